Context: an optimization exercise on an open-source flow, tuned for a short achievable clock period and few clock cycles. The choices shown serve that exercise and are no tape-out recipe. The RTL was checked by simulation tests, not by an equivalence proof against the original design. Order is by start time. A run may have started before the one above it ended, and the first run may already hold edits. Some runs may be left out. An edit can pass the tests and still lose a function that they never use. No activity file was given, so power comes from the tool's default toggle rates.

**constraint.sdc**
```tcl
create_clock -name core_clock -period 18.0 [get_ports {i_clk}]
set_input_delay 3.6000 -clock core_clock [delete_from_list [all_inputs] [get_ports {i_clk}]]
set_output_delay 3.6000 -clock core_clock [all_outputs]
set_load 0.01 [all_outputs]
```
**config.mk**
```make
export PLATFORM = sky130hd
export DESIGN_NAME = forwarding
export DESIGN_NICKNAME = forwarding
export VERILOG_FILES = /design/flow/design.v
export SDC_FILE = /design/flow/constraint.sdc
export NUM_CORES = 4
export LEC_CHECK = 0
export CAP_MARGIN = 20
export CORE_MARGIN = 2
export CORE_UTILIZATION = 40
export SLEW_MARGIN = 20
```
**run.sh**
```bash
#!/bin/bash
# synth_recipe.tcl (not shown) runs the flow's synth.tcl, then flattens the netlist and writes it again
# the make line also repeats each setting of config.mk as NAME=value (left out here)
make -C /OpenROAD-flow-scripts/flow DESIGN_CONFIG=/design/flow/config.mk WORK_HOME=/design/flow/orfs CLKGATE_MAP_FILE= SYNTH_SCRIPT=/design/flow/synth_recipe.tcl finish
```
**design.v**
```verilog
module mux_2to1   #(parameter WIDTH = 32)
(
    input wire [WIDTH-1:0]  d0,     
    input wire [WIDTH-1:0]  d1,     
    input wire sel,    
    output reg [WIDTH-1:0] y       
);
always @(*) begin
    case (sel)
        1'b0: y = d0;  
        1'b1: y = d1;  
        default: y = d0;  
    endcase
end
endmodule
module register_nor #(parameter WIDTH = 32)
(
    input logic rst, 
    input logic en,  
    input logic clk,    
    input logic [WIDTH-1:0] D,
    output logic [WIDTH-1:0] Q
);
    logic [WIDTH-1:0] D_in;
    always_comb begin
        if (en)
            D_in = D;
        else
            D_in = Q;
    end
    always_ff @(posedge clk or posedge rst) begin
        if (rst)
            Q <= 0;
        else
            Q <= D_in;
    end
endmodule
module pc_reg (
	input wire i_clk,
	input wire i_rst,en,
	input wire [31:0] pc_next,
	output reg [31:0] pc
);
always @(posedge i_clk or posedge i_rst) begin
	if (i_rst) begin 
		pc <= 32'b0;
	end else if (en) begin
		pc <= pc_next;
	end else begin
		pc <= pc;
	end
end
endmodule
module pc_plus4 (
	input wire [31:0] pc,
	output reg [31:0] pc_four	
);
always @(*) begin
	pc_four = pc + 4;
end
endmodule
module IF_stage (
	input wire i_clk,
	input wire i_rst, 
	input wire IF_stall, EX_br_sel,  
	input wire [31:0] EX_alu_data,
	input wire [31:0] i_imem_data,
	output reg [31:0] IF_inst, IF_pc
);
	wire [31:0] IF_pc_four, IF_next_pc;
	mux_2to1 mux_pc_sel(
		    .d0(IF_pc_four),
		    .d1(EX_alu_data),
		    .sel(EX_br_sel),
		    .y(IF_next_pc)    
		);
	pc_reg pc_reg_block(
		    .i_clk(i_clk),
		    .i_rst(i_rst),
			.en(~IF_stall),
		    .pc_next(IF_next_pc),
		    .pc(IF_pc)    
		);
	pc_plus4 pc_plus4_block(
		    .pc(IF_pc),
		    .pc_four(IF_pc_four)    
		);
	assign IF_inst = i_imem_data;
endmodule
module IF_buf #(parameter WIDTH = 32)
(
    input wire i_rst, i_clk,
    input wire ID_stall, ID_flush,
    input wire [WIDTH-1:0] IF_inst, IF_pc,
    output reg [WIDTH-1:0] ID_inst,
    output reg [WIDTH-1:0] ID_pc
);
	wire flush;
	assign flush = i_rst | ID_flush;
	always @(posedge i_clk or posedge i_rst) begin
        if (i_rst) begin
            ID_pc <= 32'b0;
			ID_inst <= 32'b0;         
        end else if (ID_flush) begin
            ID_pc <= 32'b0;
			ID_inst <= 32'b0;         
        end else if (~ID_stall) begin
            ID_pc 	<= IF_pc;
			ID_inst <= IF_inst;   
        end
    end
endmodule
module MUX (
    input logic [1023:0] d,      
    input logic [4:0] sel,
    output logic [31:0] y
);
    assign y = d[32*sel +: 32];
endmodule
module MUX2 (
    input logic [4:0] A,
    input logic sel,
    output logic [4:0] out
);	
    assign out = sel ? A : 5'b0;
endmodule
module register (
    input logic rst, en, clk,
    input logic [31:0] D,
    output logic [31:0] Q
);
    always_ff @(posedge clk or posedge rst) begin    
        if (rst)
            Q <= 32'b0;
        else if (en)
            Q <= D;
    end
endmodule
module decoder_5to32 (
  input  wire [4:0]  x,   
  output reg [31:0] en    
);
  always @(*) begin
    en = 32'b0;             
    en[x] = 1'b1;       
  end
endmodule
module regfile (
	 input logic i_rst_n, i_rd_wren, i_clk,
    input logic [4:0] i_rs1_addr,
	 input logic [4:0] i_rs2_addr,
	 input logic [4:0] i_rd_addr,
	 input logic [31:0] i_rd_data,
    output logic [31:0] o_rs1_data,
	 output logic [31:0] o_rs2_data);
	 logic [4:0] rd_addr_en;
	 logic [31:0] reg_en;
	 MUX2 rdaddr_en(
					.A(i_rd_addr),
					.sel(i_rd_wren),
					.out(rd_addr_en));
	 decoder_5to32 decoder5_32(
					.x(rd_addr_en),
					.en(reg_en));
    logic [1023:0] Q;	 
	 genvar i;
	 generate
    for (i = 0; i < 32; i = i + 1) begin : register_loop
        register register_inst (
            .rst(~i_rst_n),
            .en(reg_en[i]),
            .clk(i_clk),
            .D(i == 0 ? 32'b0 : i_rd_data),
            .Q(Q[32*i +: 32])
        );
    end
	endgenerate
	MUX muxA(
					.sel(i_rs1_addr),
					.d(Q),
					.y(o_rs1_data));
	MUX muxB(
					.sel(i_rs2_addr),
					.d(Q),
					.y(o_rs2_data));
		endmodule
module cla_4bit 
( 
    input wire [3:0] A, B,
    input wire Cin,
    output reg [3:0] S,
    output reg Co
);
    wire [3:0] P, G;
    wire [4:0] C;
    assign C[0] = Cin;
    generate
	genvar i;
	for (i = 0; i < 4; i = i + 1) begin : adder_loop
		assign G[i] = A[i] & B[i];     
        	assign P[i] = A[i] ^ B[i];     
        	assign C[i+1] = G[i] | (P[i] & C[i]);  
		assign S[i] = P[i] ^ C[i];     
        end
    endgenerate
	assign Co=C[4];
endmodule
module cla_32bit (
    input [31:0] a,
    input [31:0] b,
    input Cin,
    output [31:0] S,
    output Cout
);
    wire [8:0] c;
    assign c[0]=Cin ;
    wire [31:0] b_sel;
    genvar i;
    generate
        for (i = 0; i < 8; i = i + 1) begin : cla_loop
            wire [3:0] a_part = a[4*i +: 4];
            wire [3:0] b_part = b[4*i +: 4];
            wire [3:0] sum_part;
            wire cout_part;
            cla_4bit cla (
                .A(a_part),
                .B(b_part),
                .Cin(c[i]),
                .S(S[4*i +: 4]),
                .Co(cout_part)
            );
            assign c[i+1] =  cout_part;
        end
    endgenerate
    assign Cout= c[8];
endmodule
module BRC (
    input wire [31:0] rs1_data, rs2_data,
    input wire br_un,
    output reg br_less, br_equal
);
    logic [31:0]S;
    logic Cin, a , b, f, c, Cout;
    assign a= rs1_data[31];
    assign b= rs2_data[31];
    assign c= ~Cout;    
    logic [31:0] xor_result;
    assign xor_result = rs1_data ^ rs2_data;
    assign br_equal = ~|xor_result;
cla_32bit sub_block (
	        .a(rs1_data),
	        .b(~rs2_data),
		.S(S),
	        .Cin(1'b1),
		.Cout(Cout)
    );
    assign f =( (~a & ~b &c) | a&(b ~^ c) ) &~br_equal ;
mux_2to1 #(.WIDTH(1)) mux_block (
        .d0(f),
        .d1(c),
        .sel(br_un),
        .y(br_less)
    );
endmodule 
/*verilator lint_off UNUSED*/
module immGen(
    input [31:0] instr,    
    output reg [31:0] immediate  
);
    always @(*) begin
        case (instr[6:0])
            7'b0010011, 7'b0000011, 7'b1100111: begin  
                immediate = {{20{instr[31]}}, instr[31:20]};
            end
            7'b0100011: begin  
                immediate = {{20{instr[31]}}, instr[31:25], instr[11:7]};
            end
            7'b1100011: begin  
                immediate = {{19{instr[31]}}, instr[31], instr[7], instr[30:25], instr[11:8], 1'b0};
            end
            7'b1101111: begin  
                immediate = {{11{instr[31]}}, instr[31], instr[19:12], instr[20], instr[30:21], 1'b0};
            end
            7'b0110111, 7'b0010111: begin  
                immediate = {instr[31:12], 12'b0};
            end
            default: begin
                immediate = 32'b0;  
            end
        endcase
    end
endmodule
/*verilator lint_on UNUSED*/
/*verilator lint_off UNUSED*/
module controlunit(
    input logic [31:0] instr,      
    input logic br_less,           
    input logic br_equal,          
	output logic br_un,  
    output logic pc_sel,        
    output logic rd_wren,          
    output logic mem_wren,         
    output logic mem_rden,         
    output logic op_a_sel,         
    output logic op_b_sel, id_is_rs2, id_is_rs1,       
    output logic [1:0] wb_sel,     
    output logic [2:0] funct3,     
    output logic [3:0] alu_op,
    output logic w_b_LSU,
    output logic l_unsigned, 
    output logic o_insn_vld  
);
    logic [6:0] opcode;
    logic [6:0] funct7;
    assign opcode = instr[6:0];
    assign funct3 = instr[14:12];
    assign funct7 = instr[31:25];
	localparam OPCODE_RTYPE     = 7'b0110011;
	localparam OPCODE_ITYPE     = 7'b0010011;
	localparam OPCODE_LOAD      = 7'b0000011;
	localparam OPCODE_STORE     = 7'b0100011;
	localparam OPCODE_BRANCH    = 7'b1100011;
	localparam OPCODE_JAL		= 7'b1101111;
	localparam OPCODE_JALR		= 7'b1100111;
	localparam OPCODE_LUI		= 7'b0110111;
	localparam OPCODE_AUIPC		= 7'b0010111;
    always_comb begin
        pc_sel      = 1'b0;
        br_un 		= 1'b0;
        rd_wren     = 1'b0;
        mem_wren    = 1'b0;
		id_is_rs2   = 1'b0;
		id_is_rs1   = 1'b0;
        mem_rden    = 1'b0;
        op_a_sel    = 1'b0;
        op_b_sel    = 1'b0;
        wb_sel      = 2'b00;
        alu_op		= 4'b0;
		w_b_LSU 	= 1'b0;
		l_unsigned 	= 1'b0;
		o_insn_vld  = 1'b0;
        case (opcode)
            OPCODE_BRANCH: begin  
            rd_wren     = 1'b0;
            mem_wren    = 1'b0;
			id_is_rs2   = 1'b1;
			id_is_rs1   = 1'b1;
            mem_rden    = 1'b0;
            op_a_sel    = 1'b1;
            op_b_sel    = 1'b1;
            wb_sel      = 2'b00;
            alu_op		= 4'b0;
           	w_b_LSU 	= 1'b0;
			l_unsigned 	= 1'b0;
                case (funct3)  
                    3'b000: begin  
                    pc_sel = br_equal;  
                    br_un = 1'b0;
		    o_insn_vld  = 1'b1;
                    end  
                    3'b001: begin  
                    pc_sel = ~br_equal;      
                    br_un = 1'b0;
		    o_insn_vld  = 1'b1;
                    end  
                    3'b100: begin  
                    pc_sel = br_less;        
                    br_un = 1'b0;
		    o_insn_vld  = 1'b1;
                    end  
                    3'b101: begin  
                    pc_sel = ~br_less;       
                    br_un = 1'b0;
		    o_insn_vld  = 1'b1;
                    end  
                    3'b110: begin  
                    pc_sel = br_less;        
                    br_un = 1'b1;
		    o_insn_vld  = 1'b1;
                    end  
                    3'b111: begin  
                    pc_sel = ~br_less;
                    br_un = 1'b1;
		    o_insn_vld  = 1'b1;
                    end  
                default:     
		    o_insn_vld  = 1'b0;
                endcase
            end
            OPCODE_LOAD: begin  
            	pc_sel      = 1'b0;
            	br_un 		= 1'b0;
            	mem_wren    = 1'b0;
            	mem_rden    = 1'b1;
            	op_a_sel    = 1'b0;
				id_is_rs1   = 1'b1;
            	alu_op		= 4'b0;
                rd_wren 	= 1'b1;      
                op_b_sel 	= 1'b1;     
                wb_sel 		= 2'b01; 
                case (funct3)
                    3'd0: begin  
						w_b_LSU = 1'b1;
						l_unsigned = 1'b0;
                				o_insn_vld  = 1'b1;     
					end
					3'd1: begin  
						w_b_LSU = 1'b0;
						l_unsigned = 1'b0;
                				o_insn_vld  = 1'b1;     
					end
					3'd2: begin  
						w_b_LSU = 1'b0;
						l_unsigned = 1'b0;
                				o_insn_vld  = 1'b1;     
					end
					3'd4: begin  
						w_b_LSU = 1'b1;
						l_unsigned = 1'b1;
                				o_insn_vld  = 1'b1;     
					end
					3'd5: begin  
						w_b_LSU = 1'b0;
						l_unsigned = 1'b1;
                				o_insn_vld  = 1'b1;     
					end
					default:				
                				o_insn_vld  = 1'b0;     
                endcase
            end
            OPCODE_STORE: begin  
            	pc_sel      = 1'b0;
				br_un 		= 1'b0;
				rd_wren     = 1'b0;
				mem_wren 	= 1'b1;
				mem_rden 	= 1'b0;
				op_a_sel	= 1'b0;
				op_b_sel    = 1'b1;
				id_is_rs2   = 1'b1;
				id_is_rs1   = 1'b1;
				wb_sel      = 2'b00;
				alu_op		= 4'b0;
                case (funct3)
                    3'd0: begin  
						w_b_LSU = 1'b1;
						l_unsigned = 1'b0;
						o_insn_vld  = 1'b1;
                    end
                    3'd1: begin  
                    	w_b_LSU = 1'b0;
						l_unsigned = 1'b0;
						o_insn_vld  = 1'b1;
					end
		   3'd2: begin  
                    	w_b_LSU = 1'b0;
						l_unsigned = 1'b0;
						o_insn_vld  = 1'b1;
					end
				default:
						o_insn_vld  = 1'b0;
                endcase
            end
            OPCODE_ITYPE: begin  
                rd_wren 	= 1'b1;         
                op_a_sel 	= 1'b0;        
                op_b_sel 	= 1'b1;        
                wb_sel 		= 2'b00;
				id_is_rs1   = 1'b1;         
                pc_sel      = 1'b0;
				br_un 		= 1'b0;
				mem_wren = 1'b0;
				mem_rden = 1'b0;
				w_b_LSU = 1'b0;
				l_unsigned = 1'b0;
				o_insn_vld  = 1'b1;
				case (funct3)
                	3'b000: alu_op = 4'b0000;
                   	3'b001: alu_op = 4'b0111;	
           			3'b010: alu_op = 4'b0010;
           			3'b011: alu_op = 4'b0011;
                    3'b100: alu_op = 4'b0100;
                    3'b101: alu_op = (funct7[5] ? 4'b1001 : 4'b1000);	
                    3'b110: alu_op = 4'b0101;
                    3'b111: alu_op = 4'b0110;
                endcase
            end
            OPCODE_RTYPE: begin  
				pc_sel 	= 1'b0;
                rd_wren = 1'b1;         
                op_a_sel = 1'b0;        
                op_b_sel = 1'b0;        
                wb_sel = 2'b00;         
                mem_wren = 1'b0;
				id_is_rs2 = 1'b1;
				id_is_rs1   = 1'b1;
                mem_rden = 1'b0;
				br_un 	= 1'b0;
				w_b_LSU = 1'b0;
				l_unsigned = 1'b0;
				o_insn_vld  = 1'b1;
                case (funct3)
	            	3'b000: alu_op = (funct7[5] ? 4'b0001: 4'b0000);  
	                3'b001: alu_op = 4'b0111;
                    3'b010: alu_op = 4'b0010;
                    3'b011: alu_op = 4'b0011;
                    3'b100: alu_op = 4'b0100;
                    3'b101: alu_op = (funct7[5] ? 4'b1001 : 4'b1000);
                    3'b110: alu_op = 4'b0101;
                    3'b111: alu_op = 4'b0110;
                endcase
            end
			OPCODE_JAL: begin  
                pc_sel      = 1'b1;
                br_un 		= 1'b0;
                rd_wren     = 1'b1;
                mem_wren    = 1'b0;
                mem_rden    = 1'b0;
                op_a_sel    = 1'b1;
                op_b_sel    = 1'b1;
                wb_sel      = 2'b11;
                alu_op		= 4'b0;
                w_b_LSU		= 1'b0;
				l_unsigned 	= 1'b0;
				o_insn_vld  = 1'b1;
            end
            OPCODE_JALR: begin  
                pc_sel      = 1'b1;
                br_un 		= 1'b0;
                id_is_rs1   = 1'b1;
                rd_wren     = 1'b1;
                mem_wren    = 1'b0;
                mem_rden    = 1'b0;
               	op_a_sel    = 1'b0;
                op_b_sel    = 1'b1;
                wb_sel      = 2'b11;
                alu_op		= 4'b0;
                w_b_LSU		= 1'b0;
                l_unsigned 	= 1'b0;
                o_insn_vld  = 1'b1;
            end
			 OPCODE_LUI: begin 
                pc_sel      = 1'b0;
                br_un 		= 1'b0;
                rd_wren     = 1'b1;
                mem_wren    = 1'b0;
                mem_rden    = 1'b0;
               	op_a_sel    = 1'b0;
                op_b_sel    = 1'b1;
                wb_sel      = 2'b00;
                alu_op		= 4'b0;
                w_b_LSU		= 1'b0;
                l_unsigned 	= 1'b0;
                o_insn_vld  = 1'b1;
            end
			OPCODE_AUIPC: begin 
                pc_sel      = 1'b0;
                br_un 		= 1'b0;
                rd_wren     = 1'b1;
                mem_wren    = 1'b0;
                mem_rden    = 1'b0;
               	op_a_sel    = 1'b1;
                op_b_sel    = 1'b1;
                wb_sel      = 2'b00;
                alu_op		= 4'b0;
                w_b_LSU		= 1'b0;
                l_unsigned 	= 1'b0;
                o_insn_vld  = 1'b1;
            end
            default: o_insn_vld  = 1'b0;
        endcase
    end
endmodule: controlunit
/*verilator lint_off UNUSED*/
module ID_stage (
	input wire i_clk,
	input wire i_rst, 
	input wire WB_rd_wren, 
	input wire [31:0] ID_inst, WB_wb_data,
	input wire [4:0] WB_rd_addr,
	input wire ID_forward_rs1, ID_forward_rs2,
	output reg [1:0]  ID_wb_sel,
	output reg [3:0]  ID_alu_op,
	output reg  ID_rd_wren, ID_mem_wren, ID_mem_rden, ID_op_b_sel, ID_op_a_sel, ID_insn_vld,id_is_rs1, id_is_rs2,ID_br_un,  
	output reg [31:0] ID_rs1_data, ID_rs2_data, ID_immediate,
	output reg [4:0] ID_rd_addr, ID_rs1_addr, ID_rs2_addr,
	output reg [2:0] ID_funct3
);
	wire [31:0] reg_res1_data, reg_res2_data;
    assign ID_rs1_addr = (ID_inst[6:0] == 7'b0110111) ? 5'd0 : ID_inst [19:15];
    assign ID_rs2_addr = ID_inst [24:20];
    assign ID_rd_addr  = ID_inst [11:7];
	mux_2to1 forward_rs1_sel(
		    .d0(reg_res1_data),
		    .d1(WB_wb_data),
		    .sel(ID_forward_rs1),
		    .y(ID_rs1_data)    
		);
	mux_2to1 forward_rss_sel(
		    .d0(reg_res2_data),
		    .d1(WB_wb_data),
		    .sel(ID_forward_rs2),
		    .y(ID_rs2_data)    
		);
    regfile regfile_block(
        .i_rst_n(~i_rst),
        .i_clk(i_clk),
        .i_rs1_addr(ID_rs1_addr),
        .i_rs2_addr(ID_rs2_addr),
        .i_rd_addr(WB_rd_addr), 
        .i_rd_wren(WB_rd_wren), 
        .i_rd_data(WB_wb_data),
        .o_rs1_data(reg_res1_data),
        .o_rs2_data(reg_res2_data)    
    );
    immGen immGen_block(
        .instr(ID_inst),
        .immediate(ID_immediate)
    );
	controlunit controlunit(
        .instr(ID_inst),
        .br_un(ID_br_un),
	.id_is_rs1(id_is_rs1),
	.id_is_rs2(id_is_rs2),
        .rd_wren(ID_rd_wren), 
        .mem_wren(ID_mem_wren),
        .mem_rden(ID_mem_rden),
        .funct3(ID_funct3),
	.wb_sel(ID_wb_sel),
        .op_a_sel(ID_op_a_sel),
        .op_b_sel(ID_op_b_sel),
        .alu_op(ID_alu_op),
        .o_insn_vld(ID_insn_vld)
    );
endmodule
module ID_buf (
	input wire i_clk, i_rst, EX_flush,
	input wire ID_rd_wren, ID_br_un, ID_mem_wren, ID_mem_rden, ID_op_b_sel, ID_op_a_sel, ID_insn_vld,id_is_rs1, id_is_rs2,  
	input wire [2:0] ID_funct3,
	input wire [1:0] ID_wb_sel,
	input wire [3:0] ID_alu_op,
	input wire [31:0] ID_rs1_data, ID_rs2_data, ID_immediate, ID_pc,ID_inst,
	input wire [4:0] ID_rd_addr, ID_rs1_addr, ID_rs2_addr,
	output reg [1:0] EX_wb_sel,
	output reg [3:0] EX_alu_op,
	output reg EX_rd_wren, EX_br_un, EX_mem_wren, EX_mem_rden,  EX_op_b_sel, EX_op_a_sel, EX_insn_vld,ex_is_rs1, ex_is_rs2,  
	output reg [2:0] EX_funct3,
	output reg [31:0] EX_rs1_data, EX_rs2_data, EX_immediate, EX_pc,EX_inst,
	output reg [4:0] EX_rd_addr, EX_rs1_addr, EX_rs2_addr	
);
	always @(posedge i_clk or posedge i_rst) begin
    if (i_rst) begin
      EX_rs1_data       <= 32'd0;
      EX_rs2_data      	<= 32'd0;
      EX_immediate    	<= 32'd0;
      EX_pc    			<= 32'd0;
      EX_inst    		<= 32'd0;
	  EX_rd_addr   		<= 5'd0;
	  EX_rs1_addr   		<= 5'd0;
	  EX_rs2_addr   		<= 5'd0;
      EX_funct3    		<= 3'd0;
      ex_is_rs1     	<= 1'd0;
      ex_is_rs2     	<= 1'd0;		
      EX_rd_wren     	<= 1'd0;
      EX_br_un     	<= 1'd0;
      EX_wb_sel      	<= 1'd0;
      EX_mem_wren     	<= 1'd0;
      EX_mem_rden      	<= 1'd0;
      EX_alu_op     	<= 1'd0;
      EX_op_b_sel     	<= 1'd0;
      EX_op_a_sel      	<= 1'd0;
      EX_insn_vld     	<= 1'd0;
    end else if (EX_flush) begin
      EX_rs1_data       <= 32'd0;
      EX_rs2_data      	<= 32'd0;
      EX_immediate    	<= 32'd0;
      EX_pc    			<= 32'd0;
      EX_inst    		<= 32'd0;
	  EX_rd_addr   		<= 5'd0;
	  EX_rs1_addr   		<= 5'd0;
	  EX_rs2_addr   		<= 5'd0;
      EX_funct3    		<= 3'd0;
      ex_is_rs1     	<= 1'd0;
      ex_is_rs2     	<= 1'd0;		
      EX_rd_wren     	<= 1'd0;
      EX_br_un     	<= 1'd0;
      EX_wb_sel      	<= 1'd0;
      EX_mem_wren     	<= 1'd0;
      EX_mem_rden      	<= 1'd0;
      EX_alu_op     	<= 1'd0;
      EX_op_b_sel     	<= 1'd0;
      EX_op_a_sel      	<= 1'd0;
      EX_insn_vld     	<= 1'd0;
    end else begin
      ex_is_rs1     	<= id_is_rs1;
      ex_is_rs2     	<= id_is_rs2;
      EX_rs1_data       <= ID_rs1_data;
      EX_rs2_data      	<= ID_rs2_data;
      EX_immediate    	<= ID_immediate;
      EX_pc    			<= ID_pc;
	  EX_inst    			<= ID_inst;
	  EX_rd_addr   		<= ID_rd_addr;
	  EX_rs1_addr   		<= ID_rs1_addr;
	  EX_rs2_addr   		<= ID_rs2_addr;
      EX_funct3    		<= ID_funct3;
      EX_rd_wren     	<= ID_rd_wren;
      EX_br_un     	<= ID_br_un;
      EX_wb_sel      	<= ID_wb_sel;
      EX_mem_wren     	<= ID_mem_wren;
      EX_mem_rden      	<= ID_mem_rden;
      EX_alu_op     	<= ID_alu_op;
      EX_op_b_sel     	<= ID_op_b_sel;
      EX_op_a_sel      	<= ID_op_a_sel;
      EX_insn_vld     	<= ID_insn_vld;
    end
  end
endmodule
module full_adder(
    input a, 
    input b, 
    input cin, 
    output sum, 
    output cout
);
    assign sum = a ^ b ^ cin;        		     
    assign cout = (a & b) | (b & cin) | (a & cin);   
endmodule
/*verilator lint_off UNOPTFLAT*/
module adder (
    input [31:0] a,     
    input [31:0] b,     
    input cin,          
    output [31:0] sum,  
    output cout         
);
    wire [31:0] carry;  
    generate
        genvar i;
        full_adder fa0 (
            .a(a[0]),
            .b(b[0]),
            .cin(cin),
            .sum(sum[0]),
            .cout(carry[0])
        );
        for (i = 1; i < 32; i = i + 1) begin : gen_block  
            full_adder fa (
                .a(a[i]),
                .b(b[i]),
                .cin(carry[i-1]),
                .sum(sum[i]),
                .cout(carry[i])
            );
        end
    endgenerate
    assign cout = carry[31];
endmodule
/*verilator lint_on UNOPTFLAT*/
module subtractor(
    input  [31:0] a, 
    input  [31:0] b,  
    input  cin,	
    output  [31:0] sub,
    output  cout      
);
    wire [31:0] b_neg;   
    assign b_neg = ~b;
    adder adder_inst (
        .a(a),
        .b(b_neg),        
        .cin(cin),        
        .sum(sub),        
        .cout(cout)       
    );
endmodule
module and_32bit (
    input [31:0] a,     
    input [31:0] b,     
    output [31:0] result   
);
    assign result = a & b;  
endmodule
module or_32bit (
    input [31:0] a,     
    input [31:0] b,     
    output [31:0] result   
);
    assign result = a | b;  
endmodule
module xor_32bit (
    input [31:0] a,     
    input [31:0] b,     
    output [31:0] result   
);
    assign result = a ^ b;  
endmodule
module sll (
    input [31:0] a,           
    input [4:0] b,            
    output reg [31:0] result  
);
    reg [31:0] stage1, stage2, stage3, stage4;
    always @(*) begin
        if (b[4] == 1'b1)
            stage1 = {a[15:0], 16'b0};
        else
            stage1 = a;
        if (b[3] == 1'b1)
            stage2 = {stage1[23:0], 8'b0};
        else
            stage2 = stage1;
        if (b[2] == 1'b1)
            stage3 = {stage2[27:0], 4'b0};
        else
            stage3 = stage2;
        if (b[1] == 1'b1)
            stage4 = {stage3[29:0], 2'b0};
        else
            stage4 = stage3;
        if (b[0] == 1'b1)
            result = {stage4[30:0], 1'b0};
        else
            result = stage4;
    end
endmodule
module slr (
    input [31:0] a,           
    input [4:0] b,            
    output reg [31:0] result  
);
    reg [31:0] stage1, stage2, stage3, stage4;
    always @(*) begin
        if (b[4] == 1'b1)
            stage1 = {16'b0, a[31:16]};
        else
            stage1 = a;
        if (b[3] == 1'b1)
            stage2 = {8'b0, stage1[31:8]};
        else
            stage2 = stage1;
        if (b[2] == 1'b1)
            stage3 = {4'b0, stage2[31:4]};
        else
            stage3 = stage2;
        if (b[1] == 1'b1)
            stage4 = {2'b0, stage3[31:2]};
        else
            stage4 = stage3;
        if (b[0] == 1'b1)
            result = {1'b0, stage4[31:1]};
        else
            result = stage4;
    end
endmodule
module sra (
    input [31:0] a,             
    input [4:0] b,              
    output reg [31:0] result    
);
    reg [31:0] stage1, stage2, stage3, stage4;
    wire sign_bit;
    assign sign_bit = a[31];   
    always @(*) begin
        if (b[4] == 1'b1)
            stage1 = {{16{sign_bit}}, a[31:16]};
        else
            stage1 = a;
        if (b[3] == 1'b1)
            stage2 = {{8{sign_bit}}, stage1[31:8]};
        else
            stage2 = stage1;
        if (b[2] == 1'b1)
            stage3 = {{4{sign_bit}}, stage2[31:4]};
        else
            stage3 = stage2;
        if (b[1] == 1'b1)
            stage4 = {{2{sign_bit}}, stage3[31:2]};
        else
            stage4 = stage3;
        if (b[0] == 1'b1)
            result = {sign_bit, stage4[31:1]};
        else
            result = stage4;
    end
endmodule
/*verilator lint_off UNUSED*/
module slt (
    input [31:0] a,   
    input [31:0] b,   
    output reg [31:0] result   
);
    wire [31:0] b_negated;
    wire [31:0] diff;
    wire cout;
    wire is_a_neg, is_b_neg, diff_sign;
    assign b_negated = ~b ;
    adder subtractor_unit (
        .a(a),
        .b(b_negated),
        .cin(1'b1),
        .sum(diff),
        .cout(cout)
    );
    assign is_a_neg = a[31];
    assign is_b_neg = b[31];
    assign diff_sign = diff[31];
    always @(*) begin
        if (is_a_neg != is_b_neg) begin
            result = {31'b0,is_a_neg};
        end else begin
            result = {31'b0,diff_sign};
        end
    end
endmodule
/*verilator lint_off UNUSED*/
/*verilator lint_off UNUSED*/
module sltu (
    input [31:0] a,     
    input [31:0] b,     
    output reg [31:0] result   
);
    wire [31:0] b_negated;
    wire [31:0] diff;
    wire cout;
    assign b_negated = ~b;
    adder subtractor (
        .a(a),
        .b(b_negated),
        .cin(1'b1),
        .sum(diff),
        .cout(cout)
    );
    always @(*) begin
        result = {31'b0,~cout};
    end
endmodule
/*verilator lint_off UNUSED*/
module alu(
    input [31:0] i_operand_a, 		  
    input [31:0] i_operand_b, 		      
    input [3:0] i_alu_op, 
    output reg [31:0] o_alu_data  
);
/*verilator lint_off UNUSED*/
    wire [31:0] add_res, sub_res, and_res, or_res, xor_res, sll_res, slr_res, sra_res, slt_res, sltu_res;  
    wire cout_res, cout_sub;
    adder add_unit 	(.a(i_operand_a), .b(i_operand_b), .cin(1'b0), .sum(add_res), .cout(cout_res));
    subtractor sub_unit (.a(i_operand_a), .b(i_operand_b), .cin(1'b1), .sub(sub_res), .cout(cout_sub));
    slt slt_unit  	(.a(i_operand_a), .b(i_operand_b), .result(slt_res));  
    sltu sltu_unit 	(.a(i_operand_a), .b(i_operand_b), .result(sltu_res));  
    xor_32bit xor_unit  	(.a(i_operand_a), .b(i_operand_b), .result(xor_res));
    or_32bit or_unit  	(.a(i_operand_a), .b(i_operand_b), .result(or_res));
    and_32bit and_unit  	(.a(i_operand_a), .b(i_operand_b), .result(and_res));
    sll sll_unit  	(.a(i_operand_a), .b(i_operand_b[4:0]), .result(sll_res));
    slr slr_unit  	(.a(i_operand_a), .b(i_operand_b[4:0]), .result(slr_res));
    sra sra_unit  	(.a(i_operand_a), .b(i_operand_b[4:0]), .result(sra_res));
    always @* begin
        case (i_alu_op)
            4'b0000: o_alu_data = add_res;
            4'b0001: o_alu_data = sub_res;
            4'b0010: o_alu_data = slt_res; 
            4'b0011: o_alu_data = sltu_res;
            4'b0100: o_alu_data = xor_res;
            4'b0101: o_alu_data = or_res;
            4'b0110: o_alu_data = and_res;
            4'b0111: o_alu_data = sll_res;
            4'b1000: o_alu_data = slr_res;    
            4'b1001: o_alu_data = sra_res;           
            default: o_alu_data = 32'b0;  
        endcase
    end
endmodule  
/*verilator lint_off UNUSED*/
module brc_taken_n_forwarding(
	input  logic [31:0]   i_inst,
	input  logic 		  i_br_less,
	input  logic  		  i_br_equal,
	output logic		  brc_taken
);
	localparam [4:0]	B_TYPE = 5'b11000,
							JAL    = 5'b11011,
							JALR   = 5'b11001;
	localparam [2:0]	BEQ  = 3'b000,
							BNE  = 3'b001,
							BLT  = 3'b100,
							BGE  = 3'b101,
							BLTU = 3'b110,
							BGEU = 3'b111;
	localparam 			pc_four     = 1'b0,
							pc_plus_imm = 1'b1;
	always_comb begin: proc_decoder_o_pc
		if(i_inst[6:2] == B_TYPE) begin  
			case(i_inst[14:12])  
				BEQ  : brc_taken   = i_br_equal;
				BNE  : brc_taken   = ~i_br_equal;
				BLT  : brc_taken   = i_br_less;
				BGE  : brc_taken   = ~i_br_less;
				BLTU : brc_taken   = i_br_less;
				BGEU : brc_taken   = ~i_br_less;
				default: brc_taken   = pc_four;
			endcase
		end else if((i_inst[6:2] == JAL) || (i_inst[6:2] == JALR)) brc_taken = pc_plus_imm;
		else brc_taken = pc_four;
	end		  
endmodule 
module EX_stage (
	input wire i_clk,
	input wire i_rst, 
	input wire EX_rd_wren, EX_br_un, EX_mem_wren, EX_mem_rden, EX_op_b_sel, EX_op_a_sel, EX_insn_vld, MEM_flush,  
	input wire [2:0] EX_funct3, 
	input wire [1:0] EX_wb_sel, ID_forward_A, ID_forward_B, 
	input wire [31:0] EX_rs1_data, EX_rs2_data, EX_immediate, EX_pc, EX_inst,
	input wire [31:0] WB_wb_data,
	input wire [4:0] EX_rd_addr,
	input wire [3:0]  EX_alu_op,
	output reg [1:0] MEM_wb_sel,
	output reg MEM_rd_wren, MEM_mem_wren, MEM_mem_rden, MEM_insn_vld, EX_br_sel, MEM_br_sel,
	output reg [2:0] MEM_funct3,
	output reg [31:0] MEM_alu_data, MEM_rs2_data, MEM_pc, EX_alu_data, MEM_inst,
	output reg [4:0] MEM_rd_addr
);
	wire [31:0] operand_a, operand_b;
	wire [31:0] EX_forward_dataA, EX_forward_dataB;
	wire br_less, br_equal;
	wire [31:0] MEM_fwd_data;
	assign MEM_fwd_data = (MEM_wb_sel == 2'b11) ? (MEM_pc + 32'd4) : MEM_alu_data;
	BRC BRC_block (
        .rs1_data(EX_forward_dataA), 
        .rs2_data(EX_forward_dataB),
        .br_un(EX_br_un),
        .br_less(br_less), 
        .br_equal(br_equal)    
    );
	brc_taken_n_forwarding brc_taken_block (
        .i_inst    (EX_inst),         
        .i_br_less (br_less),      
        .i_br_equal(br_equal),    
        .brc_taken (EX_br_sel)      
    );
	mux_4to1 forward_a_sel(
        .d0(EX_rs1_data),
        .d1(WB_wb_data),
        .d2(MEM_fwd_data),
        .d3(EX_rs1_data),
        .sel(ID_forward_A),
        .y(EX_forward_dataA)
    );
	mux_4to1 forward_b_sel(
        .d0(EX_rs2_data),
        .d1(WB_wb_data),
        .d2(MEM_fwd_data),
        .d3(EX_rs2_data),
        .sel(ID_forward_B),
        .y(EX_forward_dataB)
    );
	mux_2to1 mux_op_a_sel(
		    .d0(EX_forward_dataA),
		    .d1(EX_pc),
		    .sel(EX_op_a_sel),
		    .y(operand_a)    
		);
	mux_2to1 mux_op_b_sel(
		    .d0(EX_forward_dataB),
		    .d1(EX_immediate),
		    .sel(EX_op_b_sel),
		    .y(operand_b)    
		);
	alu alu_block(
        .i_operand_a(operand_a),
        .i_operand_b(operand_b),
        .i_alu_op(EX_alu_op),
        .o_alu_data(EX_alu_data)
    );
		always @(posedge i_clk or posedge i_rst) begin
    if (i_rst) begin
      MEM_rs2_data      <= 32'd0;
      MEM_alu_data    	<= 32'd0;
      MEM_pc    	<= 32'd0;
	  MEM_inst    	<= 32'd0;
      MEM_rd_addr   	<= 5'd0;
      MEM_funct3    	<= 3'd0;
      MEM_rd_wren     	<= 1'd0;
     MEM_br_sel     	<= 1'd0;
      MEM_wb_sel      	<= 1'd0;
      MEM_mem_wren     	<= 1'd0;
      MEM_mem_rden      <= 1'd0;
      MEM_insn_vld     	<= 1'd0;
    end else if (MEM_flush) begin
      MEM_rs2_data      <= 32'd0;
      MEM_alu_data    	<= 32'd0;
      MEM_pc    	<= 32'd0;
	  MEM_inst    	<= 32'd0;
      MEM_rd_addr   	<= 5'd0;
      MEM_funct3    	<= 3'd0;
      MEM_rd_wren     	<= 1'd0;
     MEM_br_sel     	<= 1'd0;
      MEM_wb_sel      	<= 1'd0;
      MEM_mem_wren     	<= 1'd0;
      MEM_mem_rden      <= 1'd0;
      MEM_insn_vld     	<= 1'd0;
    end else begin
      MEM_rs2_data      <= EX_forward_dataB;
      MEM_alu_data    	<= EX_alu_data;
      MEM_pc    		<= EX_pc;
	  MEM_inst    		<= EX_inst;
      MEM_rd_addr       <= EX_rd_addr;
      MEM_funct3    	<= EX_funct3;
      MEM_rd_wren     	<= EX_rd_wren;
     MEM_br_sel     	<= EX_br_sel;
      MEM_wb_sel      	<= EX_wb_sel;
      MEM_mem_wren     	<= EX_mem_wren;
      MEM_mem_rden      <= EX_mem_rden;
      MEM_insn_vld     	<= EX_insn_vld;
    end
  end
endmodule
module decode_buf (
	input wire [31:0] i_lsu_addr,   
	output reg output_buf_en,    
	output reg sram_buf_en    
);
    wire [31:0] addr;
    assign addr =  i_lsu_addr[31:0];
    assign output_buf_en = ~addr[15] & ( addr[14] & addr[13] & addr[12] ) & ~( addr[11] | addr[10] | addr[9] | addr[8] ) ;
    assign sram_buf_en = ~addr[15] & ~addr[14] & addr[13] ;
endmodule
/*verilator lint_off UNUSED*/
module dmem (
    input wire i_rst,                
    input wire [31:0] i_lsu_addr,    
    input wire i_lsu_wren,           
    input wire i_lsu_rden, sram_buf_en,  
    input wire [31:0] wdata,         
    input wire [2:0] funct3,         
    output reg [31:0] rdata,         
    output wire [10:0] o_mem_addr,   
    output reg  [31:0] o_mem_wdata,  
    output reg  [3:0]  o_mem_wmask,  
    input  wire [31:0] i_mem_rdata   
);
    wire [1:0] byte_offset;
	wire write_en, read_en;
    reg  [7:0]  rd_byte;
    reg  [15:0] rd_half;
    assign o_mem_addr = i_lsu_addr[12:2];
    assign byte_offset = i_lsu_addr[1:0];
	assign write_en = ~i_rst & i_lsu_wren & sram_buf_en;
	assign read_en = ~i_rst & i_lsu_rden & sram_buf_en;
    always_comb begin
        case (byte_offset)
            2'b00: rd_byte = i_mem_rdata[7:0];
            2'b01: rd_byte = i_mem_rdata[15:8];
            2'b10: rd_byte = i_mem_rdata[23:16];
            default: rd_byte = i_mem_rdata[31:24];
        endcase
        rd_half = byte_offset[1] ? i_mem_rdata[31:16] : i_mem_rdata[15:0];
    end
    always_comb begin
        if (read_en) begin
            case (funct3)
                3'd0: rdata = {{24{rd_byte[7]}}, rd_byte};    
                3'd1: rdata = {{16{rd_half[15]}}, rd_half};   
                3'd2: rdata = i_mem_rdata;                    
                3'd4: rdata = {24'b0, rd_byte};               
                3'd5: rdata = {16'b0, rd_half};               
                default: rdata = 32'b0;
            endcase
        end else begin
            rdata = 32'b0;
        end
    end
    always_comb begin
        o_mem_wdata = wdata;
        o_mem_wmask = 4'b0000;
        case (funct3)
            3'd0: begin  
                o_mem_wdata = {4{wdata[7:0]}};
                o_mem_wmask = {4{write_en}} & (4'b0001 << byte_offset);
            end
            3'd1: begin  
                o_mem_wdata = {2{wdata[15:0]}};
                o_mem_wmask = {4{write_en}} & (byte_offset[1] ? 4'b1100 : 4'b0011);
            end
            3'd2: begin  
                o_mem_wmask = {4{write_en}};
            end
            default: o_mem_wmask = 4'b0000;
        endcase
    end
endmodule
module input_bank (
    input wire [31:0] i_io_sw, i_lsu_addr, 
    input wire [3:0] i_io_btn,    
    input wire i_clk, i_rst,  i_lsu_wren, o_ACK,i_lsu_rden,  
    input wire [2:0] funct3,       
    output reg [31:0] input_buffer_out    
);
    wire [31:0] i_io_btn_in;
    reg [31:0] buttons_buf_out;
    reg [31:0] swiches_buf_out;
    reg [31:0] flag_buf_out;
    wire [31:0] ready;
    reg sw_en, btn_en, flag_en;
    reg [1:0] sel;  
    reg [31:0] read_data;
    wire [1:0] byte_offset;        
    wire read_en;
    wire [31:0] addr;
    assign i_io_btn_in = {28'b0, i_io_btn};
    assign byte_offset = i_lsu_addr[1:0];  
    assign addr = i_lsu_addr[31:0];  
    assign read_en = ~i_rst & i_lsu_rden;
    register_nor buttons_buf(
        .clk    (i_clk),
        .rst    (i_rst),
        .en     (1'b1),
        .D      (i_io_btn_in),
        .Q      (buttons_buf_out)
    );
    register_nor swiches_buf(
        .clk    (i_clk),
        .rst    (i_rst),
        .en     (1'b1),
        .D      (i_io_sw),
        .Q      (swiches_buf_out)
    );
    register_nor flag_buf(
        .clk    (i_clk),
        .rst    (i_rst | i_lsu_wren | read_en),
        .en     (o_ACK),
        .D      ({31'b0, o_ACK}),
        .Q      (flag_buf_out)
    );
    assign ready = flag_buf_out | {31'b0, o_ACK};
	always @(*) begin
    	sw_en = ~addr[15] & 
                   (addr[14] & addr[13] & addr[12] ) & 
                   (addr[11] &~addr[10] & ~addr[9] & ~addr[8] ) & (~addr[7] & ~addr[6] & ~addr[5] & ~addr[4])  & (~addr[3] & ~addr[2]);
    	btn_en = ~addr[15] & 
                    (addr[14] & addr[13] & addr[12] ) & 
                    ( addr[11] & ~addr[10] & ~addr[9] & ~addr[8]) & (~addr[7] & ~addr[6] & ~addr[5] & addr[4] ) & (~addr[3] & ~addr[2]);
    	flag_en = ~addr[15] & 
                     (addr[14] & addr[13] & addr[12] & addr[11]) & 
                     (~addr[10] & ~addr[9] & ~addr[8] & ~addr[7] & ~addr[6] & addr[5] & ~addr[4] & ~addr[3] & ~addr[2]);
    	sel[0] = ~flag_en & btn_en & ~sw_en;
    	sel[1] = flag_en & ~btn_en & ~sw_en;
	end
    mux_4to1 mux(
        .d0(swiches_buf_out),
        .d1(buttons_buf_out),
        .d2(ready),
        .d3(swiches_buf_out),
        .sel(sel),            
        .y(read_data)
    );
    always @(*) begin
        if (read_en) begin
            case (funct3)
                3'd0: begin  
                    case (byte_offset)
                        2'b00: input_buffer_out = {{24{read_data[7]}}, read_data[7:0]};     
                        2'b01: input_buffer_out = {{24{read_data[15]}}, read_data[15:8]};   
                        2'b10: input_buffer_out = {{24{read_data[23]}}, read_data[23:16]};  
                        2'b11: input_buffer_out = {{24{read_data[31]}}, read_data[31:24]};  
                        default: input_buffer_out = 32'b0;
                    endcase
                end
                3'd1: begin  
                    input_buffer_out = {{16{read_data[15]}}, read_data[15:0]};
                end
                3'd2: begin  
                    input_buffer_out = read_data;
                end
                3'd4: begin  
                    case (byte_offset)
                        2'b00: input_buffer_out = {24'b0, read_data[7:0]};    
                        2'b01: input_buffer_out = {24'b0, read_data[15:8]};   
                        2'b10: input_buffer_out = {24'b0, read_data[23:16]};  
                        2'b11: input_buffer_out = {24'b0, read_data[31:24]};  
                        default: input_buffer_out = 32'b0;
                    endcase
                end
                3'd5: begin  
                    input_buffer_out = {16'b0, read_data[15:0]};
                end
                default: begin
                    input_buffer_out = 32'b0;  
                end
            endcase
        end else begin
            input_buffer_out = 32'b0;  
        end
    end
endmodule
module output_bank (
    input wire i_clk,                
    input wire i_rst,                
    input wire i_lsu_wren,           
    input wire i_lsu_rden,            
    input wire [31:0] i_lsu_addr,        
    input wire [31:0] i_st_data,       
    input wire [2:0] funct3,       
    input wire 	  output_buf_en,
	output reg [31:0] o_ld_data,  
	output reg [31:0] o_io_ledr,    
	output reg [31:0] o_io_ledg,
	output reg [6:0]  o_io_hex0,
	output reg [6:0]  o_io_hex1,
	output reg [6:0]  o_io_hex2,
	output reg [6:0]  o_io_hex3,
	output reg [6:0]  o_io_hex4,
	output reg [6:0]  o_io_hex5,
	output reg [6:0]  o_io_hex6,
	output reg [6:0]  o_io_hex7,
	output reg [31:0] o_io_lcd  
);
    	reg [31:0] red_reg ;  
	reg [31:0] green_reg ;  
	reg [31:0] seven_seg_reg[1:0];  
	reg [31:0] lcd_reg;  
	reg [31:0] read_data;  
    	wire [12:0] addr_word;         
    	wire [1:0] byte_offset;        
	reg write_en;
	reg read_en;
	reg red_en;
	reg green_en;
	reg seven_seg_en;
	reg lcd_en;
    	assign addr_word = i_lsu_addr[14:2];  
    	assign byte_offset = i_lsu_addr[1:0];  
	assign write_en= ~i_rst & i_lsu_wren & output_buf_en;
	assign read_en = ~i_rst & i_lsu_rden & output_buf_en;
    always @(*) begin
        red_en = 1'b0;
        green_en = 1'b0;
        seven_seg_en = 1'b0;
        lcd_en = 1'b0;
        case (i_lsu_addr[5:3])
            3'b000: red_en = ~i_rst & output_buf_en & ~i_lsu_addr[2];
            3'b010: green_en = ~i_rst & output_buf_en & ~i_lsu_addr[2];
            3'b100: seven_seg_en = ~i_rst & output_buf_en;
            3'b110: lcd_en = ~i_rst & output_buf_en & ~i_lsu_addr[2];
        endcase
    end
    always @(*) begin
        read_data = 32'b0;  
        case (i_lsu_addr[5:4])
            2'd0: read_data = red_reg;
            2'd1: read_data = green_reg;
            2'd2: read_data = seven_seg_en ? 
                    (i_lsu_addr[2] ? seven_seg_reg[1] : seven_seg_reg[0]) : 32'b0;
            2'd3: read_data = lcd_reg;
            default: read_data = 32'b0;
        endcase
    end
    always @(*) begin
        if (read_en) begin
            case (funct3)
                3'd0: begin  
                    case (byte_offset)
                        2'b00: o_ld_data = {{24{read_data[7]}}, read_data[7:0]};     
                        2'b01: o_ld_data = {{24{read_data[15]}}, read_data[15:8]};   
                        2'b10: o_ld_data = {{24{read_data[23]}}, read_data[23:16]};  
                        2'b11: o_ld_data = {{24{read_data[31]}}, read_data[31:24]};  
                        default: o_ld_data = 32'b0;
                    endcase
                end
                3'd1: begin  
                    o_ld_data = {{16{read_data[15]}}, read_data[15:0]};
                end
                3'd2: begin  
                    o_ld_data = read_data;
                end
                3'd4: begin  
                    case (byte_offset)
                        2'b00: o_ld_data = {24'b0, read_data[7:0]};    
                        2'b01: o_ld_data = {24'b0, read_data[15:8]};   
                        2'b10: o_ld_data = {24'b0, read_data[23:16]};  
                        2'b11: o_ld_data = {24'b0, read_data[31:24]};  
                        default: o_ld_data = 32'b0;
                    endcase
                end
                3'd5: begin  
                    o_ld_data = {16'b0, read_data[15:0]};
                end
                default: begin
                    o_ld_data = 32'b0;  
                end
            endcase
        end else begin
            o_ld_data = 32'b0;  
        end
    end
    always @(posedge i_clk or posedge i_rst) begin 
        if (i_rst) begin
            red_reg <=0; 
        end else if (red_en & write_en) begin
            case (funct3)
                3'd0: begin  
                    case (byte_offset)
                        2'b00: red_reg[7:0]   <= i_st_data[7:0];    
                        2'b01: red_reg[15:8]  <= i_st_data[7:0];    
                        2'b10: red_reg[23:16] <= i_st_data[7:0];    
                        2'b11: red_reg[31:24] <= i_st_data[7:0];    
                    endcase
                end
                3'd1: begin  
                        red_reg[15:0] <= i_st_data[15:0];
                end
                3'd2: begin  
                    red_reg <= i_st_data;  
                end
            endcase
        end
    end
	always @(posedge i_clk or posedge i_rst) begin  
        if (i_rst) begin
            green_reg <=0; 
        end else if (green_en & write_en) begin
            case (funct3)
                3'd0: begin  
                    case (byte_offset)
                        2'b00: green_reg[7:0]   <= i_st_data[7:0];    
                        2'b01: green_reg[15:8]  <= i_st_data[7:0];    
                        2'b10: green_reg[23:16] <= i_st_data[7:0];    
                        2'b11: green_reg[31:24] <= i_st_data[7:0];    
                    endcase
                end
                3'd1: begin  
                        green_reg[15:0] <= i_st_data[15:0];
                end
                3'd2: begin  
                    green_reg <= i_st_data;  
                end
                default: begin
                end
            endcase
        end
    end
	always @(posedge i_clk or posedge i_rst) begin  
        if (i_rst) begin
            seven_seg_reg[0] <=0; 
			seven_seg_reg[1] <=0; 
        end else if (seven_seg_en & ~i_lsu_addr[2] & write_en) begin 	 
            case (funct3)
                3'd0: begin  
                    case (byte_offset)
		                2'b00: seven_seg_reg[0][7:0]   <= i_st_data[7:0];    
		                2'b01: seven_seg_reg[0][15:8]  <= i_st_data[7:0];    
		                2'b10: seven_seg_reg[0][23:16] <= i_st_data[7:0];    
		                2'b11: seven_seg_reg[0][31:24] <= i_st_data[7:0];    
                endcase
                end
                3'd1: begin  
                        seven_seg_reg[0][15:0] <= i_st_data[15:0];
                end
                3'd2: begin  
                    seven_seg_reg[0] <= i_st_data;  
                end
                default: begin
                end
            endcase
        end else if (seven_seg_en & i_lsu_addr[2] & write_en) begin                  
            case (funct3)
                3'd0: begin  
                    case (byte_offset)
		                2'b00: seven_seg_reg[1][7:0]   <= i_st_data[7:0];    
		                2'b01: seven_seg_reg[1][15:8]  <= i_st_data[7:0];    
		                2'b10: seven_seg_reg[1][23:16] <= i_st_data[7:0];    
		                2'b11: seven_seg_reg[1][31:24] <= i_st_data[7:0];    
                endcase
                end
                3'd1: begin  
                        seven_seg_reg[1][15:0] <= i_st_data[15:0];
                end
                3'd2: begin  
                    seven_seg_reg[1] <= i_st_data;  
                end
                default: begin
                end
            endcase
        end
    end
	always @(posedge i_clk or posedge i_rst) begin  
        if (i_rst) begin
            lcd_reg <=0; 
        end else if (lcd_en & write_en) begin
            case (funct3)
                3'd0: begin  
                    case (byte_offset)
                        2'b00: lcd_reg[7:0]   <= i_st_data[7:0];    
                        2'b01: lcd_reg[15:8]  <= i_st_data[7:0];    
                        2'b10: lcd_reg[23:16] <= i_st_data[7:0];    
                        2'b11: lcd_reg[31:24] <= i_st_data[7:0];    
                    endcase
                end
                3'd1: begin  
                        lcd_reg[15:0] <= i_st_data[15:0];
                end
                3'd2: begin  
                    lcd_reg <= i_st_data;  
                end
                default: begin
                end
            endcase
        end
    end
	always @(*) begin
		o_io_lcd = lcd_reg;
	end
    assign o_io_ledr = red_reg;
    assign o_io_ledg = green_reg;
				assign o_io_hex0 = seven_seg_reg[0][0 +: 7]; 
			    assign o_io_hex1 = seven_seg_reg[0][8 +: 7]; 
			    assign o_io_hex2 = seven_seg_reg[0][16 +: 7]; 
			    assign o_io_hex3 = seven_seg_reg[0][24 +: 7]; 
				assign o_io_hex4 = seven_seg_reg[1][0 +: 7]; 
			    assign o_io_hex5 = seven_seg_reg[1][8 +: 7]; 
			    assign o_io_hex6 = seven_seg_reg[1][16 +: 7]; 
			    assign o_io_hex7 = seven_seg_reg[1][24 +: 7];
endmodule
module out_mux (
	input wire [31:0] ip,   
	input wire [31:0] op,
	input wire [31:0] sram,
 	input wire [31:0] addr,       
	output reg [31:0] o_ld_data    
);
	wire [1:0] sel;
	wire 	   ip_en,op_en,sram_en;
	assign ip_en = ~addr[15] & 
								(addr[14] & addr[13] & addr[12] & addr[11]) & 
								(~addr[10] & ~addr[9] & ~addr[8] & ~addr[7] & ~addr[6]);
	assign op_en = ~addr[15] & 
								(addr[14] & addr[13] & addr[12]) & 
								(~addr[11] & ~addr[10] & ~addr[9] & ~addr[8] & ~addr[7] & ~addr[6] );
	assign sram_en = ~addr[15] & ~addr[14] & addr[13];
	assign sel[1] = ~ip_en & ~op_en & sram_en;
	assign sel[0] = ~ip_en &  op_en & ~sram_en;	
mux_4to1 mux_(
    .d0    	(ip),
    .d1    	(op),
    .d2  	(sram),
    .d3    	(ip),
    .sel 	(sel),
    .y 		(o_ld_data)
    );
endmodule
module LSU (
	input wire [31:0] i_io_sw,   
	input wire [3:0] i_io_btn,    
	input wire i_clk, i_rst, i_lsu_wren, i_lsu_rden,
	input wire [2:0] funct3,
	input wire [31:0] i_lsu_addr,
	input wire [31:0] i_st_data,
	output reg [31:0] o_ld_data,
	output reg [31:0] o_io_ledr,
	output reg [31:0] o_io_ledg,
	output reg [6:0] o_io_hex0,
	output reg [6:0] o_io_hex1,
	output reg [6:0] o_io_hex2,
	output reg [6:0] o_io_hex3,
	output reg [6:0] o_io_hex4,
	output reg [6:0] o_io_hex5,
	output reg [6:0] o_io_hex6,
	output reg [6:0] o_io_hex7,
	output reg [31:0] o_io_lcd,
	output wire [10:0] o_mem_addr,
	output wire [31:0] o_mem_wdata,
	output wire [3:0]  o_mem_wmask,
	input  wire [31:0] i_mem_rdata
);
	wire [31:0] addr ;
    assign addr = i_lsu_addr;
	wire [31:0] input_buffer_out;
input_bank input_buff(
    .i_io_sw   			(i_io_sw),
    .i_io_btn   		(i_io_btn),
	.i_lsu_addr  		(i_lsu_addr),
    .i_clk 				(i_clk),
    .i_rst  			(i_rst),
    .i_lsu_wren 		(i_lsu_wren),
    .i_lsu_rden  		(i_lsu_rden),
    .o_ACK  			(1'b0),
	.funct3		  		(funct3),
    .input_buffer_out   (input_buffer_out)
	);
	wire output_buf_en ;
	wire sram_buf_en  ;
decode_buf sel_buf(
    .i_lsu_addr    (i_lsu_addr),
    .output_buf_en (output_buf_en),
    .sram_buf_en   (sram_buf_en)
	);
	wire [31:0] o_ld_data_op ;
output_bank output_buf(
    .i_clk (i_clk),
    .i_rst (i_rst),
    .i_lsu_wren   (i_lsu_wren),
    .i_lsu_rden   (i_lsu_rden),
    .i_lsu_addr   (i_lsu_addr),  
    .i_st_data    (i_st_data),
	.funct3		  (funct3),
    .output_buf_en (output_buf_en),
    .o_ld_data (o_ld_data_op),
    .o_io_ledr (o_io_ledr),
    .o_io_ledg (o_io_ledg),
    .o_io_hex0 (o_io_hex0),
    .o_io_hex1 (o_io_hex1),
    .o_io_hex2 (o_io_hex2),
    .o_io_hex3 (o_io_hex3),
    .o_io_hex4 (o_io_hex4),
    .o_io_hex5 (o_io_hex5),
    .o_io_hex6 (o_io_hex6),
    .o_io_hex7 (o_io_hex7),
    .o_io_lcd  (o_io_lcd)
	);
	wire [31:0] o_RDATA;
dmem dmem_bank(
	.i_rst(i_rst),
    .i_lsu_addr(i_lsu_addr),
	.sram_buf_en(sram_buf_en),
    .i_lsu_wren(i_lsu_wren),
    .i_lsu_rden(i_lsu_rden),
    .wdata(i_st_data),
    .funct3(funct3),
    .rdata(o_RDATA),
    .o_mem_addr(o_mem_addr),
    .o_mem_wdata(o_mem_wdata),
    .o_mem_wmask(o_mem_wmask),
    .i_mem_rdata(i_mem_rdata)
    );
out_mux mux_out_data(
    .addr(addr),
	.ip(input_buffer_out),
    .op(o_ld_data_op),
    .sram(o_RDATA),
    .o_ld_data(o_ld_data)
    );
endmodule
module MA_stage (
	input wire [31:0] i_io_sw,   
	input wire [3:0] i_io_btn,    
	input wire i_clk, i_rst,
	output reg [31:0] o_io_ledr, 
	output reg [31:0] o_io_ledg,
	output reg [6:0] o_io_hex0,
	output reg [6:0] o_io_hex1,
	output reg [6:0] o_io_hex2,
	output reg [6:0] o_io_hex3,
	output reg [6:0] o_io_hex4,
	output reg [6:0] o_io_hex5,
	output reg [6:0] o_io_hex6,
	output reg [6:0] o_io_hex7,
	output reg [31:0] o_io_lcd, 
	output wire [10:0] o_mem_addr,
	output wire [31:0] o_mem_wdata,
	output wire [3:0]  o_mem_wmask,
	input  wire [31:0] i_mem_rdata,
	input wire MEM_rd_wren, MEM_mem_wren, MEM_mem_rden, MEM_insn_vld,
	input wire [2:0] MEM_funct3,
	input wire [1:0] MEM_wb_sel,
	input wire [31:0] MEM_alu_data, MEM_rs2_data, MEM_pc,MEM_inst, 
	input wire [4:0] MEM_rd_addr,
	output reg  [1:0]WB_wb_sel,
	output reg  WB_rd_wren,
	output reg  WB_insn_vld,
	output reg [31:0] WB_alu_data,WB_inst,
	output reg [31:0] WB_ld_data,
	output reg [31:0] WB_pc,
	output reg [4:0]  WB_rd_addr
);
	wire [31:0] MEM_ld_data;
    LSU lsu_block(
        .i_io_sw(i_io_sw),
        .i_io_btn(i_io_btn),
        .i_lsu_wren(MEM_mem_wren),
        .i_lsu_rden(MEM_mem_rden),
        .i_clk(i_clk),
        .i_rst(i_rst),
        .i_lsu_addr(MEM_alu_data),
        .i_st_data(MEM_rs2_data),
        .o_ld_data(MEM_ld_data),
        .o_io_ledr(o_io_ledr),
        .o_io_ledg(o_io_ledg),
        .o_io_hex0(o_io_hex0),
        .o_io_hex1(o_io_hex1),
        .o_io_hex2(o_io_hex2),
        .o_io_hex3(o_io_hex3),
        .o_io_hex4(o_io_hex4),
        .o_io_hex5(o_io_hex5),
        .o_io_hex6(o_io_hex6),
        .o_io_hex7(o_io_hex7),
        .o_io_lcd(o_io_lcd),
		.funct3(MEM_funct3),
        .o_mem_addr(o_mem_addr),
        .o_mem_wdata(o_mem_wdata),
        .o_mem_wmask(o_mem_wmask),
        .i_mem_rdata(i_mem_rdata)
		);
always @(posedge i_clk or posedge i_rst) begin
    if(i_rst) begin
      WB_alu_data      	<= 32'd0;
      WB_ld_data    	<= 32'd0;
      WB_pc    	<= 32'd0;
	  WB_inst    	<= 32'd0;
	  WB_rd_addr   		<= 5'd0;
      WB_wb_sel     	<= 1'd0;
      WB_rd_wren     	<= 1'd0;
      WB_insn_vld      	<= 1'd0;
    end else begin
      WB_alu_data      	<= MEM_alu_data;
      WB_ld_data    	<= MEM_ld_data;
      WB_pc    			<= MEM_pc;
      WB_inst    			<= MEM_inst;
	  WB_rd_addr   		<= MEM_rd_addr;
      WB_wb_sel     	<= MEM_wb_sel;
      WB_rd_wren     	<= MEM_rd_wren;
      WB_insn_vld      	<= MEM_insn_vld;
    end
  end
endmodule
module mux_4to1 #(parameter WIDTH = 32)
(
    input wire [WIDTH-1:0] d0,     
    input wire [WIDTH-1:0] d1,     
    input wire [WIDTH-1:0] d2,     
    input wire [WIDTH-1:0] d3,     
    input wire [1:0] sel,          
    output reg [WIDTH-1:0] y       
);
always @(*) begin
    case (sel)
        2'b00: y = d0;  
        2'b01: y = d1;  
        2'b10: y = d2;  
        2'b11: y = d3;  
        default: y = d0;  
    endcase
end
endmodule
module WB_stage (
	input wire [1:0] WB_wb_sel,
	input wire [31:0] WB_alu_data,  
	input wire [31:0] WB_ld_data,  
	input wire [31:0] WB_pc,     
	output reg [31:0] WB_wb_data, o_pc_debug
);
	reg  [31:0] WB_pc_four;
	always @(*) begin
	WB_pc_four = WB_pc + 32'd4;
	o_pc_debug = WB_pc;
	end
    mux_4to1 mux_wb_data(
        .d0(WB_alu_data),
        .d1(WB_ld_data),
        .d2(WB_alu_data),
        .d3(WB_pc_four),
        .sel(WB_wb_sel),
        .y(WB_wb_data)
    );
endmodule
module hazard_detect(
   input wire EX_rd_wren,         
   input wire MEM_rd_wren,        
   input wire WB_rd_wren,         
   input wire id_is_rs1, id_is_rs2,  
   input wire ex_is_rs1, ex_is_rs2,        
   input wire MEM_br_sel,
   input wire EX_br_sel, EX_mem_rden, MEM_mem_rden,
   input wire [4:0] EX_rd_addr,   
   input wire [4:0] MEM_rd_addr,  
   input wire [4:0] WB_rd_addr,   
   input wire [4:0] ID_rs1_addr,  
   input wire [4:0] ID_rs2_addr,  
   input wire [4:0] EX_rs1_addr,  
   input wire [4:0] EX_rs2_addr,  
   input wire [31:0] ID_inst,
   output reg [1:0] ID_forward_A,         
   output reg [1:0] ID_forward_B,         
   output reg 		ID_forward_rs1, ID_forward_rs2,       
   output reg pc_enable_o,         
   output reg id_enable_o,         
   output reg ex_enable_o,         
   output reg mem_enable_o,        
   output reg wb_enable_o,         
   output reg id_reset_no,         
   output reg ex_reset_no,         
   output reg mem_reset_no,        
   output reg wb_reset_no          
);
	always_comb begin
		ID_forward_A = 2'b00;
		if (ex_is_rs1) begin
			if (MEM_rd_wren && (MEM_rd_addr != 5'b00000) && (MEM_rd_addr == EX_rs1_addr)) begin
				ID_forward_A = 2'b10;
			end else if (WB_rd_wren && (WB_rd_addr != 5'b00000) && (WB_rd_addr == EX_rs1_addr)) begin
				ID_forward_A = 2'b01;
			end
		end
		ID_forward_B = 2'b00;
		if (MEM_rd_wren && (MEM_rd_addr != 5'b00000) 
				&& (MEM_rd_addr == EX_rs2_addr)&& ex_is_rs2)
		    ID_forward_B = 2'b10;
		else if (WB_rd_wren && (WB_rd_addr != 5'b00000) 
				    && (WB_rd_addr == EX_rs2_addr)&& ex_is_rs2)
		    ID_forward_B = 2'b01;
		ID_forward_rs1 = 1'b0;
		ID_forward_rs2 = 1'b0;
		if (WB_rd_wren && (WB_rd_addr != 5'b0) &&
                     (WB_rd_addr == ID_rs1_addr) && id_is_rs1)
		    ID_forward_rs1 = 1'b1;
		if (WB_rd_wren && (WB_rd_addr != 5'b0) &&
                      (WB_rd_addr == ID_rs2_addr) && id_is_rs2)
		    ID_forward_rs2 = 1'b1;
	end
   always_comb
	begin
    pc_enable_o = 1'b1;
    id_enable_o = 1'b1;
    ex_enable_o = 1'b1;
    mem_enable_o = 1'b1;
    wb_enable_o = 1'b1;
    id_reset_no = 1'b1;
    ex_reset_no = 1'b1;
    mem_reset_no = 1'b1;
    wb_reset_no = 1'b1;
  if (EX_br_sel ) 
        begin
			  pc_enable_o = 1'b1;
              id_enable_o = 1'b1;
              ex_enable_o = 1'b1;
              id_reset_no = 1'b0;   
			  ex_reset_no = 1'b0;   
        end
	     if (EX_mem_rden | MEM_mem_rden)
        begin
			  pc_enable_o = MEM_mem_rden;
              id_enable_o = MEM_mem_rden;
              ex_enable_o = 1'b1;
              id_reset_no = 1'b1;   
              ex_reset_no = MEM_mem_rden;   
        end
end
endmodule: hazard_detect
module forwarding (
    input wire i_clk,
    input wire i_rst_n,
    input wire [31:0] i_io_sw,
    input wire [3:0] i_io_btn,
    output reg [31:0] o_pc_debug,
    output reg        o_insn_vld,
    output reg [31:0] o_io_ledr,
    output reg [31:0] o_io_ledg,
    output reg [6:0] o_io_hex0,
    output reg [6:0] o_io_hex1,
    output reg [6:0] o_io_hex2,
    output reg [6:0] o_io_hex3,
    output reg [6:0] o_io_hex4,
    output reg [6:0] o_io_hex5,
    output reg [6:0] o_io_hex6,
    output reg [6:0] o_io_hex7,
    output reg [31:0] o_io_lcd,
    output wire [31:0] o_imem_addr,
    input  wire [31:0] i_imem_data,
    output wire [10:0] o_dmem_addr,
    output wire [31:0] o_dmem_wdata,
    output wire [3:0]  o_dmem_wmask,
    input  wire [31:0] i_dmem_rdata
);	
	wire IF_stall;
	wire [31:0] IF_inst, IF_pc, EX_alu_data;
	wire ID_stall, ID_flush;
	wire [31:0] ID_pc, ID_inst;
	wire [4:0] WB_rd_addr;
	wire [3:0] ID_alu_op ;
	wire [1:0] ID_wb_sel;
	wire ID_rd_wren, ID_br_sel, ID_br_un, ID_mem_wren, ID_mem_rden, ID_op_b_sel, ID_op_a_sel, ID_insn_vld, id_is_rs2, ID_forward_rs1, ID_forward_rs2; 
	wire [31:0] ID_rs1_data, ID_rs2_data, ID_immediate;
	wire [4:0] ID_rd_addr, ID_rs1_addr, ID_rs2_addr;
	wire [2:0] ID_funct3;
	wire EX_flush;
	wire [3:0] EX_alu_op ;
	wire [1:0] EX_wb_sel;
	wire EX_rd_wren, EX_br_sel,EX_br_un, EX_mem_wren, EX_mem_rden,  EX_op_b_sel, EX_op_a_sel, EX_insn_vld;
	wire [2:0] EX_funct3;
	wire [31:0] EX_rs1_data, EX_rs2_data, EX_immediate, EX_pc, EX_inst;
	wire [4:0] EX_rd_addr, EX_rs1_addr, EX_rs2_addr;
	wire [1:0]  MEM_wb_sel;
	wire MEM_rd_wren, MEM_mem_wren, MEM_mem_rden, MEM_insn_vld, MEM_flush, MEM_br_sel;
	wire [2:0] MEM_funct3;
	wire [31:0] MEM_alu_data, MEM_rs2_data, MEM_pc, MEM_inst;
	wire [4:0] MEM_rd_addr;
	wire [1:0] WB_wb_sel;
	wire WB_insn_vld;
	wire [31:0] WB_alu_data;
	wire [31:0] WB_ld_data;
	wire [31:0] WB_pc;
	wire [31:0] WB_wb_data, WB_inst;
	wire pc_enable_o;      
	wire id_enable_o;      
	wire ex_enable_o;      
	wire mem_enable_o;     
	wire wb_enable_o;
	wire [1:0] ID_forward_A;
	wire [1:0] ID_forward_B;      
	wire id_reset_no;      
	wire ex_reset_no;      
	wire mem_reset_no;     
	wire wb_reset_no;      
    IF_stage IF_block(
        .i_clk(i_clk),
        .i_rst(~i_rst_n),
        .IF_stall(~IF_stall),
        .EX_br_sel(EX_br_sel),
        .EX_alu_data(EX_alu_data),
        .i_imem_data(i_imem_data),
        .IF_inst(IF_inst),
        .IF_pc(IF_pc)
    );
    IF_buf IF_buf_block(
        .i_clk(i_clk),
        .i_rst(~i_rst_n),
        .ID_stall(~ID_stall),
        .ID_flush(~ID_flush),
        .IF_inst(IF_inst),
        .IF_pc(IF_pc),
        .ID_inst(ID_inst),
        .ID_pc(ID_pc)    
    );
    ID_stage ID_stage_block (
        .i_clk		(i_clk),
        .i_rst		(~i_rst_n),
		.WB_rd_wren   (WB_rd_wren),   
		.ID_inst      (ID_inst),      
		.WB_wb_data   (WB_wb_data),   
		.WB_rd_addr   (WB_rd_addr),   
		.ID_rd_wren   (ID_rd_wren),
		.ID_br_un    (ID_br_un),
		.ID_wb_sel    (ID_wb_sel),
		.ID_mem_wren  (ID_mem_wren),
		.ID_mem_rden  (ID_mem_rden),
		.ID_alu_op    (ID_alu_op),
		.ID_op_b_sel  (ID_op_b_sel),
		.ID_op_a_sel  (ID_op_a_sel),
		.ID_insn_vld  (ID_insn_vld),
		.id_is_rs1    (id_is_rs1),
		.id_is_rs2    (id_is_rs2),
		.ID_forward_rs1    (ID_forward_rs1),
		.ID_forward_rs2    (ID_forward_rs2),
		.ID_rs1_data  (ID_rs1_data),
		.ID_rs2_data  (ID_rs2_data),
		.ID_immediate (ID_immediate),
		.ID_rd_addr   (ID_rd_addr),
		.ID_rs1_addr   (ID_rs1_addr),
		.ID_rs2_addr   (ID_rs2_addr),
		.ID_funct3    (ID_funct3)
);
    ID_buf ID_buf_block (
        .i_clk		(i_clk),
        .i_rst		(~i_rst_n),
    	.EX_flush      (~EX_flush),        
	    .id_is_rs1    (id_is_rs1),
	    .id_is_rs2    (id_is_rs2),
    .ID_rd_wren    (ID_rd_wren),
    .ID_br_un     (ID_br_un),
    .ID_wb_sel     (ID_wb_sel),
    .ID_mem_wren   (ID_mem_wren),
    .ID_mem_rden   (ID_mem_rden),
    .ID_alu_op     (ID_alu_op),
    .ID_op_b_sel   (ID_op_b_sel),
    .ID_op_a_sel   (ID_op_a_sel),
    .ID_insn_vld   (ID_insn_vld),
    .ID_funct3     (ID_funct3),
    .ID_rs1_data   (ID_rs1_data),
    .ID_rs2_data   (ID_rs2_data),
    .ID_immediate  (ID_immediate),
    .ID_pc         (ID_pc),
    .ID_rd_addr    (ID_rd_addr),
	.ID_rs1_addr    (ID_rs1_addr),
	.ID_rs2_addr    (ID_rs2_addr),
	.ID_inst    (ID_inst),
	    .ex_is_rs1    (ex_is_rs1),
	    .ex_is_rs2    (ex_is_rs2),
	.EX_inst    (EX_inst),
    .EX_rd_wren    (EX_rd_wren),
    .EX_br_un     (EX_br_un),
    .EX_wb_sel     (EX_wb_sel),
    .EX_mem_wren   (EX_mem_wren),
    .EX_mem_rden   (EX_mem_rden),
    .EX_alu_op     (EX_alu_op),
    .EX_op_b_sel   (EX_op_b_sel),
    .EX_op_a_sel   (EX_op_a_sel),
    .EX_insn_vld   (EX_insn_vld),
    .EX_funct3     (EX_funct3),
    .EX_rs1_data   (EX_rs1_data),
    .EX_rs2_data   (EX_rs2_data),
	.EX_rs1_addr   (EX_rs1_addr),
	.EX_rs2_addr   (EX_rs2_addr),
    .EX_immediate  (EX_immediate),
    .EX_pc         (EX_pc),
    .EX_rd_addr    (EX_rd_addr)
);
    EX_stage EX_stage_block (
        .i_clk		(i_clk),
        .i_rst		(~i_rst_n),      
		.ID_forward_A(ID_forward_A),     
		.ID_forward_B(ID_forward_B),
    	.EX_br_un     (EX_br_un),
		.EX_rd_wren    (EX_rd_wren), 
		.WB_wb_data    (WB_wb_data),
		.EX_wb_sel     (EX_wb_sel),
		.EX_mem_wren   (EX_mem_wren),
		.EX_mem_rden   (EX_mem_rden),
		.EX_alu_op     (EX_alu_op),
		.EX_op_b_sel   (EX_op_b_sel),
		.EX_op_a_sel   (EX_op_a_sel),
		.EX_insn_vld   (EX_insn_vld),
		.EX_funct3     (EX_funct3),
		.EX_rs1_data   (EX_rs1_data),
		.EX_rs2_data   (EX_rs2_data),
		.EX_immediate  (EX_immediate),
		.EX_pc         (EX_pc),
		.EX_rd_addr    (EX_rd_addr),
		.EX_inst    (EX_inst),
		.MEM_inst    (MEM_inst),
    	.MEM_flush      (~MEM_flush),
		.EX_br_sel   (EX_br_sel),
		.MEM_br_sel   (MEM_br_sel), 
		.EX_alu_data   (EX_alu_data),
		.MEM_rd_wren   (MEM_rd_wren),
		.MEM_wb_sel    (MEM_wb_sel),
		.MEM_mem_wren  (MEM_mem_wren),
		.MEM_mem_rden  (MEM_mem_rden),
		.MEM_insn_vld  (MEM_insn_vld),
		.MEM_funct3    (MEM_funct3),
		.MEM_alu_data  (MEM_alu_data),
		.MEM_rs2_data  (MEM_rs2_data),
		.MEM_pc        (MEM_pc),
		.MEM_rd_addr   (MEM_rd_addr)
);
    MA_stage MA_stage_block (
		.i_io_sw        (i_io_sw),       
		.i_io_btn       (i_io_btn),      
		.i_clk          (i_clk),         
		.i_rst          (~i_rst_n),         
		.o_io_ledr      (o_io_ledr),     
		.o_io_ledg      (o_io_ledg),     
		.o_io_hex0      (o_io_hex0),     
		.o_io_hex1      (o_io_hex1),     
		.o_io_hex2      (o_io_hex2),   
		.o_io_hex3      (o_io_hex3),     
		.o_io_hex4      (o_io_hex4),     
		.o_io_hex5      (o_io_hex5),     
		.o_io_hex6      (o_io_hex6),     
		.o_io_hex7      (o_io_hex7),     
		.o_io_lcd       (o_io_lcd),      
		.o_mem_addr     (o_dmem_addr),
		.o_mem_wdata    (o_dmem_wdata),
		.o_mem_wmask    (o_dmem_wmask),
		.i_mem_rdata    (i_dmem_rdata),
		.MEM_rd_wren    (MEM_rd_wren),   
		.MEM_wb_sel     (MEM_wb_sel),    
		.MEM_mem_wren   (MEM_mem_wren),  
		.MEM_mem_rden   (MEM_mem_rden),  
		.MEM_insn_vld   (MEM_insn_vld),  
		.MEM_funct3     (MEM_funct3),    
		.MEM_alu_data   (MEM_alu_data),  
		.MEM_rs2_data   (MEM_rs2_data),  
		.MEM_pc         (MEM_pc),        
		.MEM_rd_addr    (MEM_rd_addr),
		.MEM_inst    (MEM_inst),   
		.WB_inst    (WB_inst),
		.WB_wb_sel      (WB_wb_sel),    
		.WB_rd_wren     (WB_rd_wren),    
		.WB_insn_vld    (o_insn_vld),   
		.WB_alu_data    (WB_alu_data),   
		.WB_ld_data     (WB_ld_data),    
		.WB_pc    		(WB_pc),    
		.WB_rd_addr     (WB_rd_addr)     
);
	WB_stage WB_stage_block (
		.WB_wb_sel     (WB_wb_sel),     
		.WB_alu_data   (WB_alu_data),   
		.WB_ld_data    (WB_ld_data),    
		.WB_pc    (WB_pc),    
		.o_pc_debug    (o_pc_debug), 
		.WB_wb_data    (WB_wb_data)    
);
	hazard_detect hazard_detect_inst (
		.EX_rd_wren(EX_rd_wren),         
		.MEM_rd_wren(MEM_rd_wren),       
		.WB_rd_wren(WB_rd_wren),        
		.MEM_br_sel(MEM_br_sel),
		.ID_inst   (ID_inst),         
		.EX_br_sel(EX_br_sel),           
		.id_is_rs1(id_is_rs1),               
		.id_is_rs2(id_is_rs2),  
		.ex_is_rs1(ex_is_rs1),               
		.ex_is_rs2(ex_is_rs2),
    	.MEM_mem_rden   (MEM_mem_rden),
    	.EX_mem_rden   (EX_mem_rden),             
		.ID_forward_rs1    (ID_forward_rs1),
		.ID_forward_rs2    (ID_forward_rs2),
		.EX_rd_addr(EX_rd_addr),         
		.MEM_rd_addr(MEM_rd_addr),      
		.WB_rd_addr(WB_rd_addr),        
		.ID_rs1_addr(ID_rs1_addr),       
		.ID_rs2_addr(ID_rs2_addr),          
		.EX_rs1_addr(EX_rs1_addr),       
		.EX_rs2_addr(EX_rs2_addr),   
		.ID_forward_A(ID_forward_A),     
		.ID_forward_B(ID_forward_B),
		.pc_enable_o(IF_stall),       
		.id_enable_o(ID_stall),       
		.id_reset_no(ID_flush),       
		.ex_reset_no(EX_flush),
    	.mem_reset_no    (MEM_flush)       
	);
    assign o_imem_addr = IF_pc;
endmodule
```
==> results of run 1 <==
## path summary, 6_finish.rpt
kind | start | endpoint | depth (start not counted)
max | EX_stage_block.MEM_rd_addr[1] | IF_block.pc_reg_block.pc[0] | 60
min | ID_buf_block.EX_insn_vld | EX_stage_block.MEM_insn_vld | 0
max reg2reg | EX_stage_block.MEM_rd_addr[1] | IF_block.pc_reg_block.pc[0] | 60
min reg2reg | ID_buf_block.EX_insn_vld | EX_stage_block.MEM_insn_vld | 0
max in group asynchronous | i_rst_n | IF_buf_block.ID_inst[24] | 5
min in group asynchronous | i_rst_n | asynchronous set/reset pin | 1
## per-stage QoR
| step | instance area, um2 | std cells | power, mW | setup slack, ns | hold slack [ns] |
|---|---|---|---|---|---|
| floorplan | 95200 | 10300 | 6.48 | 3.84 | 0.331 |
| global placement | 101000 | 13100 | 8.63 | 2.57 | 0.344 |
| detailed placement | 102000 | 13100 | 8.62 | 2.50 | 0.337 |
| CTS | 108000 | 13500 | 12.7 | 2.47 | 0.350 |
| global route | 108000 | 13500 | 13.1 | 1.55 | 0.355 |
| finish | 108000 | 13500 | 12.8 | 2.31 | 0.349 |
## layout make-up
type	count	share of cell area [%]
sequential	1665	38.6
tap	3167	3.67
multi-input combinational	7466	45.6
clock inverter	81	1.02
timing repair buffer	643	5.49
clock buffer	261	4.97
inverter	173	0.603
antenna	25	0.0579
## cells by family after synthesis
group | share of synthesized area (%)
flip-flops | 43.8
buffers and inverters | 5.09
AND/OR/NAND/NOR | 15.8
AO/OA/AOI/OAI | 19.6
adder cells (fa/ha/maj) | 2.99
multiplexers | 12.3
XOR/XNOR | 0.570
## per-layer routing
layer,up-vias,part of all wire [%]
met2,5632,43
met5,-,0.042
li1,36800,-
met4,26,7.1
met3,1254,10
met1,43800,40
## power by group
group	switching, mW	leakage [nW]	total (mW)	internal [mW]
clock	1.72	3.18	4.07	2.35
combinational	2.76	18.9	3.93	1.17
sequential	0.721	22.6	4.82	4.10
total	5.20	44.6	12.8	7.62
## cells in the mapped netlist (all sizes together) (103+ instances only)
cell type,instances
o21ai,1368
a21oi,626
nor3,103
nand3,348
mux2,154
mux4,325
nor2,512
nand2,1933
inv,170
and3,125
mux2i,261
dfrtp,1665
ha,128
clkbuf,754
buf,255
==> metrics.md, run 1 <==
| Metric | Value |
|---|---|
| Gpl congestion | 1.07 |
| Required time of the worst setup path | 18.77 ns |
| Crit-path max cell delay | 0.57 ns |
| Largest register FFs | 992 |
| Vias per inst | 6.49 |
| Startpoint Class | flop |
| Reg2Reg Setup Slack | 2.31 ns |
| Post-CTS Resized | 0 |
| Mapped Area | 95,200 um2 |
| Crit-path slowest cell | or4_4 |
| Layout area overhead | 13.5% |
| Initial Util | 40.1% |
| Clk sink count | 1,665 |
| Status | timing/DRC/antenna clean |
| Synth cell types | 102 |
| Num ports | 366 |
| # Max-Cap Violations | 0 |
| Slew Limit Headroom | 11.2% |
| Avg Synthesized Cell Area | 9.23 um2 |
| DR iter-0 viols | 11.4k |
| # setup viols final | 0 |
| Setup TNS | 0 ns |
| Met3 global-route usage | 8.20% |
| Synth area leaders | dfrtp_1, mux4_2, nand2_1 |
| Post-CTS setup buffer count | 0 |
| Max clock buf depth | 3 |
| Remaining DRCs | 0 |
| Commonest non-fill, non-tap cell in the layout | nand2_1 |
| Clk_skew | 0.0506 ns |
| Num CTS Buffers | 188 |
| Syn_nets | 10.6k |
| Routed vias | 87.5k |
| Gr busiest metal | met2 |
| CP dominant cell by count | fa_1 |
| Routed wire length | 460,000 um |
| Core Util, Final | 45.5% |
| Max-slew violation count | 0 |
| Number of synthesized flops with an enable pin | 0 |
| Largest net degree at the start of global routing | 173 |
| Leakage | 44.6 nW |
| Crit path kind | reg -> reg |
| CTS H-tree lvls | 4 |
| Area of the core | 237,000 um2 |
| Fillers | 22.7k |
| Critical Path Sink Type | flop |
| Post-synthesis sequential area ratio | 43.8% |
| Clock Pin Slew Worst Setup and Hold Paths | 0.07 ns |
| Buffers on Ports | 365 |
| Yosys top cell area share | 43.8% |
| Worst min-delay path class | reg -> reg |
| Initial antenna violation count | 34 |
| Met1 Track Usage GR | 49.8% |
| Period utilization | 87.1% |
| Crit path DAT | 16.46 ns |
| Sequential cell area | 41,700 um2 |
| Tmin final | 15.69 ns |
| Number of global-route vias before repair | 82.9k |
| Number of synthesized register bits | 1,665 |
| Max Clk Rate | 63.8 MHz |
| Worst-margin pin slew | 1.32 ns |
| First-pass DRT Iterations | 8 |
| WP buf/inv | 15 |
| Clock Root Buffer | clkbuf_16 |
| Die area | 242,000 um2 |
| Clock Latency Late Sink | 0.89 ns |
| Crit-path max FO | 19 |
| Most used DFF post-synth | dfrtp_1 |
| RSZ-0062 raised after global routing | false |
| DIE WIDTH | 492 um |
| HPWL Detailed | 315,000 um |
| CTS Hold Bufs | 0 |
| Die H | 492 um |
| Ys async rst share | 100% |
| Met2 Usage GRT | 54.9% |
| Final count of hold timing violations | 0 |
| PwrDens | 119 nW/um2 |
| GRT overflow | 0 |
| First-pass GRT wire length | 647,000 um |
| VDD IR max | 0.0000916 V |
| Final nets | 10.4k |
| Post-route ant nets | 0 |
| Row cnt | 179 |
| CTS tree | yes |
| Syn Inst Count | 10.3k |
| YS warnings | 55 |
| Area of the multi-input gates | 49,300 um2 |
| GR Util All Layers | 37.1% |
| CP top delay family | adder cells |
| Share of post-route cells with drive strength above 1 | 12.3% |
| Avg WL per Cell | 34.1 um |
| Most frequent cells in the layout | nand2_1, dfrtp_1, o21ai_0 |
| Leading area contributor after synthesis | dfrtp_1 |
Testbench counts, summed over its fixed seeds: cycles 26,334.
==> run 2, diff against run 1 <==
==> design.v (replaced) <==
module forwarding (
    input  wire        i_clk,
    input  wire        i_rst_n,
    input  wire [31:0] i_io_sw,
    input  wire [3:0]  i_io_btn,
    output logic [31:0] o_pc_debug,
    output logic        o_insn_vld,
    output logic [31:0] o_io_ledr,
    output logic [31:0] o_io_ledg,
    output logic [6:0]  o_io_hex0,
    output logic [6:0]  o_io_hex1,
    output logic [6:0]  o_io_hex2,
    output logic [6:0]  o_io_hex3,
    output logic [6:0]  o_io_hex4,
    output logic [6:0]  o_io_hex5,
    output logic [6:0]  o_io_hex6,
    output logic [6:0]  o_io_hex7,
    output logic [31:0] o_io_lcd,
    output wire  [31:0] o_imem_addr,
    input  wire  [31:0] i_imem_data,
    output wire  [10:0] o_dmem_addr,
    output wire  [31:0] o_dmem_wdata,
    output wire  [3:0]  o_dmem_wmask,
    input  wire  [31:0] i_dmem_rdata
);
  reg  [31:0] f_pc;
  reg         d_valid;
  reg  [31:0] d_ir, d_pc;
  reg         e_valid, e_we, e_load, e_store, e_br, e_jalr, e_pred, e_early, e_sub;
  reg  [4:0]  e_rd;
  reg  [2:0]  e_f3;
  reg  [31:0] e_pc, e_a, e_b, e_s, e_target, e_eval;
  reg         e_fa_m, e_fa_w, e_fb_m, e_fb_w, e_fs_m, e_fs_w, e_bimm;
  reg         e_sel_add, e_sel_sll, e_sel_slt, e_sel_sltu, e_sel_xor, e_sel_srl, e_sel_sra, e_sel_or, e_sel_and;
  reg         m_valid, m_we, m_load, m_ldio;
  reg  [4:0]  m_rd;
  reg  [2:0]  m_f3;
  reg  [1:0]  m_boff;
  reg  [31:0] m_pc, m_result, m_wdata;
  reg  [10:0] m_addr;
  reg  [3:0]  m_wmask, m_bmask;
  reg  [4:0]  m_io_we;
  reg  [6:0]  m_io_rsel;
  reg         w_we;
  reg  [4:0]  w_rd;
  reg  [31:0] w_val;
  reg  [31:0] rf [0:31];
  reg  [31:0] io_red, io_green, io_seg0, io_seg1, io_lcd, io_sw;
  reg  [3:0]  io_btn;
  assign o_imem_addr  = f_pc;
  assign o_dmem_addr  = m_addr;
  assign o_dmem_wdata = m_wdata;
  assign o_dmem_wmask = m_wmask;
  assign o_io_ledr = io_red;
  assign o_io_ledg = io_green;
  assign o_io_hex0 = io_seg0[6:0];
  assign o_io_hex1 = io_seg0[14:8];
  assign o_io_hex2 = io_seg0[22:16];
  assign o_io_hex3 = io_seg0[30:24];
  assign o_io_hex4 = io_seg1[6:0];
  assign o_io_hex5 = io_seg1[14:8];
  assign o_io_hex6 = io_seg1[22:16];
  assign o_io_hex7 = io_seg1[30:24];
  assign o_io_lcd  = io_lcd;
  wire [31:0] ir = d_ir;
  wire [4:0]  op = ir[6:2];
  wire is_lui   = op == 5'b01101;
  wire is_auipc = op == 5'b00101;
  wire is_jal   = op == 5'b11011;
  wire is_jalr  = op == 5'b11001;
  wire is_br    = op == 5'b11000;
  wire is_load  = op == 5'b00000;
  wire is_store = op == 5'b01000;
  wire is_opimm = op == 5'b00100;
  wire is_op    = op == 5'b01100;
  wire [4:0] rd  = ir[11:7];
  wire [4:0] rs1 = ir[19:15];
  wire [4:0] rs2 = ir[24:20];
  wire [2:0] f3  = ir[14:12];
  wire use1 = ~(is_lui | is_auipc | is_jal);
  wire use2 = is_op | is_store | is_br;
  wire d_we = ~(is_store | is_br) & (rd != 5'd0);
  wire [31:0] imm_i = {{20{ir[31]}}, ir[31:20]};
  wire [31:0] imm_s = {{20{ir[31]}}, ir[31:25], ir[11:7]};
  wire [31:0] imm_b = {{19{ir[31]}}, ir[31], ir[7], ir[30:25], ir[11:8], 1'b0};
  wire [31:0] imm_u = {ir[31:12], 12'd0};
  wire [31:0] imm_j = {{11{ir[31]}}, ir[31], ir[19:12], ir[20], ir[30:21], 1'b0};
  wire [31:0] rf1 = (rs1 == 5'd0) ? 32'd0 : rf[rs1];
  wire [31:0] rf2 = (rs2 == 5'd0) ? 32'd0 : rf[rs2];
  wire w_hit1 = w_we & (w_rd == rs1);
  wire w_hit2 = w_we & (w_rd == rs2);
  wire [31:0] v1 = w_hit1 ? w_val : rf1;
  wire [31:0] v2 = w_hit2 ? w_val : rf2;
  wire e_hit1 = e_valid & e_we & (e_rd == rs1);
  wire e_hit2 = e_valid & e_we & (e_rd == rs2);
  wire m_hit1 = m_valid & m_we & (m_rd == rs1);
  wire m_hit2 = m_valid & m_we & (m_rd == rs2);
  wire stall = d_valid & e_valid & e_load &
               ((use1 & e_hit1) | (use2 & e_hit2));
  wire rdy1 = e_hit1 ? e_early : ~(m_hit1 & m_load);
  wire rdy2 = e_hit2 ? e_early : ~(m_hit2 & m_load);
  wire [31:0] c1 = e_hit1 ? e_eval : m_hit1 ? m_result : v1;
  wire [31:0] c2 = e_hit2 ? e_eval : m_hit2 ? m_result : v2;
  wire c_eq  = c1 == c2;
  wire c_lo  = c1[30:0] < c2[30:0];
  wire c_lt  = (c1[31] ^ c2[31]) ? c1[31] : c_lo;
  wire c_ltu = (c1[31] ^ c2[31]) ? c2[31] : c_lo;
  reg  c_taken;
  always_comb begin
    case (f3)
      3'b000:  c_taken = c_eq;
      3'b001:  c_taken = ~c_eq;
      3'b100:  c_taken = c_lt;
      3'b101:  c_taken = ~c_lt;
      3'b110:  c_taken = c_ltu;
      default: c_taken = ~c_ltu;
    endcase
  end
  wire [31:0] pc_imm = d_pc + (is_jal ? imm_j : is_br ? imm_b : imm_u);
  wire [31:0] pc4_d  = d_pc + 32'd4;
  wire [31:0] jalr_t = c1 + imm_i;
  wire br_ready   = rdy1 & rdy2;
  wire id_br_ex   = is_br & ~br_ready;            
  wire id_pred    = id_br_ex & ir[31];            
  wire id_jalr_ex = is_jalr & ~rdy1;
  wire id_redir_raw = is_jal | (is_br & (br_ready ? c_taken : ir[31])) | (is_jalr & rdy1);
  wire [31:0] id_target = is_jalr ? {jalr_t[31:1], 1'b0} : pc_imm;
  wire [31:0] d_eval = is_lui ? imm_u : is_auipc ? pc_imm : pc4_d;
  wire d_early = is_lui | is_auipc | is_jal | is_jalr;
  wire d_bimm = ~(is_op | is_br);
  wire [31:0] d_b = d_bimm ? (is_store ? imm_s : imm_i) : v2;
  wire [31:0] A = ({32{e_fa_m}} & m_result) | ({32{e_fa_w}} & w_val) | ({32{~e_fa_m & ~e_fa_w}} & e_a);
  wire [31:0] B = ({32{e_fb_m}} & m_result) | ({32{e_fb_w}} & w_val) | ({32{~e_fb_m & ~e_fb_w}} & e_b);
  wire [31:0] S = ({32{e_fs_m}} & m_result) | ({32{e_fs_w}} & w_val) | ({32{~e_fs_m & ~e_fs_w}} & e_s);
  wire [31:0] sum  = A + (e_sub ? ~B : B) + {31'd0, e_sub};
  wire        lo   = A[30:0] < B[30:0];
  wire        lt   = (A[31] ^ B[31]) ? A[31] : lo;
  wire        ltu  = (A[31] ^ B[31]) ? B[31] : lo;
  wire        eq   = A == B;
  wire [31:0] sll  = A << B[4:0];
  wire [31:0] srl  = A >> B[4:0];
  wire [31:0] sra  = srl | ({32{A[31]}} & ~(32'hffffffff >> B[4:0]));
  wire [31:0] alu =
      ({32{e_sel_add}}  & sum) |
      ({32{e_sel_sll}}  & sll) |
      ({32{e_sel_slt}}  & {31'd0, lt}) |
      ({32{e_sel_sltu}} & {31'd0, ltu}) |
      ({32{e_sel_xor}}  & (A ^ B)) |
      ({32{e_sel_srl}}  & srl) |
      ({32{e_sel_sra}}  & sra) |
      ({32{e_sel_or}}   & (A | B)) |
      ({32{e_sel_and}}  & (A & B)) |
      ({32{e_early}}    & e_eval);
  reg e_taken;
  always_comb begin
    case (e_f3)
      3'b000:  e_taken = eq;
      3'b001:  e_taken = ~eq;
      3'b100:  e_taken = lt;
      3'b101:  e_taken = ~lt;
      3'b110:  e_taken = ltu;
      default: e_taken = ~ltu;
    endcase
  end
  wire ex_redirect = e_valid & ((e_br & (e_taken ^ e_pred)) | e_jalr);
  wire [31:0] ex_target = e_jalr ? {sum[31:1], 1'b0} : (e_taken ? e_target : e_eval);
  wire in_dmem = sum[15:13] == 3'b001;
  wire in_io   = sum[15:12] == 4'h7;
  reg [3:0] mask;
  always_comb begin
    case (e_f3[1:0])
      2'b00:   mask = 4'b0001 << sum[1:0];
      2'b01:   mask = sum[1] ? 4'b1100 : 4'b0011;
      default: mask = 4'b1111;
    endcase
  end
  wire [31:0] wdata = (e_f3[1:0] == 2'b00) ? {4{S[7:0]}} :
                      (e_f3[1:0] == 2'b01) ? {2{S[15:0]}} : S;
  wire [11:0] ioa = sum[11:0];
  wire io_a_red   = in_io & (ioa[11:2] == 10'h000);
  wire io_a_green = in_io & (ioa[11:2] == 10'h004);
  wire io_a_seg0  = in_io & (ioa[11:2] == 10'h008);
  wire io_a_seg1  = in_io & (ioa[11:2] == 10'h009);
  wire io_a_lcd   = in_io & (ioa[11:2] == 10'h00c);
  wire io_a_sw    = in_io & (ioa[11:2] == 10'h200);
  wire io_a_btn   = in_io & (ioa[11:2] == 10'h204);
  wire [31:0] io_rdata =
      ({32{m_io_rsel[0]}} & io_red) |
      ({32{m_io_rsel[1]}} & io_green) |
      ({32{m_io_rsel[2]}} & io_seg0) |
      ({32{m_io_rsel[3]}} & io_seg1) |
      ({32{m_io_rsel[4]}} & io_lcd) |
      ({32{m_io_rsel[5]}} & io_sw) |
      ({32{m_io_rsel[6]}} & {28'd0, io_btn});
  wire [31:0] word = m_ldio ? io_rdata : i_dmem_rdata;
  wire [15:0] half = m_boff[1] ? word[31:16] : word[15:0];
  wire [7:0]  byt  = m_boff[0] ? half[15:8] : half[7:0];
  reg  [31:0] ldata;
  always_comb begin
    case (m_f3)
      3'b000:  ldata = {{24{byt[7]}}, byt};
      3'b100:  ldata = {24'd0, byt};
      3'b001:  ldata = {{16{half[15]}}, half};
      3'b101:  ldata = {16'd0, half};
      default: ldata = word;
    endcase
  end
  wire id_go   = d_valid & ~stall & ~ex_redirect;
  wire id_take = id_go & id_redir_raw;
  always_ff @(posedge i_clk or negedge i_rst_n) begin
    if (!i_rst_n) begin
      f_pc    <= 32'd0;
      d_valid <= 1'b0;
      e_valid <= 1'b0;
      m_valid <= 1'b0;
      o_insn_vld <= 1'b0;
      m_wmask <= 4'd0;
      m_io_we <= 5'd0;
      w_we <= 1'b0;
      io_red <= 32'd0; io_green <= 32'd0; io_seg0 <= 32'd0; io_seg1 <= 32'd0; io_lcd <= 32'd0;
    end else begin
      if (ex_redirect)  f_pc <= ex_target;
      else if (stall)   f_pc <= f_pc;
      else if (id_take) f_pc <= id_target;
      else              f_pc <= f_pc + 32'd4;
      if (ex_redirect)  d_valid <= 1'b0;
      else if (!stall)  d_valid <= ~id_take;
      e_valid <= id_go;
      m_valid <= e_valid;
      m_wmask <= (e_valid & e_store & in_dmem) ? mask : 4'd0;
      m_io_we <= {5{e_valid & e_store}} & {io_a_lcd, io_a_seg1, io_a_seg0, io_a_green, io_a_red};
      o_insn_vld <= m_valid;
      w_we <= m_valid & m_we;
      for (int i = 0; i < 4; i++) begin
        if (m_io_we[0] & m_bmask[i]) io_red[8*i +: 8]   <= m_wdata[8*i +: 8];
        if (m_io_we[1] & m_bmask[i]) io_green[8*i +: 8] <= m_wdata[8*i +: 8];
        if (m_io_we[2] & m_bmask[i]) io_seg0[8*i +: 8]  <= m_wdata[8*i +: 8];
        if (m_io_we[3] & m_bmask[i]) io_seg1[8*i +: 8]  <= m_wdata[8*i +: 8];
        if (m_io_we[4] & m_bmask[i]) io_lcd[8*i +: 8]   <= m_wdata[8*i +: 8];
      end
    end
  end
  always_ff @(posedge i_clk) begin
    io_sw  <= i_io_sw;
    io_btn <= i_io_btn;
    if (!stall) begin
      d_ir <= i_imem_data;
      d_pc <= f_pc;
    end
    e_we     <= d_we;
    e_load   <= is_load;
    e_store  <= is_store;
    e_br     <= id_br_ex;
    e_jalr   <= id_jalr_ex;
    e_pred   <= id_pred;
    e_early  <= d_early;
    e_sub    <= is_op & ir[30] & (f3 == 3'b000);
    e_rd     <= rd;
    e_f3     <= f3;
    e_pc     <= d_pc;
    e_a      <= v1;
    e_b      <= d_b;
    e_s      <= v2;
    e_target <= pc_imm;
    e_eval   <= d_eval;
    e_fa_m   <= use1 & e_hit1;
    e_fa_w   <= use1 & ~e_hit1 & m_hit1;
    e_fb_m   <= ~d_bimm & e_hit2;
    e_fb_w   <= ~d_bimm & ~e_hit2 & m_hit2;
    e_fs_m   <= use2 & e_hit2;
    e_fs_w   <= use2 & ~e_hit2 & m_hit2;
    e_bimm   <= d_bimm;
    e_sel_add  <= is_load | is_store | ((is_op | is_opimm) & (f3 == 3'b000));
    e_sel_sll  <= (is_op | is_opimm) & (f3 == 3'b001);
    e_sel_slt  <= (is_op | is_opimm) & (f3 == 3'b010);
    e_sel_sltu <= (is_op | is_opimm) & (f3 == 3'b011);
    e_sel_xor  <= (is_op | is_opimm) & (f3 == 3'b100);
    e_sel_srl  <= (is_op | is_opimm) & (f3 == 3'b101) & ~ir[30];
    e_sel_sra  <= (is_op | is_opimm) & (f3 == 3'b101) & ir[30];
    e_sel_or   <= (is_op | is_opimm) & (f3 == 3'b110);
    e_sel_and  <= (is_op | is_opimm) & (f3 == 3'b111);
    m_we     <= e_we;
    m_load   <= e_load;
    m_ldio   <= ~in_dmem;
    m_rd     <= e_rd;
    m_f3     <= e_f3;
    m_boff   <= sum[1:0];
    m_pc     <= e_pc;
    m_result <= alu;
    m_addr   <= sum[12:2];
    m_wdata  <= wdata;
    m_bmask  <= mask;
    m_io_rsel <= {io_a_btn, io_a_sw, io_a_lcd, io_a_seg1, io_a_seg0, io_a_green, io_a_red};
    w_rd  <= m_rd;
    w_val <= m_load ? ldata : m_result;
    o_pc_debug <= m_pc;
    if (w_we) rf[w_rd] <= w_val;
  end
endmodule
==> run 2 against run 1 <==
  * Final area down 6.1%
  * Clock skew down 0.0018 ns
  * Non-clock buffer count down 79
  * Critical path type unchanged
  * Largest power group unchanged
  * Highest routed layer unchanged
==> metrics.md, run 2 <==
| Metric | Value |
|---|---|
| Largest register FFs | 1,024 (was 992) |
| Post-CTS Resized | 0 (unchanged) |
| Placed cell areas | 95,300 um2 (was 102,000 um2) |
| Met2 Usage GRT | 45.9% (was 54.9%) |
| Initial antenna violation count | 16 (was 34) |
| # setup viols final | 0 (unchanged) |
| CTS H-tree lvls | 4 (unchanged) |
| First-pass GRT wire length | 467,000 um (was 647,000 um) |
| Hold path depth | 0 (unchanged) |
| Worst-margin pin slew | 1.16 ns (was 1.32 ns) |
| Max clock buf depth | 3 (unchanged) |
| CTS tree | yes (unchanged) |
| Sequential cell area | 47,200 um2 (was 41,700 um2) |
| Top-count cell post-synth | edfxtp_1 (was nand2_1) |
| VDD IR max | 0.000110 V (was 0.0000916 V) |
| Syn Inst Count | 6,647 (was 10.3k) |
| Die area | 224,000 um2 (was 242,000 um2) |
| Met3 global-route usage | 6.00% (was 8.20%) |
| HPWL Detailed | 227,000 um (was 315,000 um) |
| Gpl congestion | 1.03 (was 1.07) |
| Final count of hold timing violations | 0 (unchanged) |
| Remaining DRCs | 0 (unchanged) |
| Max Clk Rate | 106 MHz (was 63.8 MHz) |
| Most used DFF post-synth | edfxtp_1 (was dfrtp_1) |
| Vias per inst | 6.38 (was 6.49) |
| Num ports | 366 (unchanged) |
| Met1 Track Usage GR | 38.4% (was 49.8%) |
| Period utilization | 52.6% (was 87.1%) |
| Required time of the worst setup path | 18.74 ns (was 18.77 ns) |
| DR iter-0 viols | 8,603 (was 11.4k) |
| Post-route ant nets | 0 (unchanged) |
| Layout area overhead | 15.0% (was 13.5%) |
| PwrDens | 118 nW/um2 (was 119 nW/um2) |
| GR Util All Layers | 29.2% (was 37.1%) |
| Tmin final | 9.46 ns (was 15.69 ns) |
| Largest Register | rf |
| Clk_skew | 0.0487 ns (was 0.0506 ns) |
| Initial Util | 40.2% (was 40.1%) |
| Worst min-delay path class | reg -> reg (unchanged) |
| Setup ws final | 8.54 ns (was 2.31 ns) |
| Status | timing/DRC/antenna clean (unchanged) |
| Crit path DAT | 10.20 ns (was 16.46 ns) |
| Avg WL per Cell | 33.5 um (was 34.1 um) |
| Max-slew violation count | 0 (unchanged) |
| Crit-path max FO | 93 (was 19) |
| Dpl ws | 8.45 ns (was 2.50 ns) |
| Clock Root Buffer | clkbuf_16 (unchanged) |
| Commonest non-fill, non-tap cell in the layout | edfxtp_1 (was nand2_1) |
| Critical hold path startpoint | e_pc[29] (was ID_buf_block.EX_insn_vld) |
| Leakage | 37.1 nW (was 44.6 nW) |
| Largest net degree at the start of global routing | 112 (was 173) |
| Clock Latency Late Sink | 0.88 ns (was 0.89 ns) |
| Share of post-route cells with drive strength above 1 | 20.1% (was 12.3%) |
| Row cnt | 172 (was 179) |
| DIE WIDTH | 474 um (was 492 um) |
| Yosys top cell area share | 36.9% (was 43.8%) |
| YS warnings | 1 (was 55) |
| Die H | 474 um (was 492 um) |
| Syn_nets | 6,972 (was 10.6k) |
| Synth cell types | 94 (was 102) |
| Synth area leaders | edfxtp_1, mux4_2, dfxtp_1 (was dfrtp_1, mux4_2, nand2_1) |
| Ys async rst share | 11.7% (was 100%) |
| Mapped Area | 88,300 um2 (was 95,200 um2) |
| Fillers | 19.4k (was 22.7k) |
| Number of synthesized flops with an enable pin | 1,086 (was 0) |
| Area of the multi-input gates | 38,900 um2 (was 49,300 um2) |
| Most frequent cells in the layout | edfxtp_1, mux4_2, nand2_1 (was nand2_1, dfrtp_1, o21ai_0) |
| Setup TNS | 0 ns (unchanged) |
| # Max-Cap Violations | 0 (unchanged) |
| Power consumption | 12.0 mW (was 12.8 mW) |
| Critical Path Sink Type | flop (unchanged) |
| Number of global-route vias before repair | 61.3k (was 82.9k) |
| First-pass DRT Iterations | 6 (was 8) |
| Fin area | 102,000 um2 (was 108,000 um2) |
| Buffers on Ports | 363 (was 365) |
| Crit path kind | reg -> reg (unchanged) |
| Startpoint Class | flop (unchanged) |
| GRT overflow | 0 (unchanged) |
| Num CTS Buffers | 186 (was 188) |
| Slew Limit Headroom | 22.1% (was 11.2%) |
| CTS Hold Bufs | 0 (unchanged) |
| Leading area contributor after synthesis | edfxtp_1 (was dfrtp_1) |
| Gr busiest metal | met2 (unchanged) |
| Final nets | 7,232 (was 10.4k) |
| Post-synthesis sequential area ratio | 53.4% (was 43.8%) |
| Routed wire length | 333,000 um (was 460,000 um) |
| Reg2Reg Depth | 22 (was 60) |
| Clk sink count | 1,760 (was 1,665) |
| Clock Pin Slew Worst Setup and Hold Paths | 0.06 ns (was 0.07 ns) |
| Post-synth top cells | edfxtp_1, mux4_2, nand2_1 (was nand2_1, dfrtp_1, o21ai_0) |
| Avg Synthesized Cell Area | 13.3 um2 (was 9.23 um2) |
| Post-CTS setup buffer count | 0 (unchanged) |
| Area of the core | 220,000 um2 (was 237,000 um2) |
| RSZ-0062 raised after global routing | false (unchanged) |
| Hold slack | 0.318 ns (was 0.349 ns) |
| Number of synthesized register bits | 1,760 (was 1,665) |
| Routed vias | 63.5k (was 87.5k) |
[run 2: cell families after synthesis]
logic type | Yosys count | synth area share [%]
fa+ha+maj | 224 | 3.20
compound gates | 1439 | 10.8
simple gates | 1385 | 7.00
flops | 1760 | 53.4
buf+inv | 634 | 3.01
mux | 1015 | 20.7
xor+xnor | 190 | 1.89
[run 2: per-layer routing]
layer / wire [um] / vias to the layer above
met2: 153000 / 3634
met1: 129000 / 32700
met5: 41 / -
li1: - / 26400
met3: 31300 / 721
met4: 19300 / 6
[run 2: final timing paths]
check,endpoint,slack (ns)
worst max-delay path,f_pc[25],8.54
worst min-delay path,m_pc[29],0.32
worst max register to register,f_pc[25],8.54
worst min register to register,m_pc[29],0.32
max in group asynchronous,io_seg1[14],13.49
min in group asynchronous,o_insn_vld,2.61
[run 2: report_power, final]
part | internal [mW] | switching, mW | total, mW | leakage (nW)
Sequential | 4.75 | 0.450 | 5.20 | 16.8
Combinational | 1.04 | 1.86 | 2.90 | 17.3
Clock | 2.18 | 1.70 | 3.88 | 2.99
Total | 7.97 | 4.01 | 12.0 | 37.1
[run 2: final cells by class]
| class | instances | area share, % |
|---|---|---|
| clock inverter | 104 | 1.03 |
| multi-input combinational | 4253 | 38.3 |
| timing repair buffer | 564 | 5.14 |
| clock buffer | 243 | 5.00 |
| antenna | 12 | 0.0296 |
| inverter | 142 | 0.527 |
| tap | 2871 | 3.54 |
| sequential | 1760 | 46.5 |
[run 2: critical path, cell delays in order (launching register included)]
cell and delay, ns:
dfxtp_4 0.73, buf_4 0.57, buf_12 0.49, buf_4 0.76, mux4_2 0.60, mux4_2 0.48
mux2i_1 0.24, o21ai_0 0.15, mux2i_1 0.38, a21oi_1 0.25, ha_1 0.39, nand4_1 0.14
or3_1 0.42, nor3_1 0.61, nand4_1 0.40, a21oi_1 0.23, nand2_1 0.08, o32ai_2 0.52
a211oi_1 0.17, buf_4 0.23, nor2_2 0.55, o21ai_0 0.23, a211o_1 0.33
[run 2: per-stage QoR]
step / util (%) / instances
detailed placement: 43.4 / 9587
floorplan: - / 6647
CTS: 46.2 / 9934
finish: 46.3 / 9949
global route: 46.2 / 9937
global placement: 43.4 / 9585
Testbench counts for the RTL of run 2, summed over its fixed seeds: cycles 23,023.
==> run 3, diff against run 2 <==
--- a/config.mk
+++ b/config.mk
@@ -7,2 +7,3 @@
 export LEC_CHECK = 0
+export ABC_CLOCK_PERIOD_IN_PS = 4000
 export CAP_MARGIN = 20
@@ -10,2 +11,3 @@
 export CORE_UTILIZATION = 40
+export SETUP_SLACK_MARGIN = 5
 export SLEW_MARGIN = 20
==> run 3 against run 2 <==
  * Power unchanged
  * Core utilization unchanged
  * Die area unchanged
  * Global-route usage unchanged
  * Routed wire length unchanged
  * Register-to-register slack about the same
  * Non-clock buffer count unchanged
  * Final area unchanged
  * Sequential cell count unchanged
  * Synthesized cell count unchanged
  * Critical path depth unchanged
  * Largest power group unchanged
==> metrics.md, run 3 <==
| Metric | Value |
|---|---|
| Clock Root Buffer | clkbuf_16 (unchanged) |
| Crit-path max FO | 93 (unchanged) |
| First-pass GRT wire length | 467,000 um (unchanged) |
| Most frequent cells in the layout | edfxtp_1, mux4_2, nand2_1 (unchanged) |
| # Max-Cap Violations | 0 (unchanged) |
| Hold slack | 0.318 ns (unchanged) |
| Die area | 224,000 um2 (unchanged) |
| GR Util All Layers | 29.2% (unchanged) |
| HPWL Detailed | 227,000 um (unchanged) |
| Yosys top cell area share | 36.9% (unchanged) |
| Metal-1 WL | 129,000 um (unchanged) |
| CP dominant cell by count | buf_4 (unchanged) |
| Met3 routed WL | 31,300 um (unchanged) |
| VDD IR max | 0.000110 V (unchanged) |
| Max clock buf depth | 3 (unchanged) |
| Share of post-route cells with drive strength above 1 | 20.1% (unchanged) |
| Crit path DAT | 10.20 ns (about the same) |
| Leakage | 37.1 nW (unchanged) |
| Row cnt | 172 (unchanged) |
| Post-CTS Resized | 0 (unchanged) |
| Buffers on Ports | 363 (unchanged) |
| Final count of hold timing violations | 0 (unchanged) |
| Post-synthesis sequential area ratio | 53.4% (unchanged) |
| # setup viols final | 0 (unchanged) |
| Post-route ant nets | 0 (unchanged) |
| Critical Path Sink Type | flop (unchanged) |
| Max Clk Rate | 106 MHz (unchanged) |
| Status | timing/DRC/antenna clean (unchanged) |
| Number of synthesized flops with an enable pin | 1,086 (unchanged) |
| First-pass DRT Iterations | 6 (unchanged) |
| Most used DFF post-synth | edfxtp_1 (unchanged) |
| PwrDens | 118 nW/um2 (unchanged) |
| Max-slew violation count | 0 (unchanged) |
| CTS tree | yes (unchanged) |
| Tmin final | 9.46 ns (unchanged) |
| RSZ-0062 raised after global routing | false (unchanged) |
| Crit-path max cell delay | 0.76 ns (about the same) |
| Clk_skew | 0.0487 ns (unchanged) |
| Synth area leaders | edfxtp_1, mux4_2, dfxtp_1 (unchanged) |
| Leading area contributor after synthesis | edfxtp_1 (unchanged) |
| Routed wire length | 333,000 um (unchanged) |
| Mapped Area | 88,300 um2 (unchanged) |
| Initial antenna violation count | 16 (unchanged) |
| Ys async rst share | 11.7% (unchanged) |
| Avg Synthesized Cell Area | 13.3 um2 (unchanged) |
| Worst-margin pin slew | 1.16 ns (unchanged) |
| Clock Latency Late Sink | 0.88 ns (about the same) |
| Post-CTS setup buffer count | 0 (unchanged) |
| CTS Hold Bufs | 0 (unchanged) |
| Gpl congestion | 1.03 (unchanged) |
| Avg WL per Cell | 33.5 um (unchanged) |
| Layout area overhead | 15.0% (unchanged) |
| Worst min-delay path class | reg -> reg (unchanged) |
| GRT overflow | 0 (unchanged) |
| DIE WIDTH | 474 um (unchanged) |
| Area of the core | 220,000 um2 (unchanged) |
| Syn_nets | 6,972 (unchanged) |
| Largest register FFs | 1,024 (unchanged) |
| Final nets | 7,232 (unchanged) |
| Worst path cell trace | buf_4 -> buf_12 -> buf_4 -> mux4_2 -> mux4_2 -> mux2i_1 -> o21ai_0 -> mux2i_1 -> a21oi_1 -> ha_1 -> nand4_1 -> or3_1 -> nor3_1 -> nand4_1 -> a21oi_1 -> nand2_1 -> o32ai_2 -> a211oi_1 -> buf_4 -> nor2_2 -> o21ai_0 -> a211o_1 (unchanged) |
| Setup TNS | 0 ns (unchanged) |
| Initial Util | 40.2% (unchanged) |
| DR iter-0 viols | 8,603 (unchanged) |
| Crit path kind | reg -> reg (unchanged) |
| Clk sink count | 1,760 (unchanged) |
| Required time of the worst setup path | 18.74 ns (about the same) |
| Num ports | 366 (unchanged) |
| Startpoint Class | flop (unchanged) |
| Largest net degree at the start of global routing | 112 (unchanged) |
| Finished Layout Cells | 9,949 (unchanged) |
| YS warnings | 1 (unchanged) |
| Syn Inst Count | 6,647 (unchanged) |
| Post-synth top cells | edfxtp_1, mux4_2, nand2_1 (unchanged) |
| Top-count cell post-synth | edfxtp_1 (unchanged) |
| Routed vias | 63.5k (unchanged) |
| Placed cells | 9,587 (unchanged) |
| Num CTS Buffers | 186 (unchanged) |
| CTS H-tree lvls | 4 (unchanged) |
| Number of global-route vias before repair | 61.3k (unchanged) |
| WL met2 | 153,000 um (unchanged) |
| Number of synthesized register bits | 1,760 (unchanged) |
| Largest Register | rf (unchanged) |
| Vias per inst | 6.38 (unchanged) |
| Remaining DRCs | 0 (unchanged) |
| Top sig layer | met5 (unchanged) |
| Slew Limit Headroom | 22.1% (unchanged) |
| Die H | 474 um (unchanged) |
| Clock Pin Slew Worst Setup and Hold Paths | 0.06 ns (about the same) |
| Period utilization | 52.6% (unchanged) |
| Synth cell types | 94 (unchanged) |
| Commonest non-fill, non-tap cell in the layout | edfxtp_1 (unchanged) |
| Crit-path slowest cell | buf_4 (unchanged) |
[run 3: cell counts after synthesis]
No cell type changed its count.
[run 3: cells by family after synthesis]
group                    synth area share (%)
adder cells (fa/ha/maj)                  3.20
buffers and inverters                    3.01
XOR/XNOR                                 1.89
flip-flops                               53.4
AND/OR/NAND/NOR                          7.00
multiplexers                             20.7
AO/OA/AOI/OAI                            10.8
[run 3: stage by stage]
step / total power [mW] / instance area (um2) / util (%) / worst slack [ns]
after global routing: 12.3 / 102000 / 46.2 / 8.05
after CTS: 11.9 / 101000 / 46.2 / 8.46
final: 12.0 / 102000 / 46.3 / 8.54
after floorplan: 6.61 / 88300 / - / 11.72
after global placement: 8.05 / 95300 / 43.4 / 8.53
after detailed placement: 8.07 / 95300 / 43.4 / 8.45
[run 3: report_power, final]
group	internal, mW	leakage (nW)	switching [mW]
logic	1.04	17.3	1.86
registers	4.75	16.8	0.450
clock network	2.18	2.99	1.70
[run 3: area by class of cell]
cell class / count / area, um2
diodes: 12 / 30.0
clock buffers: 243 / 5070
clock inverters: 104 / 1050
fillers: 19400 / 118000
inverters: 142 / 536
multi-input cells: 4253 / 38900
flip-flops and latches: 1760 / 47200
well taps: 2871 / 3590
repair buffers: 564 / 5220
[run 3: metal layers]
metal,global-route usage (%),vias up
li1,-,26400
met5,0,-
met4,14.3,6
met1,38.4,32700
met3,6.00,721
met2,45.9,3634
[run 3: worst max-delay path: cells and delay by family (launching register included)]
| kind | cells | cell delay (ns) |
|---|---|---|
| buffers and inverters | 4 | 2.05 |
| flip-flops | 1 | 0.73 |
| adder cells (fa/ha/maj) | 1 | 0.39 |
| AND/OR/NAND/NOR | 6 | 2.20 |
| multiplexers | 4 | 1.70 |
| AO/OA/AOI/OAI | 7 | 1.88 |
[run 3: worst paths after layout]
| path | startpoint | endpoint | slack (ns) | cells after the start |
|---|---|---|---|---|
| hold / removal | e_pc[29] | m_pc[29] | 0.32 | 0 |
| hold reg to reg | e_pc[29] | m_pc[29] | 0.32 | 0 |
| max in group asynchronous | i_rst_n | io_seg1[14] | 13.49 | 3 |
| min in group asynchronous | i_rst_n | o_insn_vld | 2.61 | 1 |
| setup / recovery | flop | f_pc[25] | 8.54 | 22 |
| setup reg to reg | flop | f_pc[25] | 8.54 | 22 |

-- separate check: timing with driven ports --
How much do the figures lean on ideal ports? The routed layouts below were timed once more, with nothing changed but the port constraints. Step 1, drivers: a clkbuf_16 drives i_clk and a buf_2 each remaining input, both assumed. Step 2 adds t to the input delays and takes it off the output delays; t is the mean of the earliest and latest rising clock arrival at the registers after step 1. Input paths then give back, and output paths get back, about the clock's delay inside the block. Slacks: no drivers / after step 1 / after step 2; pairs: no drivers / after step 1.
run | shift t [ns] | setup slack, ns | worst setup path at the end | clock arrival spread, ns | worst data-port slew with drivers (ns)
run 1 | 0.968 | 2.314 / 2.314 / 2.314 | register to register | 0.052 / 0.052 | 0.11
run 2 | 0.947 | 8.541 / 8.541 / 8.541 | register to register | 0.049 / 0.050 | 0.17
run 3 | 0.947 | 8.541 / 8.541 / 8.541 | register to register | 0.049 / 0.050 | 0.17
After both steps every run listed still meets setup and hold.
